This is an optimization exercise on Yosys and OpenROAD, whose aim is small area, not a production implementation. Where RTL was checked, it was by simulation tests only, not by an equivalence proof against the original. Runs are listed by start time; runs that overlapped did not see each other's results, and the first one shown may already differ from the original design. Not every run is shown, and edits may drop behaviour that the tests do not exercise. For runs 1 and 2, only the layout was checked, not whether the RTL still works. Power figures rest on the tool's default switching activity, not on a simulated workload.

[config.mk]
export PLATFORM = sky130hd
export DESIGN_NAME = Digital_Clock
export DESIGN_NICKNAME = Digital_Clock
export VERILOG_FILES = /design/flow/design.v
export SDC_FILE = /design/flow/constraint.sdc
export NUM_CORES = 4
export LEC_CHECK = 0
export CAP_MARGIN = 20
export CORE_MARGIN = 2
export CORE_UTILIZATION = 40
export SLEW_MARGIN = 20
[constraint.sdc]
create_clock -name core_clock -period 20.0 [get_ports {clock}]
set_input_delay 4.0000 -clock core_clock [delete_from_list [all_inputs] [get_ports {clock}]]
set_output_delay 4.0000 -clock core_clock [all_outputs]
set_load 0.01 [all_outputs]
[design.v]
module Digital_Clock(clock, rst, button1, button2, switches, timeZone, LEDArray, audioOut, dOnesHours, dTensHours, dOnesMins, dTensMins, dMeridiem, dTimeZone);
    input clock;  
    input rst;
    input button1, button2;
	 input [6:0] switches;
	 input [2:0] timeZone;
	 reg [5:0] prevTZ;
	 reg [5:0] valueTZ;
	 reg changeTZ;
	 output reg [9:0] LEDArray;
	 reg audioPlay;
	 output audioOut;
    reg [5:0] seconds;
    reg [5:0] minutes;
    reg [5:0] hours; 
	 reg [5:0] displayHours;
	 reg [5:0] displayMinutes;
	 reg [5:0] displaySeconds;
	 reg reset;
	 reg [5:0] timerSeconds;
	 reg [5:0] timerMinutes;
	 reg [5:0] timerHours;
	 reg [3:0] timerComplete;
	 reg [2:0] timerSet;
	 reg [5:0] alarmSeconds;
	 reg [5:0] alarmMinutes;
	 reg [5:0] alarmHours;
	 reg [3:0] alarmBlinker;
	 reg [2:0] alarmSet;
	 output [6:0] dTensHours; 
    output [6:0] dOnesHours;
	 output [6:0] dTensMins; 
	 output [6:0] dOnesMins; 
	 output [6:0] dMeridiem; 
	 output [6:0] dTimeZone;
	 reg [1:0] meridiem;
	 wire dividedClock;
	 wire secTick;
	 ClockDivider oneSec(clock, rst, dividedClock, secTick);
	 music alarmSound(clock, rst, audioPlay, audioOut);
				always @(*) begin
						casex (timeZone)
							3'b000: valueTZ = 6'b000000;  
							3'b001: valueTZ = 6'b000011;  
							3'b010: valueTZ = 6'b000100;  
							3'b011: valueTZ = 6'b000101;  
							3'b100: valueTZ = 6'b000110;  
							3'b101: valueTZ = 6'b000111;  
							3'b110: valueTZ = 6'b001000;  
							3'b111: valueTZ = 6'b001001;  
							default: valueTZ = 6'b000000;
						endcase
						changeTZ = (valueTZ != prevTZ);
				end
	 always @(*) begin
		if (~button1 && ~button2) begin
		reset = 1'b1;
		end
		else begin
		reset = 1'b0;
		end
	 end
    always @(posedge clock) begin
		if (rst) begin
			LEDArray <= 10'd0; audioPlay <= 1'b0; meridiem <= 2'b00; prevTZ <= 6'd0;
			seconds <= 6'd0; minutes <= 6'd0; hours <= 6'd0;
			displaySeconds = 6'd0; displayMinutes = 6'd0; displayHours = 6'd0;
			timerSeconds <= 6'd0; timerMinutes <= 6'd0; timerHours <= 6'd0;
			timerComplete <= 4'd0; timerSet <= 3'd0;
			alarmSeconds <= 6'd0; alarmMinutes <= 6'd0; alarmHours <= 6'd0;
			alarmBlinker <= 4'd0; alarmSet <= 3'd0;
		end
		else if (secTick) begin
		prevTZ <= valueTZ;
		if(switches[0]) begin
			if (switches[4]) begin
				if((~switches[2]) & (~switches[3])) begin
					if (~button1) begin
						if(seconds >=  6'b111011) begin
						seconds <= 6'b000000;
						end 
						else begin
						seconds <= seconds + 6'b000001;
						end
					end
					else if (~button2) begin
						if(seconds == 6'b000000) begin
						seconds <= 6'b111011;
						end 
						else begin
						seconds <= seconds - 6'b000001;
						end
					end 
					displaySeconds = seconds;
				end
				else if((switches[2]) & (~switches[3])) begin
					if (~button1) begin
						if(timerSeconds >=  6'b111011) begin
						timerSeconds <= 6'b000000;
						end 
						else begin
						timerSeconds <= timerSeconds + 6'b000001;
						end
					end
					else if (~button2) begin
						if(timerSeconds == 6'b000000) begin
						timerSeconds <= 6'b111011;
						end 
						else begin
						timerSeconds <= timerSeconds - 6'b000001;
						end
					end 
					timerSet[0] <= 1'b1;
					displaySeconds = timerSeconds;
				end
				if((~switches[2]) & (switches[3])) begin
					if (~button1) begin
						if(alarmSeconds >=  6'b111011) begin
						alarmSeconds <= 6'b000000;
						end 
						else begin
						alarmSeconds <= alarmSeconds + 6'b000001;
						end
					end
					else if (~button2) begin
						if(alarmSeconds == 6'b000000) begin
						alarmSeconds <= 6'b111011;
						end 
						else begin
						alarmSeconds <= alarmSeconds - 6'b000001;
						end
					end 
					alarmSet[0] <= 1'b1;
					displaySeconds = alarmSeconds;
				end
			end
			if (switches[5]) begin
				if((~switches[2]) & (~switches[3])) begin
					if (~button1) begin
						if(minutes >= 6'b111011) begin
						minutes <= 6'b000000;
						end
						else begin
						minutes <= minutes + 6'b000001;
						end
					end 
					else if (~button2) begin
						if(minutes == 6'b000000) begin
						minutes <= 6'b111011;
						end 
						else begin
						minutes <= minutes - 6'b000001;
						end
					end 
					displayMinutes = minutes;
				end
				else if((switches[2]) & (~switches[3])) begin
					if (~button1) begin
						if(timerMinutes >= 6'b111011) begin
						timerMinutes <= 6'b000000;
						end
						else begin
						timerMinutes <= timerMinutes + 6'b000001;
						end
					end 
					else if (~button2) begin
						if(timerMinutes == 6'b000000) begin
						timerMinutes <= 6'b111011;
						end 
						else begin
						timerMinutes <= timerMinutes - 6'b000001;
						end
					end 
					timerSet[1] <= 1'b1;
					displayMinutes = timerMinutes;
				end
						if((~switches[2]) & (switches[3])) begin
							if (~button1) begin
						if(alarmMinutes >= 6'b111011) begin
						alarmMinutes <= 6'b000000;
						end
						else begin
						alarmMinutes <= alarmMinutes + 6'b000001;
						end
					end 
					else if (~button2) begin
						if(alarmMinutes == 6'b000000) begin
						alarmMinutes <= 6'b111011;
						end 
						else begin
						alarmMinutes <= alarmMinutes - 6'b000001;
						end
					end 
					alarmSet[1] <= 1'b1;
					displayMinutes = alarmMinutes;
				end
			end
			if (switches[6]) begin
				if((~switches[2]) & (~switches[3])) begin
					if (~button1) begin
						if(hours >=  6'b010111) begin
						hours <= 6'b000000;
						end 
						else begin
						hours <= hours + 6'b000001;
						end
					end 
					else if (~button2) begin
						if(hours == 6'b000000) begin
						hours <= 6'b010111;
						end 
						else begin
						hours <= hours - 6'b000001;
						end
					end 
					displayHours = hours;
				end
				if((switches[2]) & (~switches[3])) begin
					if (~button1) begin
						if(timerHours >=  6'b010111) begin
						timerHours <= 6'b000000;
						end 
						else begin
						timerHours <= timerHours + 6'b000001;
						end
					end 
					else if (~button2) begin
						if(timerHours == 6'b000000) begin
						timerHours <= 6'b010111;
						end 
						else begin
						timerHours <= timerHours - 6'b000001;
						end
					end 
					timerSet[2] <= 1'b1;
					displayHours = timerHours;
				end
				if((~switches[2]) & (switches[3])) begin
					if (~button1) begin
						if(alarmHours >=  6'b010111) begin
						alarmHours <= 6'b000000;
						end 
						else begin
						alarmHours <= alarmHours + 6'b000001;
						end
					end 
					else if (~button2) begin
						if(alarmHours == 6'b000000) begin
						alarmHours <= 6'b010111;
						end 
						else begin
						alarmHours <= alarmHours - 6'b000001;
						end
					end 
					alarmSet[2] <= 1'b1;
					displayHours = alarmHours;
				end
			end
		end
		if ((~switches[0]) & (switches[3])) begin
		  if(((alarmSet == 3'b111)) & ((alarmSeconds == seconds) & (alarmMinutes == minutes) & (alarmHours == hours)) | (alarmBlinker != 4'b0000)) begin
						audioPlay <= 1'b1;
				if(secTick) begin
						alarmBlinker <= alarmBlinker + 4'b0001;
							if(~button1 | ~button2) begin
							alarmBlinker <= 4'b1111;
							end
							if(alarmBlinker == 4'b1101) begin
							alarmBlinker <= 4'b0000;
							end
							else if(alarmBlinker == 4'b1111) begin
							alarmBlinker <= 4'b0000;
							audioPlay <= 1'b0;
							end
							else if(alarmBlinker[0] == 1'b1) begin
							LEDArray <= 10'b0000000000;
							end
							else begin
							LEDArray <= 10'b1111111111;
							end
				end
			end
	 end
	if ((~switches[0]) & (switches[2])) begin
	if(timerSet == 3'b111) begin
		if(timerComplete == 4'b0000) begin
		if(secTick) begin
			timerSeconds <= timerSeconds - 6'b000001;
			if(timerSeconds == 6'b000000) begin
				if(timerMinutes > 6'b000000) begin
				timerSeconds <= 6'b111011;
				timerMinutes <= timerMinutes - 6'b000001;
				end
				else begin
					if(timerHours > 6'b000000)begin
						timerMinutes <= 6'b111011;
						timerSeconds <= 6'b111011;
						timerHours <= timerHours - 6'b000001;
					end
					else begin
							timerComplete <= timerComplete + 4'b0001;
					end
				end
			end 
		end
		displaySeconds = timerSeconds;
		displayMinutes = timerMinutes;
		displayHours = timerHours;
	end
		else begin
				audioPlay <= 1'b1;
						if(~button1 | ~button2) begin
							timerComplete <= 4'b1111;
						end
						if(timerComplete == 4'b1101) begin
							timerComplete <= 4'b0000;
							end
						else if(timerComplete == 4'b1111) begin
							timerComplete <= 4'b0000;
							audioPlay <= 1'b0;
							timerSet <= 3'b000;
							end
							else if(timerComplete[0] == 1'b1) begin
							LEDArray <= 10'b0000000000;
							end
							else begin
							LEDArray <= 10'b1111111111;
							end
				displaySeconds = timerSeconds;
				displayMinutes = timerMinutes;
				displayHours = timerHours;
			end
		end 
	 end 
	 if(~switches[0]) begin
        if(reset == 1'b1) begin 
            seconds <= 6'b000000;
            minutes <= 6'b000000;
            hours <= 6'b000000;  
		  end
        else if(secTick) begin 
            seconds <= seconds + 6'b000001;
            if(seconds >= 6'b111011) begin 
                seconds <= 6'b000000;  
                minutes <= minutes + 6'b000001; 
                if(minutes >= 6'b111011) begin 
                    minutes <= 6'b000000;  
                    hours <= hours + 6'b000001; 
                   if(hours >=  6'b011000) begin  
                        hours <= 6'b000000; 
                    end 
                end
            end 
			end
		  if(~switches[2]) begin
		  displayMinutes = minutes;
		  displaySeconds = seconds;
		  displayHours = hours;
			end
		  if(changeTZ) begin
		  displayHours = 6'b000000;
		  end
		  else begin
					if(hours < valueTZ) begin
						displayHours = 6'b011000 - (valueTZ - hours);
						end 
					else begin
						displayHours = hours - valueTZ;
					end
					if(valueTZ == 6'b000011) begin
						if(minutes > 6'b011101) begin
							displayMinutes = minutes - 6'b011110;
							if(displayMinutes == 6'b000000) begin
								displayHours = displayHours + 6'b000001;
							end
						end
						else if (minutes < 6'b011110) begin
						if(displayMinutes == 6'b111011) begin
								displayHours = displayHours + 6'b000001;
							end
						displayMinutes = displayMinutes + 6'b011110;
						end
					displayHours = displayHours - 6'b000001;
					end
					if(displayHours >= 6'b011000) begin
					displayHours = displayHours - 6'b011000;
					end
			  end
			end
	   if (displayHours >= 6'b001100) begin
		meridiem <= 2'b10;
		end
		else begin
		meridiem <= 2'b01;
		end
		end
	end
		meridiemSevenSeg meridiemDisplay(switches[1], displaySeconds, meridiem, dMeridiem);
		timeZoneSevenSeg timeZoneDisplay (switches[1], displaySeconds, timeZone, dTimeZone);
		onesSevenSeg minOnesDisplay(0,displayMinutes, dOnesMins);
		tensSevenSeg minTensDisplay(0,displayMinutes, dTensMins);
		onesSevenSeg hourOnesDisplay(switches[1],displayHours, dOnesHours);
		tensSevenSeg hourTensDisplay(switches[1],displayHours, dTensHours);
endmodule
module onesSevenSeg (choice, x, d);
input choice;
input [5:0] x;
output [6:0] d;
assign d[0] = (((~choice) & ((~x[5] & ~x[4] & ~x[3] & ~x[2] & ~x[1] & x[0]) | (~x[5] & ~x[4] & ~x[3] & x[2] & ~x[1] & ~x[0]) | (~x[5] & ~x[4] & x[3] & ~x[2] & x[1] & x[0]) | (~x[5] & ~x[4] & x[3] & x[2] & x[1] & ~x[0]) | (~x[5] & x[4] & ~x[3] & x[2] & ~x[1] & x[0]) | (~x[5] & x[4] & x[3] & ~x[2] & ~x[1] & ~x[0]) | (~x[5] & x[4] & x[3] & x[2] & x[1] & x[0]) | (x[5] & ~x[4] & ~x[3] & ~x[2] & x[1] & ~x[0]) | (x[5] & ~x[4] & x[3] & ~x[2] & ~x[1] & x[0]) | (x[5] & ~x[4] & x[3] & x[2] & ~x[1] & ~x[0]) | (x[5] & x[4] & ~x[3] & ~x[2] & x[1] & x[0]) | (x[5] & x[4] & ~x[3] & x[2] & x[1] & ~x[0]) | (x[5] & x[4] & x[3] & x[2] & ~x[1] & x[0]))) | ((choice) & ((~x[4] & ~x[3] & ~x[2] & ~x[1] & x[0]) | (~x[4] & ~x[3] & x[2] & ~x[1] & ~x[0]) | (x[3] & ~x[2] & x[1] & x[0]) | (x[3] & x[2] & ~x[1] & x[0]) | (x[4] & ~x[2] & ~x[1] & ~x[0]) | (x[4] & x[2] & x[1] & x[0]) | (x[4] & x[3]) | (x[5]))));
assign d[1] = (((~choice) & ((~x[5] & ~x[4] & ~x[3] & x[2] & ~x[1] & x[0]) | (~x[5] & ~x[4] & ~x[3] & x[2] & x[1] & ~x[0]) | (~x[5] & ~x[4] & x[3] & x[2] & x[1] & x[0]) | (~x[5] & x[4] & ~x[3] & ~x[2] & ~x[1] & ~x[0]) | (~x[5] & x[4] & x[3] & ~x[2] & ~x[1] & x[0]) | (~x[5] & x[4] & x[3] & ~x[2] & x[1] & ~x[0]) | (x[5] & ~x[4] & ~x[3] & ~x[2] & x[1] & x[0]) | (x[5] & ~x[4] & ~x[3] & x[2] & ~x[1] & ~x[0]) | (x[5] & ~x[4] & x[3] & x[2] & ~x[1] & x[0]) | (x[5] & ~x[4] & x[3] & x[2] & x[1] & ~x[0]) | (x[5] & x[4] & ~x[3] & x[2] & x[1] & x[0]) | (x[5] & x[4] & x[3] & ~x[2] & ~x[1] & ~x[0]))) | ((choice) & ((~x[4] & ~x[3] & x[2] & ~x[1] & x[0]) | (~x[4] & ~x[3] & x[2] & x[1] & ~x[0]) | (x[4] & ~x[2] & ~x[1] & x[0]) | (x[4] & ~x[2] & x[1] & ~x[0]) | (x[4] & x[3]) | (x[5]))));
assign d[2] = (((~choice) & ((~x[5] & ~x[4] & ~x[3] & ~x[2] & x[1] & ~x[0]) | (~x[5] & ~x[4] & x[3] & x[2] & ~x[1] & ~x[0]) | (~x[5] & x[4] & ~x[3] & x[2] & x[1] & ~x[0]) | (x[5] & ~x[4] & ~x[3] & ~x[2] & ~x[1] & ~x[0]) | (x[5] & ~x[4] & x[3] & ~x[2] & x[1] & ~x[0]) | (x[5] & x[4] & ~x[3] & x[2] & ~x[1] & ~x[0]) | (x[5] & x[4] & x[3] & x[2] & x[1] & ~x[0]))) | ((choice) & ((~x[4] & ~x[3] & ~x[2] & ~x[0]) | (x[3] & x[2] & ~x[0]) | (x[4] & x[3]) | (x[5]))));
assign d[3] = (((~choice) & ((~x[5] & ~x[4] & ~x[3] & x[2] & ~x[1] & ~x[0]) | (~x[4] & ~x[3] & x[2] & x[1] & x[0]) | (~x[5] & ~x[4] & x[3] & x[2] & x[1] & ~x[0]) | (~x[5] & x[4] & x[3] & ~x[2] & ~x[1] & ~x[0]) | (x[5] & ~x[4] & ~x[3] & ~x[2] & x[1] & ~x[0]) | (x[5] & ~x[4] & ~x[3] & x[2] & x[0]) | (x[5] & ~x[4] & x[3] & x[2] & ~x[1] & ~x[0]) | (x[5] & ~x[4] & x[2] & x[1] & x[0]) | (x[5] & x[4] & ~x[3] & x[2] & x[1] & ~x[0]) | (~x[5] & ~x[4] & ~x[2] & ~x[1] & x[0]) | (~x[5] & ~x[4] & x[3] & ~x[2] & x[0]) | (~x[5] & x[4] & ~x[3] & ~x[1] & x[0]) | (x[4] & ~x[2] & x[1] & x[0]) | (~x[5] & x[4] & x[3] & x[2] & x[0]) | (~x[4] & x[3] & ~x[2] & ~x[1] & x[0]) | (x[4] & ~x[3] & ~x[2] & x[0]) | (x[5] & x[4] & x[3] & ~x[1] & x[0]))) | ((choice) & ((~x[4] & ~x[2] & ~x[1] & x[0]) | (~x[4] & ~x[3] & x[2] & ~x[1] & ~x[0]) | (~x[3] & x[2] & x[1] & x[0]) | (x[3] & ~x[2] & x[0]) | (x[3] & ~x[1] & x[0]) | (x[4] & ~x[2] & ~x[1] & ~x[0]) | (x[4] & x[1] & x[0]) | (x[4] & x[2] & x[0]) | (x[4] & x[3]) | (x[5]))));
assign d[4] = (((~choice) & ((x[0]) | (~x[5] & ~x[4] & ~x[3] & x[2] & ~x[1]) | (~x[5] & ~x[4] & x[3] & x[2] & x[1]) | (~x[5] & x[4] & x[3] & ~x[2] & ~x[1]) | (x[5] & ~x[4] & ~x[3] & ~x[2] & x[1]) | (x[5] & ~x[4] & x[3] & x[2] & ~x[1]) | (x[5] & x[4] & ~x[3] & x[2] & x[1]))) | ((choice) & ((x[0]) | (~x[4] & ~x[3] & x[2] & ~x[1]) | (x[4] & ~x[2] & ~x[1]) | (x[4] & x[3]) | (x[5]))));
assign d[5] = (((~choice) & ((~x[5] & ~x[4] & ~x[3] & ~x[2] & x[1]) | (~x[5] & ~x[4] & x[3] & x[2] & ~x[1]) | (~x[5] & x[4] & ~x[3] & x[2] & x[1]) | (x[5] & ~x[4] & ~x[3] & ~x[2] & ~x[1]) | (x[5] & ~x[4] & x[3] & ~x[2] & x[1]) | (x[5] & x[4] & ~x[3] & ~x[2] & x[1] & x[0]) | (x[5] & x[4] & ~x[3] & x[2] & ~x[1]) | (x[5] & x[4] & x[3] & x[2] & x[1]) | (~x[5] & ~x[4] & ~x[3] & ~x[2] & x[0]) | (~x[5] & ~x[4] & ~x[3] & x[1] & x[0]) | (~x[5] & ~x[4] & ~x[2] & x[1] & x[0]) | (~x[5] & x[4] & ~x[3] & ~x[1] & x[0]) | (~x[5] & x[4] & x[3] & x[1] & x[0]) | (x[5] & ~x[4] & ~x[3] & ~x[1] & x[0]) | (x[5] & ~x[4] & ~x[2] & ~x[1] & x[0]) | (x[5] & ~x[4] & x[3] & x[1] & x[0]) | (x[5] & x[4] & x[3] & ~x[1] & x[0]))) | ((choice) & ((~x[4] & ~x[3] & ~x[2]) | (x[1] & x[0]) | (x[3] & x[2]) | (x[4] & x[3]) | (x[5]))));
assign d[6] = (((~choice) & ((~x[5] & ~x[4] & ~x[3] & ~x[2] & ~x[1]) | (~x[5] & ~x[4] & ~x[3] & x[2] & x[1] & x[0]) | (~x[5] & ~x[4] & x[3] & ~x[2] & x[1]) | (~x[5] & x[4] & ~x[3] & x[2] & ~x[1]) | (~x[5] & x[4] & x[3] & x[2] & x[1]) | (x[5] & ~x[4] & ~x[3] & x[2] & ~x[1] & x[0]) | (x[5] & ~x[4] & x[3] & ~x[2] & ~x[1]) | (x[5] & ~x[4] & x[3] & x[2] & x[1] & x[0]) | (x[5] & x[4] & ~x[3] & ~x[2] & x[1]) | (x[5] & x[4] & x[3] & x[2] & ~x[1]) | (~x[5] & ~x[3] & ~x[2] & ~x[1] & x[0]) | (~x[5] & x[3] & ~x[2] & x[1] & x[0]) | (x[5] & x[3] & ~x[2] & ~x[1] & x[0]))) | ((choice) & ( (~x[4] & ~x[3] & ~x[2] & ~x[1] & x[0]) | (~x[3] & x[2] & x[1] & x[0]) | (x[3] & ~x[2] & x[1]) | (x[3] & x[2] & ~x[1] & x[0]) | (x[4] & x[1] & x[0]) | (x[4] & x[2] & x[1]) | (x[4] & x[3]) | (x[5]))));
endmodule
module tensSevenSeg (choice, x, d);
input choice;
input [5:0] x;
output [6:0] d;
assign d[0] = (((~choice) & ((~x[4] & x[3] & x[1]) | (~x[4] & x[3] & x[2]) | (~x[5] & x[4] & ~x[3] & ~x[2]) | (x[5] & ~x[4] & x[3]) | (x[4] & ~x[3] & ~x[2] & ~x[1]))) | (choice));
assign d[1] = (((~choice) & ((x[5] & x[4] & x[1]) | (x[5] & x[4] & x[2]) | (x[5] & x[4] & x[3]))) | ((choice) & ((x[3] & ~x[2] & ~x[1]) | (x[5]) | (~x[1] & x[0]) | (~x[4] & ~x[3] & x[1]) | (~x[4] & ~x[3] & x[2]) | (x[3] & x[2] & x[1]) | (x[4] & ~x[2]) | (x[4] & ~x[1]))));
assign d[2] = (((~choice) & ((~x[5] & x[4] & ~x[3] & x[2]) | (~x[5] & x[4] & x[3] & ~x[2]) | (~x[5] & x[4] & x[2] & ~x[1]))) | ((choice) & ((x[3] & ~x[2] & ~x[1]) | (x[5]) | (~x[1] & x[0]) | (~x[4] & ~x[3] & x[1]) | (~x[4] & ~x[3] & x[2]) | (x[3] & x[2] & x[1]) | (x[4] & ~x[2]) | (x[4] & ~x[1]))));
assign d[3] = (((~choice) & ((~x[4] & x[3] & x[1]) | (~x[4] & x[3] & x[2]) | (~x[5] & x[4] & ~x[3] & ~x[2]) | (x[5] & ~x[4] & x[3]) | (x[4] & ~x[3] & ~x[2] & ~x[1]))) | (choice));
assign d[4] = (((~choice) & ((~x[4] & x[3] & x[1]) | (~x[4] & x[3] & x[2]) | (x[4] & ~x[3] & ~x[2]) | (~x[5] & x[3] & x[2] & x[1]) | (x[5] & ~x[3]) | (x[5] & ~x[2]))) | (choice));
assign d[5] = (((~choice) & ((~x[5] & x[3] & x[1]) | (~x[5] & x[3] & x[2]) | (~x[5] & x[4]) | (x[5] & ~x[4] & ~x[3]))) | (choice));
assign d[6] = (((~choice) & ((~x[5] & ~x[4]) | (~x[5] & ~x[3] & ~x[2]))) | (choice));
endmodule
module meridiemSevenSeg (choice, x, xx, d);
input choice;
input [5:0] x;
input [1:0] xx;
output [6:0] d;
assign d[0] = (((choice) & ((~xx[1] & ~xx[0])|(xx[1] & xx[0]))) | ((~choice) & ((~x[4] & x[3] & x[1]) | (~x[4] & x[3] & x[2]) | (~x[5] & x[4] & ~x[3] & ~x[2]) | (x[5] & ~x[4] & x[3]) | (x[4] & ~x[3] & ~x[2] & ~x[1]))));
assign d[1] = (((choice) & ((~xx[1] & ~xx[0])|(xx[1] & xx[0]))) | ((~choice) & ((x[5] & x[4] & x[1]) | (x[5] & x[4] & x[2]) | (x[5] & x[4] & x[3]))));
assign d[2] = (((choice) & ((~xx[0])|(xx[1] & xx[0]))) | ((~choice) & ((~x[5] & x[4] & ~x[3] & x[2]) | (~x[5] & x[4] & x[3] & ~x[2]) | (~x[5] & x[4] & x[2] & ~x[1]))));
assign d[3] = (((choice) & 1) | ((~choice) & ((~x[4] & x[3] & x[1]) | (~x[4] & x[3] & x[2]) | (~x[5] & x[4] & ~x[3] & ~x[2]) | (x[5] & ~x[4] & x[3]) | (x[4] & ~x[3] & ~x[2] & ~x[1]))));
assign d[4] = (((choice) & ((~xx[1] & ~xx[0])|(xx[1] & xx[0]))) | ((~choice) & ((~x[4] & x[3] & x[1]) | (~x[4] & x[3] & x[2]) | (x[4] & ~x[3] & ~x[2]) | (~x[5] & x[3] & x[2] & x[1]) | (x[5] & ~x[3]) | (x[5] & ~x[2]))));
assign d[5] = (((choice) & ((~xx[1] & ~xx[0])|(xx[1] & xx[0]))) | ((~choice) & ((~x[5] & x[3] & x[1]) | (~x[5] & x[3] & x[2]) | (~x[5] & x[4]) | (x[5] & ~x[4] & ~x[3]))));
assign d[6] = (((choice) & ((~xx[1] & ~xx[0])|(xx[1] & xx[0]))) | ((~choice) & ((~x[5] & ~x[4]) | (~x[5] & ~x[3] & ~x[2]))));
endmodule
module timeZoneSevenSeg (choice, x, xx, d);
input choice;
input [5:0] x; 
input [2:0] xx;
output [6:0] d;
assign d[0] = (((choice) & ((~xx[2] & ~xx[1] & ~xx[0]) | (xx[2] & xx[1] & xx[0]))) | ((~choice) & ((~x[5] & ~x[4] & ~x[3] & ~x[2] & ~x[1] & x[0]) | (~x[5] & ~x[4] & ~x[3] & x[2] & ~x[1] & ~x[0]) | (~x[5] & ~x[4] & x[3] & ~x[2] & x[1] & x[0]) | (~x[5] & ~x[4] & x[3] & x[2] & x[1] & ~x[0]) | (~x[5] & x[4] & ~x[3] & x[2] & ~x[1] & x[0]) | (~x[5] & x[4] & x[3] & ~x[2] & ~x[1] & ~x[0]) | (~x[5] & x[4] & x[3] & x[2] & x[1] & x[0]) | (x[5] & ~x[4] & ~x[3] & ~x[2] & x[1] & ~x[0]) | (x[5] & ~x[4] & x[3] & ~x[2] & ~x[1] & x[0]) | (x[5] & ~x[4] & x[3] & x[2] & ~x[1] & ~x[0]) | (x[5] & x[4] & ~x[3] & ~x[2] & x[1] & x[0]) | (x[5] & x[4] & ~x[3] & x[2] & x[1] & ~x[0]) | (x[5] & x[4] & x[3] & x[2] & ~x[1] & x[0])))  );
assign d[1] = (((choice) & ((~xx[2] & xx[1] & xx[0]) | (xx[2] & ~xx[1])))  | ( (~choice) & ((~x[5] & ~x[4] & ~x[3] & x[2] & ~x[1] & x[0]) | (~x[5] & ~x[4] & ~x[3] & x[2] & x[1] & ~x[0]) | (~x[5] & ~x[4] & x[3] & x[2] & x[1] & x[0]) | (~x[5] & x[4] & ~x[3] & ~x[2] & ~x[1] & ~x[0]) | (~x[5] & x[4] & x[3] & ~x[2] & ~x[1] & x[0]) | (~x[5] & x[4] & x[3] & ~x[2] & x[1] & ~x[0]) | (x[5] & ~x[4] & ~x[3] & ~x[2] & x[1] & x[0]) | (x[5] & ~x[4] & ~x[3] & x[2] & ~x[1] & ~x[0]) | (x[5] & ~x[4] & x[3] & x[2] & ~x[1] & x[0]) | (x[5] & ~x[4] & x[3] & x[2] & x[1] & ~x[0]) | (x[5] & x[4] & ~x[3] & x[2] & x[1] & x[0]) | (x[5] & x[4] & x[3] & ~x[2] & ~x[1] & ~x[0])) )  );
assign d[2] = (((choice) & ((~xx[2] & xx[1] & xx[0]) | (xx[2] & ~xx[0])))  | ( (~choice) & ((~x[5] & ~x[4] & ~x[3] & ~x[2] & x[1] & ~x[0]) | (~x[5] & ~x[4] & x[3] & x[2] & ~x[1] & ~x[0]) | (~x[5] & x[4] & ~x[3] & x[2] & x[1] & ~x[0]) | (x[5] & ~x[4] & ~x[3] & ~x[2] & ~x[1] & ~x[0]) | (x[5] & ~x[4] & x[3] & ~x[2] & x[1] & ~x[0]) | (x[5] & x[4] & ~x[3] & x[2] & ~x[1] & ~x[0]) | (x[5] & x[4] & x[3] & x[2] & x[1] & ~x[0])) )  );
assign d[3] = (((choice) & ((~xx[2] & ~xx[1] & xx[0]) | (xx[1] & ~xx[0]))) |  ( (~choice) & ((~x[5] & ~x[4] & ~x[3] & x[2] & ~x[1] & ~x[0]) | (~x[4] & ~x[3] & x[2] & x[1] & x[0]) | (~x[5] & ~x[4] & x[3] & x[2] & x[1] & ~x[0]) | (~x[5] & x[4] & x[3] & ~x[2] & ~x[1] & ~x[0]) | (x[5] & ~x[4] & ~x[3] & ~x[2] & x[1] & ~x[0]) | (x[5] & ~x[4] & ~x[3] & x[2] & x[0]) | (x[5] & ~x[4] & x[3] & x[2] & ~x[1] & ~x[0]) | (x[5] & ~x[4] & x[2] & x[1] & x[0]) | (x[5] & x[4] & ~x[3] & x[2] & x[1] & ~x[0]) | (~x[5] & ~x[4] & ~x[2] & ~x[1] & x[0]) | (~x[5] & ~x[4] & x[3] & ~x[2] & x[0]) | (~x[5] & x[4] & ~x[3] & ~x[1] & x[0]) | (x[4] & ~x[2] & x[1] & x[0]) | (~x[5] & x[4] & x[3] & x[2] & x[0]) | (~x[4] & x[3] & ~x[2] & ~x[1] & x[0]) | (x[4] & ~x[3] & ~x[2] & x[0]) | (x[5] & x[4] & x[3] & ~x[1] & x[0])) )  );
assign d[4] = (((choice) & (xx[2] & xx[0])) |  ( (~choice) & ((x[0]) | (~x[5] & ~x[4] & ~x[3] & x[2] & ~x[1]) | (~x[5] & ~x[4] & x[3] & x[2] & x[1]) | (~x[5] & x[4] & x[3] & ~x[2] & ~x[1]) | (x[5] & ~x[4] & ~x[3] & ~x[2] & x[1]) | (x[5] & ~x[4] & x[3] & x[2] & ~x[1]) | (x[5] & x[4] & ~x[3] & x[2] & x[1])) )  );
assign d[5] = (((choice) & 0))  | ( (~choice) & ((~x[5] & ~x[4] & ~x[3] & ~x[2] & x[1]) | (~x[5] & ~x[4] & x[3] & x[2] & ~x[1]) | (~x[5] & x[4] & ~x[3] & x[2] & x[1]) | (x[5] & ~x[4] & ~x[3] & ~x[2] & ~x[1]) | (x[5] & ~x[4] & x[3] & ~x[2] & x[1]) | (x[5] & x[4] & ~x[3] & ~x[2] & x[1] & x[0]) | (x[5] & x[4] & ~x[3] & x[2] & ~x[1]) | (x[5] & x[4] & x[3] & x[2] & x[1]) | (~x[5] & ~x[4] & ~x[3] & ~x[2] & x[0]) | (~x[5] & ~x[4] & ~x[3] & x[1] & x[0]) | (~x[5] & ~x[4] & ~x[2] & x[1] & x[0]) | (~x[5] & x[4] & ~x[3] & ~x[1] & x[0]) | (~x[5] & x[4] & x[3] & x[1] & x[0]) | (x[5] & ~x[4] & ~x[3] & ~x[1] & x[0]) | (x[5] & ~x[4] & ~x[2] & ~x[1] & x[0]) | (x[5] & ~x[4] & x[3] & x[1] & x[0]) | (x[5] & x[4] & x[3] & ~x[1] & x[0])) )  ;
assign d[6] = (((choice) & ((~xx[2] & ~xx[1]) | (~xx[1] & ~xx[0]))) |  ( (~choice) & ((~x[5] & ~x[4] & ~x[3] & ~x[2] & ~x[1]) | (~x[5] & ~x[4] & ~x[3] & x[2] & x[1] & x[0]) | (~x[5] & ~x[4] & x[3] & ~x[2] & x[1]) | (~x[5] & x[4] & ~x[3] & x[2] & ~x[1]) | (~x[5] & x[4] & x[3] & x[2] & x[1]) | (x[5] & ~x[4] & ~x[3] & x[2] & ~x[1] & x[0]) | (x[5] & ~x[4] & x[3] & ~x[2] & ~x[1]) | (x[5] & ~x[4] & x[3] & x[2] & x[1] & x[0]) | (x[5] & x[4] & ~x[3] & ~x[2] & x[1]) | (x[5] & x[4] & x[3] & x[2] & ~x[1]) | (~x[5] & ~x[3] & ~x[2] & ~x[1] & x[0]) | (~x[5] & x[3] & ~x[2] & x[1] & x[0]) | (x[5] & x[3] & ~x[2] & ~x[1] & x[0])) )  );
endmodule
module ClockDivider(cin,rst,cout,tick);
input cin;
input rst;
output reg cout;
output tick;
parameter D = 30;
reg[4:0] count; 
assign tick = (count >= (D-1)) & ~cout;
always @(posedge cin)
begin
   if (rst) begin
      count <= 5'd0;
      cout <= 1'b0;
   end
   else begin
      count <= count + 5'd1;
      if (count >= (D-1)) begin
         cout <= ~cout;
         count <= 5'd0;
      end
   end
end
endmodule
module music(clk, rst, play, speaker);
input clk;
input rst;
input play;
output reg speaker;
parameter clkdivider = 10;
reg [7:0] tone;
reg [3:0] counter;
always @(posedge clk) begin
	if (rst) begin
		tone <= 8'd0;
		counter <= 4'd0;
		speaker <= 1'b0;
	end
	else if(play) begin
		tone <= tone+1;
		if(counter==0) counter <= (tone[7] ? clkdivider-1 : clkdivider/2-1); else counter <= counter-1;
		if(counter==0) speaker <= ~speaker;
	end
end
endmodule
[run.sh]
#!/bin/bash
# synth_recipe.tcl (not shown) runs the flow's synth.tcl, then flattens the netlist and writes it again
# the make line also repeats each setting of config.mk as NAME=value (left out here)
make -C /OpenROAD-flow-scripts/flow DESIGN_CONFIG=/design/flow/config.mk WORK_HOME=/design/flow/orfs CLKGATE_MAP_FILE= SYNTH_SCRIPT=/design/flow/synth_recipe.tcl finish
==> results.toml, run 1 <==
[grt]
grt_pass1_vias = 12200
gr-max-usage-layer = "met2"
met2_usage_pct = 37.5
grt_max_degree = 68
grt_use_total_pct = 22.9
grt_pass1_wl_um = 62600
grt_antenna_before_repair = 0
gr-usage-met3_pct = 3.29
overflow = 0
grt_util_met1_pct = 30.5

[detailed_routing]
drtIter0Drc = 1326
drt-total-wl_um = 38200
ant_nets = 0
post_drt_wl_per_cell_um = 17.3
drtPass1Iterations = 6
via_per_inst = 6.16
post-route-drc-count = 0
routed-via-count = 13600

[place]
gp_congestion = 0.918
placement.io_buffers = 66
dpl.cell_count = 2174
dp_hpwl_um = 26100

[power_and_ir_drop]
power_leakage_nw = 4.98
internal-power_uw = 461
swShare_pct = 29.1
p_sw_uw = 189
p_comb_share_pct = 12.1
p_per_area_nw_per_um2 = 47.1
pwr-share-seq_pct = 37.6
ir_drop_uv = 35.9
p_clk_share_pct = 50.4

[floorplan]
die_h_um = 181
num_rows = 64
initial_utilization_pct = 40.9
dieArea_um2 = 32900
die_w_um = 181
design.core.area_um2 = 30700
io_pins = 67

[timing]
slew_headroom_pct = 28.3
setup_violations = 0
tightest_slew_ns = 1.05
final.min_clock_period_ns = 10.19
finalSetupTns_ns = 0
hold_ws_ns = 0.450
drv_slew = 0
timing.fmax_mhz = 98.1
period_share_pct = 50.9
hold_viol = 0
rsz0062_at_grt = "no"
fin_skew_ns = 0.0167

[synthesis]
muxShareOfSynthArea_pct = 4.24
syn_area_um2 = 12600
synthCells = 1861
netlist.area_leader.share_pct = 19.4
yosysUniqueCellTypes = 87
synthFlopType = "dfxtp_1"
ys_seq_elements = 122
synth_edf_count = 0
netlist.top_cell.by_area = "dfxtp_1"
syn_nets = 1933
synth_top_family_by_area = "compound AO/OA/AOI/OAI gates"
synthTopCellsByArea = "dfxtp_1 19%, a21oi_1 7.0%, o21ai_0 6.5%"
synth-xor-area-share_pct = 5.10
ys_warn_count = 5
synth-async-reset-ratio_pct = 0
synth-simple-area-share_pct = 26.3
synth_adder_area_share_pct = 5.89
postSynthAreaPerCell_um2 = 6.76
yosysSeqAreaShare_pct = 19.4
synth_compound_area_share_pct = 31.6

[clock_network]
clock_sinks = 122
cts_max_level = 4
cts_buffers = 17
holdBufCountCts = 0
clock_path_buffers = 2
clkTransAtPathRegs_ns = 0.06
cts_resized = 0
cts_root_buf = "clkbuf_16"
postCtsSetupBuffers = 0
cts_tree = "yes"
worstSkewPairLatency_ns = 0.44

[layout]
nets = 1869
fillerInstances = 3198
drive_above_1_share_pct = 5.69
areaGrowthSynthToFinish_pct = 9.62
final_common_cell = "nor2_1"
fin_cells = 2206
final_cell_mix = "216 x nor2_1, 198 x nand2_1, 176 x a21oi_1"
diodes = 0

[critical_path]
worst-path-max-fanout = 29
worst-setup-path-type = "primary input to primary output"
cp-start-kind = "primary input"
crit_required_ns = 16.00
crit_arrival_ns = 6.19
cp-end-kind = "primary output"

[outcome]
status = "finished clean"

[min_path]
holdCritPathClass = "flop to flop"

[run]
cap_violations = 0
## synthesized netlist by cell type (10+ instances only)
cell type    n
a211oi_1    51
a21oi_1    176
a221oi_1    10
a22oi_1     15
a311oi_1    17
a31oi_1     28
a32oi_1     10
and3_1      11
buf_1       18
clkbuf_1   133
dfxtp_1    122
ha_1        56
inv_1       68
mux2i_1     20
mux4_2      12
nand2_1    198
nand2b_1    20
nand3_1     78
nand4_1     17
nor2_1     216
nor2b_1     28
nor3_1      62
nor3b_1     10
nor4_1      12
o211ai_1    13
o21a_1      13
o21ai_0    164
o22ai_1     30
o31ai_1     14
or2_2       11
or3_1       16
xnor2_1     27
xor2_1      40
## sequential cells by signal, summed over array words and instances (netlist names), 6 cells and up
register	cells
alarmHours	6
timerSeconds	6
timerHours	6
minutes	6
timerMinutes	6
displayHours	6
seconds	6
alarmSeconds	6
alarmSound.tone	8
hours	6
displaySeconds	6
alarmMinutes	6
LEDArray	10
displayMinutes	6
## cell families (layout without fill, tap and decap cells)
kind of cell | after synthesis | after routing
and+or+nand+nor | 711 | 711
AOI/OAI and AO/OA | 626 | 626
buffers and inverters | 237 | 186
DFF | 122 | 122
xor gates and xnor gates | 70 | 70
adders and majority gates | 58 | 58
muxes | 37 | 37
## worst max-delay path: stages
cell	delay (ns)
clkdlybuf4s50_1	0.46
buf_4	0.28
inv_1	0.24
nand3_1	0.13
o21ai_0	0.08
a22oi_1	0.15
a21oi_1	0.09
a211o_1	0.27
clkdlybuf4s50_1	0.48
## per-layer routing
layer  wire [um]  vias up
met3        2300       63
met1       17500     6402
met5           0        -
met2       17500      464
met4         997        0
li1            -     6650
## power groups by stage
stage,registers [mW],clock network (mW),logic (mW)
global placement,0.249,0,0.0766
global route,0.244,0.344,0.0861
floorplan,0.249,0,0.0567
finish,0.244,0.327,0.0785
detailed placement,0.249,0,0.0776
CTS,0.244,0.332,0.0780
## final timing paths
| path | startpoint | endpoint | slack, ns | cells past startpoint |
|---|---|---|---|---|
| setup reg to reg | minutes[1] | meridiem[0] | 14.80 | 20 |
| hold reg to reg | alarmSet[2] | alarmSet[2] | 0.45 | 2 |
| setup / recovery | switches[1] | dOnesHours[4] | 9.81 | 9 |
| hold / removal | alarmSet[2] | alarmSet[2] | 0.45 | 2 |
## through the flow
step | total power, mW | area (um^2) | setup slack [ns] | util, %
global placement | 0.326 | 13200 | 9.80 | 42.9
floorplan | 0.306 | 12600 | 11.07 | -
CTS | 0.654 | 13800 | 9.81 | 44.9
detailed placement | 0.327 | 13200 | 9.83 | 42.9
finish | 0.650 | 13800 | 9.81 | 44.9
global route | 0.674 | 13800 | 9.68 | 44.9
## layout make-up
type	count	area [um^2]	area share (%)
Sequential cell	122	2440	17.7
Tap cell	396	495	3.59
Inverter	70	263	1.90
Timing Repair Buffer	84	778	5.64
Multi-Input combinational cell	1502	9210	66.8
Clock inverter	15	183	1.32
Clock buffer	17	425	3.08
==> run 2: changes to the inputs <==
==> design.v (replaced) <==
module Digital_Clock(clock, rst, button1, button2, switches, timeZone, LEDArray, audioOut, dOnesHours, dTensHours, dOnesMins, dTensMins, dMeridiem, dTimeZone);
    input clock;
    input rst;
    input button1, button2;
    input [6:0] switches;
    input [2:0] timeZone;
    output [9:0] LEDArray;
    output audioOut;
    output [6:0] dTensHours;
    output [6:0] dOnesHours;
    output [6:0] dTensMins;
    output [6:0] dOnesMins;
    output [6:0] dMeridiem;
    output [6:0] dTimeZone;
    reg [4:0] divCnt;
    reg       divHalf;
    wire      tick = (divCnt == 5'd29) & ~divHalf;
    always @(posedge clock) begin
        if (rst) begin
            divCnt <= 5'd0; divHalf <= 1'b0;
        end else if (divCnt == 5'd29) begin
            divCnt <= 5'd0; divHalf <= ~divHalf;
        end else
            divCnt <= divCnt + 5'd1;
    end
    reg [6:0] clkS, clkM; reg [4:0] clkH;
    reg [6:0] tmrS, tmrM; reg [4:0] tmrH;
    reg [6:0] almS, almM; reg [4:0] almH;
    reg [6:0] dS, dM;     reg [4:0] dH;      
    reg [2:0] tmrSet, almSet;
    reg       tmrDone, tmrStop;               
    reg [3:0] blink;
    reg       led, play, merValid;
    reg [2:0] prevTZ;
    wire b1 = ~button1;
    wire b2 = ~button2;
    wire sw0 = switches[0], sw2 = switches[2], sw3 = switches[3];
    wire gC = ~sw2 & ~sw3, gT = sw2 & ~sw3, gA = ~sw2 & sw3;
    wire anyG = ~(sw2 & sw3);
    function [6:0] up59;
        input [6:0] v;
        if (v[6:4] >= 3'd6 || v == 7'h59) up59 = 7'h00;
        else if (v[3:0] == 4'd9) up59 = {v[6:4] + 3'd1, 4'd0};
        else up59 = {v[6:4], v[3:0] + 4'd1};
    endfunction
    function [6:0] dn59;
        input [6:0] v;
        if (v == 7'h00) dn59 = 7'h59;
        else if (v[3:0] == 4'd0) dn59 = {v[6:4] - 3'd1, 4'd9};
        else dn59 = {v[6:4], v[3:0] - 4'd1};
    endfunction
    function [6:0] add30;
        input [6:0] v;
        if (v[6:4] < 3'd3 || (v[6:4] == 3'd3 && v[3:0] < 4'd4)) add30 = {v[6:4] + 3'd3, v[3:0]};
        else if (v[3:0] >= 4'd4) add30 = {v[6:4] - 3'd3, v[3:0] - 4'd4};
        else add30 = {v[6:4] - 3'd4, v[3:0] + 4'd6};
    endfunction
    wire selT = sw0 & gT, selA = sw0 & gA;
    wire up = ~sw0 | b1;
    wire [6:0] uinS = selT ? tmrS : selA ? almS : clkS;
    wire [6:0] uinM = selT ? tmrM : selA ? almM : clkM;
    wire [4:0] uinH = selT ? tmrH : selA ? almH : clkH;
    wire [6:0] uoutS = up ? up59(uinS) : dn59(uinS);
    wire [6:0] uoutM = up ? up59(uinM) : dn59(uinM);
    wire hWrap = sw0 ? (uinH >= 5'd23) : (uinH >= 5'd24);
    wire [4:0] uoutH = up ? (hWrap ? 5'd0 : uinH + 5'd1) : ((uinH == 5'd0) ? 5'd23 : uinH - 5'd1);
    wire stepAny = b1 | b2;
    wire tSetAll = (tmrSet == 3'b111);
    wire tRun = ~sw0 & sw2 & tSetAll;
    wire tsZ = (tmrS == 7'd0), tmZ = (tmrM == 7'd0), thZ = (tmrH == 5'd0);
    wire tBorrowM = tsZ & ~(tmZ & thZ);
    wire tBorrowH = tsZ & tmZ & ~thZ;
    wire tFinish  = tsZ & tmZ & thZ;
    wire aMatch = (almSet == 3'b111) & (almS == clkS) & (almM == clkM) & (almH == clkH);
    wire aRun = ~sw0 & sw3 & (aMatch | (blink != 4'd0));
    wire both = b1 & b2;
    wire sCarry = (clkS == 7'h59);
    wire mCarry = sCarry & (clkM == 7'h59);
    wire [3:0] tzOff = (timeZone == 3'd0) ? 4'd0 : {1'b0, timeZone} + 4'd2;
    wire chTZ = (timeZone != prevTZ);
    wire nst = (timeZone == 3'd1);
    wire [6:0] dMpre = ~sw2 ? clkM : (tSetAll ? tmrM : dM);
    wire [6:0] dSrun = ~sw2 ? clkS : (tSetAll ? tmrS : dS);
    wire mGe30 = (clkM[6:4] >= 3'd3);
    wire inc = nst & ((clkM == 7'h30) | (~mGe30 & (dMpre == 7'h59)));
    wire [6:0] dMrun = (~chTZ & nst) ? (mGe30 ? {clkM[6:4] - 3'd3, clkM[3:0]} : add30(dMpre)) : dMpre;
    wire [3:0] off = nst ? (inc ? 4'd3 : 4'd4) : tzOff;
    wire [4:0] h24 = (clkH == 5'd24) ? 5'd0 : clkH;
    wire [5:0] hdiff = {1'b0, h24} - {2'b0, off};
    wire [4:0] hmod = hdiff[5] ? hdiff[4:0] + 5'd24 : hdiff[4:0];
    wire [4:0] dHrun = chTZ ? 5'd0 : (nst & (clkH == 5'd3) & ~inc) ? 5'd26 : hmod;
    always @(posedge clock) begin
        if (rst) begin
            clkS <= 0; clkM <= 0; clkH <= 0;
            tmrS <= 0; tmrM <= 0; tmrH <= 0;
            almS <= 0; almM <= 0; almH <= 0;
            dS <= 0; dM <= 0; dH <= 0;
            tmrSet <= 0; almSet <= 0; tmrDone <= 0; tmrStop <= 0;
            blink <= 0; led <= 0; play <= 0; merValid <= 0; prevTZ <= 0;
        end else if (tick) begin
            prevTZ <= timeZone;
            merValid <= 1'b1;
            if (sw0) begin
                if (switches[4] & anyG) begin
                    dS <= uinS;
                    if (stepAny) begin
                        if (gC) clkS <= uoutS;
                        if (gT) tmrS <= uoutS;
                        if (gA) almS <= uoutS;
                    end
                    if (gT) tmrSet[0] <= 1'b1;
                    if (gA) almSet[0] <= 1'b1;
                end
                if (switches[5] & anyG) begin
                    dM <= uinM;
                    if (stepAny) begin
                        if (gC) clkM <= uoutM;
                        if (gT) tmrM <= uoutM;
                        if (gA) almM <= uoutM;
                    end
                    if (gT) tmrSet[1] <= 1'b1;
                    if (gA) almSet[1] <= 1'b1;
                end
                if (switches[6] & anyG) begin
                    dH <= uinH;
                    if (stepAny) begin
                        if (gC) clkH <= uoutH;
                        if (gT) tmrH <= uoutH;
                        if (gA) almH <= uoutH;
                    end
                    if (gT) tmrSet[2] <= 1'b1;
                    if (gA) almSet[2] <= 1'b1;
                end
            end else begin
                if (both) begin
                    clkS <= 0; clkM <= 0; clkH <= 0;
                end else begin
                    clkS <= uoutS;
                    if (sCarry) clkM <= uoutM;
                    if (mCarry) clkH <= uoutH;
                end
                dS <= dSrun;
                dM <= dMrun;
                dH <= dHrun;
                if (aRun) begin
                    play <= 1'b1;
                    if (blink == 4'd13 || blink == 4'd15) blink <= 4'd0;
                    else if (stepAny) blink <= 4'd15;
                    else blink <= blink + 4'd1;
                    if (blink == 4'd15) play <= 1'b0;
                    else if (blink != 4'd13) led <= ~blink[0];
                end
                if (tRun) begin
                    if (~tmrDone & ~tmrStop) begin
                        tmrS <= (tsZ & ~tBorrowM) ? 7'h63 : dn59(tmrS);
                        if (tBorrowM) tmrM <= dn59(tmrM);
                        if (tBorrowH) tmrH <= tmrH - 5'd1;
                        if (tFinish) tmrDone <= 1'b1;
                    end else begin
                        play <= 1'b1;
                        if (tmrStop) begin
                            tmrStop <= 1'b0; tmrDone <= 1'b0;
                            play <= 1'b0;
                            tmrSet <= 3'b000;
                        end else begin
                            led <= 1'b0;
                            if (stepAny) begin tmrStop <= 1'b1; tmrDone <= 1'b0; end
                        end
                    end
                end
            end
        end
    end
    reg [7:0] tone;
    reg [3:0] tcnt;
    reg       spk;
    always @(posedge clock) begin
        if (rst) begin
            tone <= 0; tcnt <= 0; spk <= 0;
        end else if (play) begin
            tone <= tone + 8'd1;
            if (tcnt == 4'd0) begin
                tcnt <= tone[7] ? 4'd9 : 4'd4;
                spk <= ~spk;
            end else
                tcnt <= tcnt - 4'd1;
        end
    end
    assign audioOut = spk;
    assign LEDArray = {10{led}};
    wire sw1 = switches[1];
    wire [6:0] segSo, segSt, segMo, segMt;
    assign segSo[0] = (~dS[3] & ~dS[2] & ~dS[1] & dS[0]) | (dS[2] & ~dS[1] & ~dS[0]);
    assign segSo[1] = (dS[2] & ~dS[1] & dS[0]) | (dS[2] & dS[1] & ~dS[0]);
    assign segSo[2] = (~dS[2] & dS[1] & ~dS[0]);
    assign segSo[3] = (~dS[2] & ~dS[1] & dS[0]) | (dS[2] & ~dS[1] & ~dS[0]) | (dS[2] & dS[1] & dS[0]);
    assign segSo[4] = (dS[0]) | (dS[2] & ~dS[1]);
    assign segSo[5] = (~dS[3] & ~dS[2] & dS[0]) | (~dS[2] & dS[1]) | (dS[1] & dS[0]);
    assign segSo[6] = (~dS[3] & ~dS[2] & ~dS[1]) | (dS[2] & dS[1] & dS[0]);
    assign segSt[0] = (~dS[6] & ~dS[5] & dS[4]) | (dS[6] & ~dS[5] & ~dS[4]);
    assign segSt[1] = (dS[6] & dS[4]) | (dS[6] & dS[5]);
    assign segSt[2] = (~dS[6] & dS[5] & ~dS[4]);
    assign segSt[3] = (~dS[6] & ~dS[5] & dS[4]) | (dS[6] & ~dS[5] & ~dS[4]);
    assign segSt[4] = (dS[4]) | (dS[6] & ~dS[5]);
    assign segSt[5] = (~dS[6] & dS[4]) | (~dS[6] & dS[5]);
    assign segSt[6] = (~dS[6] & ~dS[5]);
    assign segMo[0] = (~dM[3] & ~dM[2] & ~dM[1] & dM[0]) | (dM[2] & ~dM[1] & ~dM[0]);
    assign segMo[1] = (dM[2] & ~dM[1] & dM[0]) | (dM[2] & dM[1] & ~dM[0]);
    assign segMo[2] = (~dM[2] & dM[1] & ~dM[0]);
    assign segMo[3] = (~dM[2] & ~dM[1] & dM[0]) | (dM[2] & ~dM[1] & ~dM[0]) | (dM[2] & dM[1] & dM[0]);
    assign segMo[4] = (dM[0]) | (dM[2] & ~dM[1]);
    assign segMo[5] = (~dM[3] & ~dM[2] & dM[0]) | (~dM[2] & dM[1]) | (dM[1] & dM[0]);
    assign segMo[6] = (~dM[3] & ~dM[2] & ~dM[1]) | (dM[2] & dM[1] & dM[0]);
    assign segMt[0] = (~dM[6] & ~dM[5] & dM[4]) | (dM[6] & ~dM[5] & ~dM[4]);
    assign segMt[1] = (dM[6] & dM[4]) | (dM[6] & dM[5]);
    assign segMt[2] = (~dM[6] & dM[5] & ~dM[4]);
    assign segMt[3] = (~dM[6] & ~dM[5] & dM[4]) | (dM[6] & ~dM[5] & ~dM[4]);
    assign segMt[4] = (dM[4]) | (dM[6] & ~dM[5]);
    assign segMt[5] = (~dM[6] & dM[4]) | (~dM[6] & dM[5]);
    assign segMt[6] = (~dM[6] & ~dM[5]);
    assign dTensMins = segMt;
    assign dOnesMins = segMo;
    wire [13:0] hSeg;
    assign hSeg[0] = (~dH[4] & ~dH[3] & ~dH[2] & ~dH[1] & dH[0]) | (~dH[4] & ~dH[3] & dH[2] & ~dH[1] & ~dH[0]) | (sw1 & dH[4] & dH[3]) | (dH[3] & ~dH[2] & dH[1] & dH[0]) | (sw1 & dH[3] & dH[2] & ~dH[1] & dH[0]) | (~sw1 & dH[3] & dH[2] & dH[1] & ~dH[0]) | (sw1 & dH[4] & ~dH[2] & ~dH[1] & ~dH[0]) | (~sw1 & dH[4] & dH[2] & ~dH[1] & dH[0]) | (sw1 & dH[4] & dH[2] & dH[1] & dH[0]) | (dH[4] & dH[3] & ~dH[1]);
    assign hSeg[1] = (~dH[4] & ~dH[3] & dH[2] & ~dH[1] & dH[0]) | (~dH[4] & ~dH[3] & dH[2] & dH[1] & ~dH[0]) | (~sw1 & dH[3] & dH[2] & dH[1] & dH[0]) | (~sw1 & dH[4] & ~dH[3] & ~dH[2] & ~dH[1] & ~dH[0]) | (sw1 & dH[4] & ~dH[2] & ~dH[1] & dH[0]) | (sw1 & dH[4] & ~dH[2] & dH[1] & ~dH[0]) | (sw1 & dH[4] & dH[3]);
    assign hSeg[2] = (sw1 & ~dH[4] & ~dH[3] & ~dH[2] & ~dH[0]) | (~dH[4] & ~dH[3] & ~dH[2] & dH[1] & ~dH[0]) | (dH[3] & dH[2] & ~dH[1] & ~dH[0]) | (sw1 & dH[3] & dH[2] & ~dH[0]) | (~sw1 & dH[4] & dH[2] & dH[1] & ~dH[0]) | (sw1 & dH[4] & dH[3]);
    assign hSeg[3] = (~dH[4] & ~dH[3] & dH[2] & ~dH[1] & ~dH[0]) | (~dH[4] & ~dH[3] & dH[2] & dH[1] & dH[0]) | (dH[3] & ~dH[2] & dH[0]) | (~sw1 & dH[3] & dH[2] & dH[1] & ~dH[0]) | (dH[4] & dH[3]) | (~dH[4] & ~dH[2] & ~dH[1] & dH[0]) | (sw1 & dH[3] & ~dH[1] & dH[0]) | (sw1 & dH[4] & ~dH[2] & ~dH[1] & ~dH[0]) | (sw1 & dH[4] & dH[1] & dH[0]) | (~sw1 & dH[4] & ~dH[2] & dH[0]) | (dH[4] & dH[2] & ~dH[1] & dH[0]);
    assign hSeg[4] = (dH[0]) | (~dH[4] & ~dH[3] & dH[2] & ~dH[1]) | (~sw1 & dH[3] & dH[2] & dH[1]) | (dH[4] & dH[3]) | (sw1 & dH[4] & ~dH[2] & ~dH[1]);
    assign hSeg[5] = (~dH[4] & ~dH[3] & ~dH[2] & dH[1]) | (dH[3] & dH[2] & ~dH[1]) | (~sw1 & dH[4] & dH[2] & dH[1]) | (sw1 & ~dH[4] & ~dH[3] & ~dH[2]) | (sw1 & dH[3] & dH[2]) | (sw1 & dH[1] & dH[0]) | (sw1 & dH[4] & dH[3]) | (~sw1 & dH[4] & ~dH[1] & dH[0]) | (~dH[4] & ~dH[2] & dH[1] & dH[0]) | (~dH[4] & ~dH[3] & ~dH[2] & dH[0]) | (~dH[4] & ~dH[3] & dH[1] & dH[0]);
    assign hSeg[6] = (~sw1 & ~dH[4] & ~dH[3] & ~dH[2] & ~dH[1]) | (~dH[4] & ~dH[3] & dH[2] & dH[1] & dH[0]) | (~dH[4] & dH[3] & ~dH[2] & dH[1]) | (~sw1 & dH[4] & dH[2] & ~dH[1]) | (~dH[4] & ~dH[3] & ~dH[2] & ~dH[1] & dH[0]) | (sw1 & dH[3] & dH[2] & ~dH[1] & dH[0]) | (sw1 & dH[4] & dH[1] & dH[0]) | (sw1 & dH[4] & dH[2] & dH[1]) | (sw1 & dH[4] & dH[3]) | (~sw1 & dH[4] & ~dH[1] & dH[0]);
    assign hSeg[7] = (~dH[4] & dH[3] & dH[1]) | (dH[3] & dH[2]) | (dH[4] & ~dH[3] & ~dH[2]) | (sw1);
    assign hSeg[8] = (sw1 & dH[3] & ~dH[2] & ~dH[1]) | (sw1 & dH[4] & ~dH[2]) | (sw1 & ~dH[1] & dH[0]) | (sw1 & ~dH[4] & dH[2] & dH[1]) | (sw1 & ~dH[3] & ~dH[2] & dH[1]) | (sw1 & ~dH[3] & dH[2] & ~dH[1]);
    assign hSeg[9] = (~sw1 & dH[4] & dH[2]) | (dH[4] & dH[3] & ~dH[1]) | (sw1 & dH[3] & ~dH[2] & ~dH[1]) | (sw1 & ~dH[1] & dH[0]) | (sw1 & dH[4] & ~dH[2]) | (sw1 & ~dH[4] & dH[2] & dH[1]) | (sw1 & ~dH[4] & ~dH[3] & dH[1]) | (sw1 & ~dH[3] & dH[2] & ~dH[1]);
    assign hSeg[10] = (~dH[4] & dH[3] & dH[1]) | (dH[3] & dH[2]) | (dH[4] & ~dH[3] & ~dH[2]) | (sw1);
    assign hSeg[11] = (dH[3] & dH[1]) | (dH[3] & dH[2]) | (dH[4] & ~dH[3] & ~dH[2]) | (sw1);
    assign hSeg[12] = (dH[3] & dH[1]) | (dH[3] & dH[2]) | (dH[4]) | (sw1);
    assign hSeg[13] = (~dH[4]) | (~dH[3] & ~dH[2]) | (sw1);
    assign dTensHours = hSeg[13:7];
    assign dOnesHours = hSeg[6:0];
    wire pm = (dH >= 5'd12);
    assign dMeridiem = sw1 ? (~merValid ? 7'b1111111 : pm ? 7'b0001100 : 7'b0001000) : segSt;
    function [6:0] tzLetter;
        input [2:0] z;
        case (z)
            3'd0: tzLetter = 7'b1000001;
            3'd1: tzLetter = 7'b1001000;
            3'd2: tzLetter = 7'b0001000;
            3'd3: tzLetter = 7'b0000110;
            3'd4: tzLetter = 7'b1000110;
            3'd5: tzLetter = 7'b0010010;
            3'd6: tzLetter = 7'b0001100;
            default: tzLetter = 7'b0010001;
        endcase
    endfunction
    wire [6:0] tzSeg = tzLetter(timeZone);
    assign dTimeZone = sw1 ? tzSeg : segSo;
endmodule
==> flow/run.sh (new file) <==
#!/bin/bash
# Own layout flow: the standard ORFS flow, with synthesis using an
# area-oriented ABC script (flow/my_synth.tcl, flow/abc_area.scr).
set -euo pipefail
WORK=$(pwd)
FLOWDIR=$WORK/flow
export MY_ABC_SCRIPT=$FLOWDIR/abc_area.scr
# same make command as standard.sh, with our synthesis script
sed -E "s#SYNTH_SCRIPT=[^ ]+#SYNTH_SCRIPT=$FLOWDIR/my_synth.tcl#" standard.sh > my_standard.sh
grep -q "SYNTH_SCRIPT=$FLOWDIR/my_synth.tcl" my_standard.sh
bash my_standard.sh "BUFFER_PORTS_ARGS=-buffer_cell sky130_fd_sc_hd__buf_1" finish > "$WORK/flow_make.log" 2>&1
==> flow/abc_area.scr (new file) <==
strash
&get -n
&deepsyn -T 30
&put
dch -f
amap
==> flow/my_synth.tcl (new file) <==
# ORFS synthesis as synth_recipe.tcl runs it, with an area-oriented ABC script
# and without the half/full-adder extraction (ABC maps that logic instead).
proc synth {args} { yosys synth -nofsm -noshare {*}$args }
proc extract_fa {args} { puts "extract_fa skipped" }
proc abc {args} {
  set i [lsearch $args -script]
  if {$i >= 0} {
    set args [lreplace $args [expr {$i+1}] [expr {$i+1}] $::env(MY_ABC_SCRIPT)]
  }
  yosys abc {*}$args
}
source $::env(SCRIPTS_DIR)/synth.tcl
# left out here: clear keep_hierarchy, flatten, clean up, hide names made inside functions, write 1_2_yosys.v
==> standard.sh (new file) <==
#!/bin/bash
# synth_recipe.tcl (not shown) runs the flow's synth.tcl, then flattens the netlist and writes it again
# the make line also repeats each setting of config.mk as NAME=value (left out here)
make -C /OpenROAD-flow-scripts/flow DESIGN_CONFIG=/design/flow/config.mk WORK_HOME=/design/flow/orfs CLKGATE_MAP_FILE= SYNTH_SCRIPT=/design/flow/synth_recipe.tcl "${@:-finish}"
removed: run.sh
==> run 2 against run 1 <==
Against the previous run: die area fell by 46%; clock-buffer cell count unchanged; still clean; sequential share of layout area grew 11 points; final area decreased by 43%; worst hold slack about the same; first-iteration DRC count shrank 36%; global-route usage up 2.6 points; non-clock buffer count fell by 8; critical path type unchanged; register-to-register slack gained 1.5 ns; largest cell class unchanged; sequential power shrank 7%.
==> results.toml, run 2 <==
[timing]
drv_slew = 0
final.min_clock_period_ns = 10.41
rsz0062_at_grt = "no"
timing.fmax_mhz = 96.0
fin_skew_ns = 0.0117
hold_viol = 0
tightest_slew_ns = 0.993
period_share_pct = 52.1
slew_headroom_pct = 33.8
finalSetupTns_ns = 0
setup_violations = 0

[synthesis]
synthTopCellsByArea = "dfxtp_1 34%, nor2_1 10%, clkinv_1 8.5%"
synth_edf_count = 0
netlist.area_leader.share_pct = 33.8
synth_common_cells = "178 x nor2_1, 151 x clkinv_1, 113 x dfxtp_1"
syn_nets = 975
yosysSeqAreaShare_pct = 33.8
ys_warn_count = 1
synthFlopType = "dfxtp_1"
netlist.top_cell.by_area = "dfxtp_1"
synthCells = 961
syn_area_um2 = 6690
synth-async-reset-ratio_pct = 0
postSynthAreaPerCell_um2 = 6.96
yosysUniqueCellTypes = 44
ys_seq_elements = 113
synth_most_common_cell = "nor2_1"

[floorplan]
design.core.area_um2 = 16500
io_pins = 67
initial_utilization_pct = 40.6
die_w_um = 133
dieArea_um2 = 17800
die_h_um = 133
num_rows = 47

[power_and_ir_drop]
ir_drop_uv = 56.5
swShare_pct = 25.8
pwr-share-seq_pct = 38.6
p_clk_share_pct = 55.4
p_per_area_nw_per_um2 = 74.9
internal-power_uw = 435
p_sw_uw = 151
p_comb_share_pct = 6.0
power_leakage_nw = 2.65

[clock_network]
clock_path_buffers = 2
cts_resized = 0
worstSkewPairLatency_ns = 0.43
cts_root_buf = "clkbuf_16"
clock_sinks = 113
postCtsSetupBuffers = 0
cts_buffers = 17
holdBufCountCts = 0
clkTransAtPathRegs_ns = 0.06
cts_tree = "yes"
cts_max_level = 4

[detailed_routing]
drt-total-wl_um = 22600
via_per_inst = 5.97
post-route-drc-count = 0
routed-via-count = 7621
drtIter0Drc = 852
drtPass1Iterations = 9
ant_nets = 0
post_drt_wl_per_cell_um = 17.7

[critical_path]
cp-end-kind = "primary output"
worst-path-max-fanout = 18
crit_required_ns = 16.00
worst-setup-path-type = "primary input to primary output"
crit_arrival_ns = 6.41
cp-start-kind = "primary input"

[grt]
grt_max_degree = 37
grt_antenna_before_repair = 0
grt_pass1_vias = 6772
grt_use_total_pct = 25.5
overflow = 0
grt_pass1_wl_um = 35900

[layout]
fin_cells = 1277
diodes = 0
final_common_cell = "nor2_1"
top_register = "tone"
final_cell_mix = "178 x nor2_1, 151 x clkinv_1, 113 x dfxtp_1"
largest_reg_flops = 8
nets = 1058
areaGrowthSynthToFinish_pct = 16.8
drive_above_1_share_pct = 4.07

[place]
dp_hpwl_um = 16900
dpl.cell_count = 1244
placement.io_buffers = 66
gp_congestion = 0.951

[run]
cap_violations = 0

[outcome]
status = "finished clean"

[min_path]
holdCritPathClass = "flop to flop"
## run 2: changes by cell type in the layout (fill, tap and decap cells not counted), moves of 56 or more
cell and change:
inv_1 -68, a21oi_1 -141, buf_1 +65, ha_1 -56, clkdlybuf4s50_1 -62, o21ai_0 -112
clkinv_1 +150, nand2_1 -125
## run 2: worst paths after layout
kind	end	depth (start not counted)	start	slack [ns]
setup reg to reg	dH[4]	14	tmrSet[1]	16.29
hold reg to reg	spk	1	spk	0.45
setup / recovery	dOnesHours[0]	11	switches[1]	9.59
hold / removal	spk	1	spk	0.45
## run 2: layout make-up
cell class                 instances  area (um^2)
clock buffer                      17          425
clock inverter                    15          194
fill                            1711         8650
inverter                         151          567
multi-input combinational        685         3770
sequential                       113         2260
tap                              220          275
timing repair buffer              76          322
## run 2: cells by family (layout without fill, tap and decap cells)
logic type	Yosys count	in the layout	share of synthesized area, %
AO/OA/AOI/OAI	294	294	30.3
buffers and inverters	163	259	9.82
flip-flops	113	113	33.8
AND/OR/NAND/NOR	391	391	26.0
## run 2: layer usage
layer	vias up	GRT usage [%]	wire length (um)
li1	3707	-	-
met1	3535	34.7	10200
met2	340	40.1	10200
met3	39	5.37	1770
met4	0	8.92	526
met5	-	0	0
## run 2: critical path, stage by stage
cell	delay, ns
buf_1	0.07
buf_4	0.21
clkinv_1	0.36
o32ai_1	0.45
o21ai_0	0.13
o21ai_0	0.12
o21bai_1	0.17
o221ai_1	0.20
or4_1	0.44
o2111ai_1	0.09
buf_1	0.17
## run 2: metrics by stage
step | hold slack [ns] | total power, mW | setup slack (ns) | instance area (um^2) | util (%)
floorplan | 0.416 | 0.251 | 10.43 | 6690 | -
global placement | 0.435 | 0.266 | 9.68 | 7190 | 43.7
detailed placement | 0.446 | 0.266 | 9.65 | 7190 | 43.7
CTS | 0.452 | 0.587 | 9.65 | 7810 | 47.4
global route | 0.486 | 0.603 | 9.31 | 7820 | 47.5
finish | 0.449 | 0.586 | 9.59 | 7820 | 47.5
## run 2: power by group through the flow
| stage | clock, mW | sequential (mW) | combinational [mW] |
|---|---|---|---|
| after CTS | 0.326 | 0.226 | 0.0346 |
| after floorplan | 0 | 0.231 | 0.0202 |
| after global routing | 0.338 | 0.226 | 0.0384 |
| after detailed placement | 0 | 0.231 | 0.0344 |
| after global placement | 0 | 0.231 | 0.0344 |
| final | 0.324 | 0.226 | 0.0354 |
==> run 3: changes to the inputs <==
--- a/design.v
+++ b/design.v
@@ -14,15 +14,39 @@
     output [6:0] dTimeZone;
     reg [4:0] divCnt;
     reg       divHalf;
-    wire      tick = (divCnt == 5'd29) & ~divHalf;
+    wire      divEnd = (divCnt == 5'd29);
+    wire      tick = divEnd & ~divHalf;
     always @(posedge clock) begin
         if (rst) begin
             divCnt <= 5'd0; divHalf <= 1'b0;
-        end else if (divCnt == 5'd29) begin
+        end else if (divEnd) begin
             divCnt <= 5'd0; divHalf <= ~divHalf;
         end else
             divCnt <= divCnt + 5'd1;
     end
+    function [6:0] up59;             
+        input [6:0] v;
+        if (v[6:4] >= 3'd6 || v == 7'h59) up59 = 7'h00;
+        else if (v[3:0] == 4'd9) up59 = {v[6:4] + 3'd1, 4'd0};
+        else up59 = {v[6:4], v[3:0] + 4'd1};
+    endfunction
+    function [6:0] dn59;             
+        input [6:0] v;
+        if (v == 7'h00) dn59 = 7'h59;
+        else if (v[3:0] == 4'd0) dn59 = {v[6:4] - 3'd1, 4'd9};
+        else dn59 = {v[6:4], v[3:0] - 4'd1};
+    endfunction
+    function [6:0] inc59;            
+        input [6:0] v;
+        if (v[3:0] == 4'd9) inc59 = (v[6:4] == 3'd5) ? 7'h00 : {v[6:4] + 3'd1, 4'd0};
+        else inc59 = {v[6:4], v[3:0] + 4'd1};
+    endfunction
+    function [6:0] add30;            
+        input [6:0] v;
+        if (v[6:4] < 3'd3 || (v[6:4] == 3'd3 && v[3:0] < 4'd4)) add30 = {v[6:4] + 3'd3, v[3:0]};
+        else if (v[3:0] >= 4'd4) add30 = {v[6:4] - 3'd3, v[3:0] - 4'd4};
+        else add30 = {v[6:4] - 3'd4, v[3:0] + 4'd6};
+    endfunction
     reg [6:0] clkS, clkM; reg [4:0] clkH;
     reg [6:0] tmrS, tmrM; reg [4:0] tmrH;
     reg [6:0] almS, almM; reg [4:0] almH;
@@ -34,53 +58,39 @@
     reg [2:0] prevTZ;
     wire b1 = ~button1;
     wire b2 = ~button2;
+    wire stepAny = b1 | b2;
+    wire both = b1 & b2;
     wire sw0 = switches[0], sw2 = switches[2], sw3 = switches[3];
     wire gC = ~sw2 & ~sw3, gT = sw2 & ~sw3, gA = ~sw2 & sw3;
     wire anyG = ~(sw2 & sw3);
-    function [6:0] up59;
-        input [6:0] v;
-        if (v[6:4] >= 3'd6 || v == 7'h59) up59 = 7'h00;
-        else if (v[3:0] == 4'd9) up59 = {v[6:4] + 3'd1, 4'd0};
-        else up59 = {v[6:4], v[3:0] + 4'd1};
-    endfunction
-    function [6:0] dn59;
-        input [6:0] v;
-        if (v == 7'h00) dn59 = 7'h59;
-        else if (v[3:0] == 4'd0) dn59 = {v[6:4] - 3'd1, 4'd9};
-        else dn59 = {v[6:4], v[3:0] - 4'd1};
-    endfunction
-    function [6:0] add30;
-        input [6:0] v;
-        if (v[6:4] < 3'd3 || (v[6:4] == 3'd3 && v[3:0] < 4'd4)) add30 = {v[6:4] + 3'd3, v[3:0]};
-        else if (v[3:0] >= 4'd4) add30 = {v[6:4] - 3'd3, v[3:0] - 4'd4};
-        else add30 = {v[6:4] - 3'd4, v[3:0] + 4'd6};
-    endfunction
-    wire selT = sw0 & gT, selA = sw0 & gA;
-    wire up = ~sw0 | b1;
-    wire [6:0] uinS = selT ? tmrS : selA ? almS : clkS;
-    wire [6:0] uinM = selT ? tmrM : selA ? almM : clkM;
-    wire [4:0] uinH = selT ? tmrH : selA ? almH : clkH;
+    wire tSetAll = (tmrSet == 3'b111);
+    wire selA = sw0 & gA;
+    wire selT = sw0 ? gT : sw2;
+    wire up = sw0 & b1;
+    wire [6:0] uinS = selA ? almS : selT ? tmrS : clkS;
+    wire [6:0] uinM = selA ? almM : selT ? tmrM : clkM;
+    wire [4:0] uinH = selA ? almH : selT ? tmrH : clkH;
     wire [6:0] uoutS = up ? up59(uinS) : dn59(uinS);
     wire [6:0] uoutM = up ? up59(uinM) : dn59(uinM);
-    wire hWrap = sw0 ? (uinH >= 5'd23) : (uinH >= 5'd24);
-    wire [4:0] uoutH = up ? (hWrap ? 5'd0 : uinH + 5'd1) : ((uinH == 5'd0) ? 5'd23 : uinH - 5'd1);
-    wire stepAny = b1 | b2;
-    wire tSetAll = (tmrSet == 3'b111);
+    wire [4:0] uoutH = up ? ((uinH >= 5'd23) ? 5'd0 : uinH + 5'd1) : ((uinH == 5'd0) ? 5'd23 : uinH - 5'd1);
     wire tRun = ~sw0 & sw2 & tSetAll;
+    wire tCount = tRun & ~tmrDone & ~tmrStop;
     wire tsZ = (tmrS == 7'd0), tmZ = (tmrM == 7'd0), thZ = (tmrH == 5'd0);
     wire tBorrowM = tsZ & ~(tmZ & thZ);
     wire tBorrowH = tsZ & tmZ & ~thZ;
     wire tFinish  = tsZ & tmZ & thZ;
     wire aMatch = (almSet == 3'b111) & (almS == clkS) & (almM == clkM) & (almH == clkH);
     wire aRun = ~sw0 & sw3 & (aMatch | (blink != 4'd0));
-    wire both = b1 & b2;
     wire sCarry = (clkS == 7'h59);
     wire mCarry = sCarry & (clkM == 7'h59);
+    wire [6:0] incS = inc59(clkS);
+    wire [6:0] incM = inc59(clkM);
+    wire [4:0] incH = (clkH == 5'd24) ? 5'd0 : clkH + 5'd1;
     wire [3:0] tzOff = (timeZone == 3'd0) ? 4'd0 : {1'b0, timeZone} + 4'd2;
     wire chTZ = (timeZone != prevTZ);
     wire nst = (timeZone == 3'd1);
-    wire [6:0] dMpre = ~sw2 ? clkM : (tSetAll ? tmrM : dM);
-    wire [6:0] dSrun = ~sw2 ? clkS : (tSetAll ? tmrS : dS);
+    wire dShow = ~sw2 | tSetAll;              
+    wire [6:0] dMpre = dShow ? uinM : dM;
     wire mGe30 = (clkM[6:4] >= 3'd3);
     wire inc = nst & ((clkM == 7'h30) | (~mGe30 & (dMpre == 7'h59)));
     wire [6:0] dMrun = (~chTZ & nst) ? (mGe30 ? {clkM[6:4] - 3'd3, clkM[3:0]} : add30(dMpre)) : dMpre;
@@ -135,11 +145,11 @@
                 if (both) begin
                     clkS <= 0; clkM <= 0; clkH <= 0;
                 end else begin
-                    clkS <= uoutS;
-                    if (sCarry) clkM <= uoutM;
-                    if (mCarry) clkH <= uoutH;
-                end
-                dS <= dSrun;
+                    clkS <= incS;
+                    if (sCarry) clkM <= incM;
+                    if (mCarry) clkH <= incH;
+                end
+                if (dShow) dS <= uinS;
                 dM <= dMrun;
                 dH <= dHrun;
                 if (aRun) begin
@@ -150,22 +160,20 @@
                     if (blink == 4'd15) play <= 1'b0;
                     else if (blink != 4'd13) led <= ~blink[0];
                 end
-                if (tRun) begin
-                    if (~tmrDone & ~tmrStop) begin
-                        tmrS <= (tsZ & ~tBorrowM) ? 7'h63 : dn59(tmrS);
-                        if (tBorrowM) tmrM <= dn59(tmrM);
-                        if (tBorrowH) tmrH <= tmrH - 5'd1;
-                        if (tFinish) tmrDone <= 1'b1;
+                if (tCount) begin
+                    tmrS <= (tsZ & ~tBorrowM) ? 7'h63 : uoutS;
+                    if (tBorrowM) tmrM <= uoutM;
+                    if (tBorrowH) tmrH <= uoutH;
+                    if (tFinish) tmrDone <= 1'b1;
+                end
+                if (tRun & (tmrDone | tmrStop)) begin
+                    play <= ~tmrStop;
+                    if (tmrStop) begin
+                        tmrStop <= 1'b0;
+                        tmrSet <= 3'b000;
                     end else begin
-                        play <= 1'b1;
-                        if (tmrStop) begin
-                            tmrStop <= 1'b0; tmrDone <= 1'b0;
-                            play <= 1'b0;
-                            tmrSet <= 3'b000;
-                        end else begin
-                            led <= 1'b0;
-                            if (stepAny) begin tmrStop <= 1'b1; tmrDone <= 1'b0; end
-                        end
+                        led <= 1'b0;
+                        if (stepAny) begin tmrStop <= 1'b1; tmrDone <= 1'b0; end
                     end
                 end
             end
@@ -252,6 +260,5 @@
             default: tzLetter = 7'b0010001;
         endcase
     endfunction
-    wire [6:0] tzSeg = tzLetter(timeZone);
-    assign dTimeZone = sw1 ? tzSeg : segSo;
+    assign dTimeZone = sw1 ? tzLetter(timeZone) : segSo;
 endmodule
==> flow/run.sh (replaced) <==
#!/bin/bash
# Own layout flow: the standard ORFS flow (standard.sh), with
#  - synthesis through flow/my_synth.tcl: ORFS synthesis with an area-oriented
#    ABC script (flow/abc_area.scr) and no half/full-adder extraction;
#  - port buffers of the smallest buffer cell;
#  - clock tree of clkbuf_4 cells without dummy loads.
# Each tool's output goes to the ORFS logs under orfs/logs; make's own output
# goes to flow_make.log in this folder.
set -euo pipefail
WORK=$(pwd)
FLOWDIR=$WORK/flow
export MY_ABC_SCRIPT=$FLOWDIR/abc_area.scr
sed -E "s#SYNTH_SCRIPT=[^ ]+#SYNTH_SCRIPT=$FLOWDIR/my_synth.tcl#" standard.sh > my_standard.sh
grep -q "SYNTH_SCRIPT=$FLOWDIR/my_synth.tcl" my_standard.sh
bash my_standard.sh \
  "BUFFER_PORTS_ARGS=-buffer_cell sky130_fd_sc_hd__buf_1" \
  "CTS_ARGS=-sink_clustering_enable -repair_clock_nets -buf_list sky130_fd_sc_hd__clkbuf_4 -dont_use_dummy_load" \
  finish > "$WORK/flow_make.log" 2>&1
==> run 3 against run 2 <==
Against the previous run: still clean; clock power decreased by 65%; clock-buffer cell count unchanged; sequential share of layout area increased by 2.4 points; sequential power about the same; power decreased by 32%; global-route usage decreased by 1.6 points; clock skew increased by 0.028 ns; combinational power increased by 68%; worst hold slack improved by 0.012 ns; final area decreased by 7.7%; core utilization decreased by 2.4 points; critical path type unchanged.
==> results.toml, run 3 <==
[power_and_ir_drop]
ir_drop_uv = 49.8
p_total_uw = 400
power_leakage_nw = 2.40
p_per_area_nw_per_um2 = 55.4

[synthesis]
ys_seq_elements = 113
syn_nets = 968
postSynthAreaPerCell_um2 = 6.92
netlist.top_cell.by_area = "dfxtp_1"
ys_warn_count = 1
synthFlopType = "dfxtp_1"
synth_most_common_cell = "nor2_1"
netlist.area_leader.share_pct = 34.3
synth-async-reset-ratio_pct = 0
syn_area_um2 = 6600
synthCells = 954
synthTopCellsByArea = "dfxtp_1 34%, nor2_1 10%, clkinv_1 9.4%"
synth_common_cells = "175 x nor2_1, 165 x clkinv_1, 113 x dfxtp_1"
yosysSeqAreaShare_pct = 34.3
synth_edf_count = 0
yosysUniqueCellTypes = 43

[floorplan]
die_w_um = 132
design.core.area_um2 = 16000
die_h_um = 132
io_pins = 67
num_rows = 46
dieArea_um2 = 17500
initial_utilization_pct = 41.2

[layout]
largest_reg_flops = 8
final_util_pct = 45.1
final_cell_mix = "175 x nor2_1, 165 x clkinv_1, 113 x dfxtp_1"
final_common_cell = "nor2_1"
top_register = "tone"
multi_input_area_um2 = 3630
fin_cells = 1250
nets = 1049
drive_above_1_share_pct = 2.42
fillerInstances = 1718
areaGrowthSynthToFinish_pct = 9.37
register_area_um2 = 2260

[critical_path]
reg2regPathDepth = 19
worst-path-buf-inv = 4
worst-path-max-fanout = 16
slowest_delay_ns = 0.55
crit_arrival_ns = 6.39
crit_required_ns = 16.00
worst-path-stages = 11
cp-start-kind = "primary input"
crit_slowest_cell = "clkinv_1"
path_delay_family = "buffers and inverters"
crit_chain = "buf_1, clkinv_1, nor2_1, clkinv_1, o32ai_1, a32oi_1, nor2_1, nor4_1, nand2_1, o221ai_1, buf_1"
cp-end-kind = "primary output"
worst-setup-path-type = "primary input to primary output"

[timing]
slew_headroom_pct = 33.5
hold_viol = 0
setup_violations = 0
final.min_clock_period_ns = 10.39
tightest_slew_ns = 0.987
timing.final.ws_setup_ns = 9.61
drv_slew = 0
fin_skew_ns = 0.0394
rsz0062_at_grt = "no"
period_share_pct = 51.9
timing.fmax_mhz = 96.3
finalSetupTns_ns = 0

[clock_network]
clock_sinks = 113
cts_max_level = 4
cts_root_buf = "clkbuf_4"
worstSkewPairLatency_ns = 0.54
postCtsSetupBuffers = 0
cts_buffers = 17
clkTransAtPathRegs_ns = 0.09
cts_resized = 0
clock_path_buffers = 2
cts_tree = "yes"
holdBufCountCts = 0

[place]
dp_slack_ns = 9.67
gp_congestion = 0.969
dp_hpwl_um = 16000
placement.io_buffers = 66
dpl.cell_count = 1232

[grt]
grt_pass1_wl_um = 33600
grt_antenna_before_repair = 1
grt_pass1_vias = 6556
grt_max_degree = 32
overflow = 0
grt_use_total_pct = 23.9

[min_path]
holdPathStages = 1
holdCritPathClass = "flop to flop"

[detailed_routing]
ant_nets = 0
drtPass1Iterations = 6
via_per_inst = 5.92
drt-total-wl_um = 21100
post_drt_wl_per_cell_um = 16.9
routed-via-count = 7404
post-route-drc-count = 0
drtIter0Drc = 710

[outcome]
status = "finished clean"

[run]
cap_violations = 0
run 3: cell types whose count changed in the layout (fill, tap and decap cells not counted), sizes merged, moves of 11 or more:
cell,previous run,this run
clkinv,154,165
o22ai,65,76
o221ai,27,16
o21ai,52,68
run 3: area by class of cell:
type	instances	area share, %
flip-flops and latches	113	31.4
repair buffers	74	4.27
well taps	216	3.75
multi-input cells	664	50.3
clock buffers	17	1.77
inverters	165	8.58
diodes	1	0.0347
run 3: per-layer routing:
| layer | track usage (%) | wire (um) |
|---|---|---|
| met1 | 33.1 | 9700 |
| met2 | 36.0 | 8970 |
| met3 | 6.48 | 1860 |
| met4 | 8.06 | 563 |
| met5 | 0 | 0 |
run 3: cell families after synthesis:
group                  synth area share [%]
AOI/OAI and AO/OA                      31.7
buffers and inverters                  10.8
DFF                                    34.3
and+or+nand+nor                        23.3
run 3: through the flow:
step	cell area [um^2]	hold slack, ns
global placement	7090	0.444
detailed placement	7090	0.447
global route	7220	0.490
finish	7220	0.462
floorplan	6600	0.426
CTS	7210	0.462
run 3: report_power, final:
group,switching (mW),total (mW),internal (mW)
sequential,0.00216,0.229,0.227
clock,0.0733,0.112,0.0386
combinational,0.0420,0.0594,0.0175
total,0.117,0.400,0.283
run 3: path summary, 6_finish.rpt:
check,start,end,slack (ns)
max reg2reg,clkM[2],dH[4],15.30
min reg2reg,almH[0],almH[0],0.46
max,switches[1],dOnesHours[1],9.61
min,almH[0],almH[0],0.46
==> run 4: changes to the inputs <==
--- a/design.v
+++ b/design.v
@@ -12,17 +12,16 @@
     output [6:0] dOnesMins;
     output [6:0] dMeridiem;
     output [6:0] dTimeZone;
-    reg [4:0] divCnt;
-    reg       divHalf;
-    wire      divEnd = (divCnt == 5'd29);
-    wire      tick = divEnd & ~divHalf;
+    reg [1:0] divQ;
+    reg [3:0] divL;
+    wire      tick = (divQ == 2'd1) & (divL == 4'b1000);
     always @(posedge clock) begin
         if (rst) begin
-            divCnt <= 5'd0; divHalf <= 1'b0;
-        end else if (divEnd) begin
-            divCnt <= 5'd0; divHalf <= ~divHalf;
-        end else
-            divCnt <= divCnt + 5'd1;
+            divQ <= 2'd0; divL <= 4'd0;
+        end else begin
+            divQ <= divQ + 2'd1;
+            divL <= {divL[2:0], ~(divL[3] ^ divL[2])};
+        end
     end
     function [6:0] up59;             
         input [6:0] v;
@@ -35,11 +34,6 @@
         if (v == 7'h00) dn59 = 7'h59;
         else if (v[3:0] == 4'd0) dn59 = {v[6:4] - 3'd1, 4'd9};
         else dn59 = {v[6:4], v[3:0] - 4'd1};
-    endfunction
-    function [6:0] inc59;            
-        input [6:0] v;
-        if (v[3:0] == 4'd9) inc59 = (v[6:4] == 3'd5) ? 7'h00 : {v[6:4] + 3'd1, 4'd0};
-        else inc59 = {v[6:4], v[3:0] + 4'd1};
     endfunction
     function [6:0] add30;            
         input [6:0] v;
@@ -64,15 +58,17 @@
     wire gC = ~sw2 & ~sw3, gT = sw2 & ~sw3, gA = ~sw2 & sw3;
     wire anyG = ~(sw2 & sw3);
     wire tSetAll = (tmrSet == 3'b111);
-    wire selA = sw0 & gA;
-    wire selT = sw0 ? gT : sw2;
-    wire up = sw0 & b1;
+    reg  clkPend;
+    wire selA = ~clkPend & sw0 & gA;
+    wire selT = ~clkPend & (sw0 ? gT : sw2);
+    wire up = clkPend | (sw0 & b1);
     wire [6:0] uinS = selA ? almS : selT ? tmrS : clkS;
     wire [6:0] uinM = selA ? almM : selT ? tmrM : clkM;
     wire [4:0] uinH = selA ? almH : selT ? tmrH : clkH;
     wire [6:0] uoutS = up ? up59(uinS) : dn59(uinS);
     wire [6:0] uoutM = up ? up59(uinM) : dn59(uinM);
-    wire [4:0] uoutH = up ? ((uinH >= 5'd23) ? 5'd0 : uinH + 5'd1) : ((uinH == 5'd0) ? 5'd23 : uinH - 5'd1);
+    wire hWrap = clkPend ? (uinH == 5'd24) : (uinH >= 5'd23);
+    wire [4:0] uoutH = up ? (hWrap ? 5'd0 : uinH + 5'd1) : ((uinH == 5'd0) ? 5'd23 : uinH - 5'd1);
     wire tRun = ~sw0 & sw2 & tSetAll;
     wire tCount = tRun & ~tmrDone & ~tmrStop;
     wire tsZ = (tmrS == 7'd0), tmZ = (tmrM == 7'd0), thZ = (tmrH == 5'd0);
@@ -83,9 +79,6 @@
     wire aRun = ~sw0 & sw3 & (aMatch | (blink != 4'd0));
     wire sCarry = (clkS == 7'h59);
     wire mCarry = sCarry & (clkM == 7'h59);
-    wire [6:0] incS = inc59(clkS);
-    wire [6:0] incM = inc59(clkM);
-    wire [4:0] incH = (clkH == 5'd24) ? 5'd0 : clkH + 5'd1;
     wire [3:0] tzOff = (timeZone == 3'd0) ? 4'd0 : {1'b0, timeZone} + 4'd2;
     wire chTZ = (timeZone != prevTZ);
     wire nst = (timeZone == 3'd1);
@@ -107,6 +100,12 @@
             dS <= 0; dM <= 0; dH <= 0;
             tmrSet <= 0; almSet <= 0; tmrDone <= 0; tmrStop <= 0;
             blink <= 0; led <= 0; play <= 0; merValid <= 0; prevTZ <= 0;
+            clkPend <= 0;
+        end else if (clkPend) begin
+            clkPend <= 1'b0;
+            clkS <= uoutS;
+            if (sCarry) clkM <= uoutM;
+            if (mCarry) clkH <= uoutH;
         end else if (tick) begin
             prevTZ <= timeZone;
             merValid <= 1'b1;
@@ -144,11 +143,8 @@
             end else begin
                 if (both) begin
                     clkS <= 0; clkM <= 0; clkH <= 0;
-                end else begin
-                    clkS <= incS;
-                    if (sCarry) clkM <= incM;
-                    if (mCarry) clkH <= incH;
-                end
+                end else
+                    clkPend <= 1'b1;
                 if (dShow) dS <= uinS;
                 dM <= dMrun;
                 dH <= dHrun;
==> run 4 against run 3 <==
Against the previous run: still clean; sequential share of layout area is 2.3 points higher; non-clock buffer count is 1 lower; worst hold slack worse by 0.030 ns; global-route usage is 0.39 points lower; flip-flop and latch count is 1 higher; critical path type unchanged; largest cell class unchanged.
==> results.toml, run 4 <==
[outcome]
status = "finished clean"

[timing]
finalSetupTns_ns = 0
drv_slew = 0
slew_headroom_pct = 29.2
fin_skew_ns = 0.0300
period_share_pct = 49.6
rsz0062_at_grt = "no"
hold_ws_ns = 0.432
timing.final.ws_setup_ns = 10.09
tightest_slew_ns = 1.05
setup_violations = 0
timing.fmax_mhz = 101
hold_viol = 0
final.min_clock_period_ns = 9.91

[min_path]
holdCritPathClass = "flop to flop"
holdPathStages = 2

[floorplan]
die_h_um = 128
initial_utilization_pct = 40.9
num_rows = 45
io_pins = 67
dieArea_um2 = 16500
design.core.area_um2 = 15100
die_w_um = 128

[place]
dpl.cell_count = 1114
dp_slack_ns = 10.11
placement.io_buffers = 66
gp_congestion = 0.916
dp_hpwl_um = 14500
placed_area_um2 = 6650

[synthesis]
netlist.top_cell.by_area = "dfxtp_1"
yosysUniqueCellTypes = 47
syn_area_um2 = 6200
synthCells = 865
muxShareOfSynthArea_pct = 0
synth-xor-area-share_pct = 0
synthFlopType = "dfxtp_1"
ys_seq_elements = 114
netlist.area_leader.share_pct = 36.8
postSynthAreaPerCell_um2 = 7.17
synth_edf_count = 0
synth_compound_area_share_pct = 29.9
synth_most_common_cell = "nor2_1"
synth-simple-area-share_pct = 23.4
synthTopCellsByArea = "dfxtp_1 37%, nor2_1 8.8%, clkinv_1 8.4%"
syn_nets = 879
synth-async-reset-ratio_pct = 0
yosysSeqAreaShare_pct = 36.8
ys_warn_count = 1
synth_common_cells = "146 x nor2_1, 139 x clkinv_1, 114 x dfxtp_1"
synth_adder_area_share_pct = 0
synth_top_family_by_area = "compound AO/OA/AOI/OAI gates"

[clock_network]
clock_path_buffers = 2
clock_sinks = 114
cts_root_buf = "clkbuf_4"
clkTransAtPathRegs_ns = 0.08
worstSkewPairLatency_ns = 0.54
cts_buffers = 17
cts_resized = 0
cts_max_level = 4
holdBufCountCts = 0
cts_tree = "yes"
postCtsSetupBuffers = 0

[power_and_ir_drop]
p_clk_share_pct = 29.4
power_leakage_nw = 2.26
ir_drop_uv = 26.6
internal-power_uw = 278
swShare_pct = 27.0
pwr-share-seq_pct = 60.1
p_comb_share_pct = 10.5
p_sw_uw = 103
p_per_area_nw_per_um2 = 56.2
p_total_uw = 381

[layout]
final_common_cell = "nor2_1"
top_register = "tone"
stdcell_area_um2 = 6780
largest_reg_flops = 8
nets = 959
final_cell_mix = "146 x nor2_1, 139 x clkinv_1, 114 x dfxtp_1"
fillerInstances = 1592
final_util_pct = 44.8
areaGrowthSynthToFinish_pct = 9.39
fin_cells = 1132
drive_above_1_share_pct = 2.76

[detailed_routing]
post-route-drc-count = 0
via_per_inst = 5.96
routed-via-count = 6743
drtIter0Drc = 629
drt-total-wl_um = 19200
ant_nets = 0
post_drt_wl_per_cell_um = 17.0
drtPass1Iterations = 5

[critical_path]
reg2regPathDepth = 19
worst-setup-path-type = "primary input to primary output"
crit_required_ns = 16.00
crit_arrival_ns = 5.91
cp-start-kind = "primary input"
worst-path-max-fanout = 15
r2r_setup_slack_ns = 14.97
crit_path_end = "dOnesHours[0]"
r2r_start = "clkPend"
cp-end-kind = "primary output"
setup.worst_path.start = "switches[1]"
r2r_end = "dH[4]"

[grt]
grt_max_degree = 37
overflow = 0
grt_pass1_vias = 5852
grt_use_total_pct = 23.5
grt_antenna_before_repair = 1
grt_pass1_wl_um = 30500

[run]
cap_violations = 0
==> run 4: cell count changes after synthesis, sizes merged, moves of 5 or more <==
cell,change
a22oi,-8
nand2,+16
clkinv,-26
o22ai,-6
nor2,-29
a211oi,-7
o21ai,-27
a222oi,+13
o221ai,-6
o21a,+5
==> run 4: worst max-delay path: stages <==
cell and delay, ns:
buf_1 0.47, clkinv_1 0.48, a31oi_1 0.29, nor2_1 0.07
or4_1 0.46, buf_1 0.14
==> run 4: metal layers <==
layer | track usage (%) | routed length [um]
met1 | 31.4 | 8750
met2 | 37.9 | 8610
met3 | 5.11 | 1440
met4 | 7.89 | 405
met5 | 0 | 0
==> run 4: cell type report <==
type / instances / area [um^2] / area share, %
multi-input cells: 600 / 3310 / 48.8
flip-flops and latches: 114 / 2280 / 33.7
inverters: 139 / 522 / 7.70
repair buffers: 73 / 302 / 4.45
well taps: 188 / 235 / 3.47
clock buffers: 17 / 128 / 1.88
diodes: 1 / 2.50 / 0.0369
==> run 4: worst min path at each step <==
stage / slack [ns] / from / to
after global placement: 0.42 / divL[1] / divL[2]
after floorplan: 0.40 / divL[1] / divL[2]
final: 0.43 / divL[1] / divL[2]
after global routing: 0.45 / divL[0] / divL[1]
after CTS: 0.44 / divL[1] / divL[2]
after detailed placement: 0.42 / divL[1] / divL[2]
==> run 4: cell families (layout without fill, tap and decap cells) <==
family,Yosys count,after routing
flip-flops,114,114
other,0,1
AO/OA/AOI/OAI,267,267
buffers and inverters,151,229
AND/OR/NAND/NOR,333,333
==> run 4: power by group through the flow <==
stage               Sequential, mW  Combinational (mW)  Clock (mW)
finish                       0.229              0.0401       0.112
detailed placement           0.234              0.0394           0
global placement             0.234              0.0397           0
floorplan                    0.234              0.0253           0
CTS                          0.229              0.0396       0.115
global route                 0.229              0.0439       0.126
==> run 5: changes to the inputs <==
--- a/design.v
+++ b/design.v
@@ -23,28 +23,10 @@
             divL <= {divL[2:0], ~(divL[3] ^ divL[2])};
         end
     end
-    function [6:0] up59;             
-        input [6:0] v;
-        if (v[6:4] >= 3'd6 || v == 7'h59) up59 = 7'h00;
-        else if (v[3:0] == 4'd9) up59 = {v[6:4] + 3'd1, 4'd0};
-        else up59 = {v[6:4], v[3:0] + 4'd1};
-    endfunction
-    function [6:0] dn59;             
-        input [6:0] v;
-        if (v == 7'h00) dn59 = 7'h59;
-        else if (v[3:0] == 4'd0) dn59 = {v[6:4] - 3'd1, 4'd9};
-        else dn59 = {v[6:4], v[3:0] - 4'd1};
-    endfunction
-    function [6:0] add30;            
-        input [6:0] v;
-        if (v[6:4] < 3'd3 || (v[6:4] == 3'd3 && v[3:0] < 4'd4)) add30 = {v[6:4] + 3'd3, v[3:0]};
-        else if (v[3:0] >= 4'd4) add30 = {v[6:4] - 3'd3, v[3:0] - 4'd4};
-        else add30 = {v[6:4] - 3'd4, v[3:0] + 4'd6};
-    endfunction
-    reg [6:0] clkS, clkM; reg [4:0] clkH;
-    reg [6:0] tmrS, tmrM; reg [4:0] tmrH;
-    reg [6:0] almS, almM; reg [4:0] almH;
-    reg [6:0] dS, dM;     reg [4:0] dH;      
+    reg [5:0] clkS, clkM; reg [4:0] clkH;
+    reg [5:0] tmrS, tmrM; reg [4:0] tmrH;
+    reg [5:0] almS, almM; reg [4:0] almH;
+    reg [5:0] dS, dM;     reg [4:0] dH;      
     reg [2:0] tmrSet, almSet;
     reg       tmrDone, tmrStop;               
     reg [3:0] blink;
@@ -62,31 +44,31 @@
     wire selA = ~clkPend & sw0 & gA;
     wire selT = ~clkPend & (sw0 ? gT : sw2);
     wire up = clkPend | (sw0 & b1);
-    wire [6:0] uinS = selA ? almS : selT ? tmrS : clkS;
-    wire [6:0] uinM = selA ? almM : selT ? tmrM : clkM;
+    wire [5:0] uinS = selA ? almS : selT ? tmrS : clkS;
+    wire [5:0] uinM = selA ? almM : selT ? tmrM : clkM;
     wire [4:0] uinH = selA ? almH : selT ? tmrH : clkH;
-    wire [6:0] uoutS = up ? up59(uinS) : dn59(uinS);
-    wire [6:0] uoutM = up ? up59(uinM) : dn59(uinM);
+    wire [5:0] uoutS = up ? ((uinS >= 6'd59) ? 6'd0 : uinS + 6'd1) : ((uinS == 6'd0) ? 6'd59 : uinS - 6'd1);
+    wire [5:0] uoutM = up ? ((uinM >= 6'd59) ? 6'd0 : uinM + 6'd1) : ((uinM == 6'd0) ? 6'd59 : uinM - 6'd1);
     wire hWrap = clkPend ? (uinH == 5'd24) : (uinH >= 5'd23);
     wire [4:0] uoutH = up ? (hWrap ? 5'd0 : uinH + 5'd1) : ((uinH == 5'd0) ? 5'd23 : uinH - 5'd1);
     wire tRun = ~sw0 & sw2 & tSetAll;
     wire tCount = tRun & ~tmrDone & ~tmrStop;
-    wire tsZ = (tmrS == 7'd0), tmZ = (tmrM == 7'd0), thZ = (tmrH == 5'd0);
+    wire tsZ = (tmrS == 6'd0), tmZ = (tmrM == 6'd0), thZ = (tmrH == 5'd0);
     wire tBorrowM = tsZ & ~(tmZ & thZ);
     wire tBorrowH = tsZ & tmZ & ~thZ;
     wire tFinish  = tsZ & tmZ & thZ;
     wire aMatch = (almSet == 3'b111) & (almS == clkS) & (almM == clkM) & (almH == clkH);
     wire aRun = ~sw0 & sw3 & (aMatch | (blink != 4'd0));
-    wire sCarry = (clkS == 7'h59);
-    wire mCarry = sCarry & (clkM == 7'h59);
+    wire sCarry = (clkS == 6'd59);
+    wire mCarry = sCarry & (clkM == 6'd59);
     wire [3:0] tzOff = (timeZone == 3'd0) ? 4'd0 : {1'b0, timeZone} + 4'd2;
     wire chTZ = (timeZone != prevTZ);
     wire nst = (timeZone == 3'd1);
     wire dShow = ~sw2 | tSetAll;              
-    wire [6:0] dMpre = dShow ? uinM : dM;
-    wire mGe30 = (clkM[6:4] >= 3'd3);
-    wire inc = nst & ((clkM == 7'h30) | (~mGe30 & (dMpre == 7'h59)));
-    wire [6:0] dMrun = (~chTZ & nst) ? (mGe30 ? {clkM[6:4] - 3'd3, clkM[3:0]} : add30(dMpre)) : dMpre;
+    wire [5:0] dMpre = dShow ? uinM : dM;
+    wire mGe30 = (clkM >= 6'd30);
+    wire inc = nst & ((clkM == 6'd30) | (~mGe30 & (dMpre == 6'd59)));
+    wire [5:0] dMrun = (~chTZ & nst) ? (mGe30 ? clkM - 6'd30 : dMpre + 6'd30) : dMpre;
     wire [3:0] off = nst ? (inc ? 4'd3 : 4'd4) : tzOff;
     wire [4:0] h24 = (clkH == 5'd24) ? 5'd0 : clkH;
     wire [5:0] hdiff = {1'b0, h24} - {2'b0, off};
@@ -157,7 +139,7 @@
                     else if (blink != 4'd13) led <= ~blink[0];
                 end
                 if (tCount) begin
-                    tmrS <= (tsZ & ~tBorrowM) ? 7'h63 : uoutS;
+                    tmrS <= (tsZ & ~tBorrowM) ? 6'd63 : uoutS;
                     if (tBorrowM) tmrM <= uoutM;
                     if (tBorrowH) tmrH <= uoutH;
                     if (tFinish) tmrDone <= 1'b1;
@@ -194,34 +176,34 @@
     assign LEDArray = {10{led}};
     wire sw1 = switches[1];
     wire [6:0] segSo, segSt, segMo, segMt;
-    assign segSo[0] = (~dS[3] & ~dS[2] & ~dS[1] & dS[0]) | (dS[2] & ~dS[1] & ~dS[0]);
-    assign segSo[1] = (dS[2] & ~dS[1] & dS[0]) | (dS[2] & dS[1] & ~dS[0]);
-    assign segSo[2] = (~dS[2] & dS[1] & ~dS[0]);
-    assign segSo[3] = (~dS[2] & ~dS[1] & dS[0]) | (dS[2] & ~dS[1] & ~dS[0]) | (dS[2] & dS[1] & dS[0]);
-    assign segSo[4] = (dS[0]) | (dS[2] & ~dS[1]);
-    assign segSo[5] = (~dS[3] & ~dS[2] & dS[0]) | (~dS[2] & dS[1]) | (dS[1] & dS[0]);
-    assign segSo[6] = (~dS[3] & ~dS[2] & ~dS[1]) | (dS[2] & dS[1] & dS[0]);
-    assign segSt[0] = (~dS[6] & ~dS[5] & dS[4]) | (dS[6] & ~dS[5] & ~dS[4]);
-    assign segSt[1] = (dS[6] & dS[4]) | (dS[6] & dS[5]);
-    assign segSt[2] = (~dS[6] & dS[5] & ~dS[4]);
-    assign segSt[3] = (~dS[6] & ~dS[5] & dS[4]) | (dS[6] & ~dS[5] & ~dS[4]);
-    assign segSt[4] = (dS[4]) | (dS[6] & ~dS[5]);
-    assign segSt[5] = (~dS[6] & dS[4]) | (~dS[6] & dS[5]);
-    assign segSt[6] = (~dS[6] & ~dS[5]);
-    assign segMo[0] = (~dM[3] & ~dM[2] & ~dM[1] & dM[0]) | (dM[2] & ~dM[1] & ~dM[0]);
-    assign segMo[1] = (dM[2] & ~dM[1] & dM[0]) | (dM[2] & dM[1] & ~dM[0]);
-    assign segMo[2] = (~dM[2] & dM[1] & ~dM[0]);
-    assign segMo[3] = (~dM[2] & ~dM[1] & dM[0]) | (dM[2] & ~dM[1] & ~dM[0]) | (dM[2] & dM[1] & dM[0]);
-    assign segMo[4] = (dM[0]) | (dM[2] & ~dM[1]);
-    assign segMo[5] = (~dM[3] & ~dM[2] & dM[0]) | (~dM[2] & dM[1]) | (dM[1] & dM[0]);
-    assign segMo[6] = (~dM[3] & ~dM[2] & ~dM[1]) | (dM[2] & dM[1] & dM[0]);
-    assign segMt[0] = (~dM[6] & ~dM[5] & dM[4]) | (dM[6] & ~dM[5] & ~dM[4]);
-    assign segMt[1] = (dM[6] & dM[4]) | (dM[6] & dM[5]);
-    assign segMt[2] = (~dM[6] & dM[5] & ~dM[4]);
-    assign segMt[3] = (~dM[6] & ~dM[5] & dM[4]) | (dM[6] & ~dM[5] & ~dM[4]);
-    assign segMt[4] = (dM[4]) | (dM[6] & ~dM[5]);
-    assign segMt[5] = (~dM[6] & dM[4]) | (~dM[6] & dM[5]);
-    assign segMt[6] = (~dM[6] & ~dM[5]);
+    assign segSo[0] = (~dS[5] & ~dS[4] & ~dS[3] & ~dS[2] & ~dS[1] & dS[0]) | (dS[5] & ~dS[4] & ~dS[3] & ~dS[2] & dS[1] & ~dS[0]) | (~dS[5] & ~dS[4] & ~dS[3] & dS[2] & ~dS[1] & ~dS[0]) | (dS[5] & ~dS[4] & dS[3] & ~dS[2] & ~dS[1] & dS[0]) | (~dS[5] & ~dS[4] & dS[3] & ~dS[2] & dS[1] & dS[0]) | (dS[5] & ~dS[4] & dS[3] & dS[2] & ~dS[1] & ~dS[0]) | (~dS[5] & ~dS[4] & dS[3] & dS[2] & dS[1] & ~dS[0]) | (dS[5] & dS[4] & ~dS[3] & ~dS[2] & dS[1] & dS[0]) | (~dS[5] & dS[4] & ~dS[3] & dS[2] & ~dS[1] & dS[0]) | (dS[5] & dS[4] & ~dS[3] & dS[2] & dS[1] & ~dS[0]) | (~dS[5] & dS[4] & dS[3] & ~dS[2] & ~dS[1] & ~dS[0]) | (dS[5] & dS[4] & dS[3] & dS[2] & ~dS[1] & dS[0]) | (~dS[5] & dS[4] & dS[3] & dS[2] & dS[1] & dS[0]);
+    assign segSo[1] = (dS[5] & ~dS[4] & ~dS[3] & ~dS[2] & dS[1] & dS[0]) | (dS[5] & ~dS[4] & ~dS[3] & dS[2] & ~dS[1] & ~dS[0]) | (~dS[5] & ~dS[4] & ~dS[3] & dS[2] & ~dS[1] & dS[0]) | (~dS[5] & ~dS[4] & ~dS[3] & dS[2] & dS[1] & ~dS[0]) | (dS[5] & ~dS[4] & dS[3] & dS[2] & ~dS[1] & dS[0]) | (dS[5] & ~dS[4] & dS[3] & dS[2] & dS[1] & ~dS[0]) | (~dS[5] & ~dS[4] & dS[3] & dS[2] & dS[1] & dS[0]) | (~dS[5] & dS[4] & ~dS[3] & ~dS[2] & ~dS[1] & ~dS[0]) | (dS[5] & dS[4] & ~dS[3] & dS[2] & dS[1] & dS[0]) | (dS[5] & dS[4] & dS[3] & ~dS[2] & ~dS[1] & ~dS[0]) | (~dS[5] & dS[4] & dS[3] & ~dS[2] & ~dS[1] & dS[0]) | (~dS[5] & dS[4] & dS[3] & ~dS[2] & dS[1] & ~dS[0]);
+    assign segSo[2] = (dS[5] & ~dS[4] & ~dS[3] & ~dS[2] & ~dS[1] & ~dS[0]) | (~dS[5] & ~dS[4] & ~dS[3] & ~dS[2] & dS[1] & ~dS[0]) | (dS[5] & dS[4] & ~dS[3] & dS[2] & ~dS[1] & ~dS[0]) | (~dS[5] & dS[4] & ~dS[3] & dS[2] & dS[1] & ~dS[0]) | (dS[5] & ~dS[4] & dS[3] & ~dS[2] & dS[1] & ~dS[0]) | (~dS[5] & ~dS[4] & dS[3] & dS[2] & ~dS[1] & ~dS[0]) | (dS[5] & dS[4] & dS[3] & dS[2] & dS[1] & ~dS[0]);
+    assign segSo[3] = (~dS[5] & ~dS[4] & ~dS[3] & dS[2] & ~dS[1] & ~dS[0]) | (~dS[4] & ~dS[3] & dS[2] & dS[1] & dS[0]) | (~dS[5] & ~dS[4] & dS[3] & dS[2] & dS[1] & ~dS[0]) | (~dS[5] & dS[4] & dS[3] & ~dS[2] & ~dS[1] & ~dS[0]) | (dS[5] & ~dS[4] & ~dS[3] & ~dS[2] & dS[1] & ~dS[0]) | (dS[5] & ~dS[4] & ~dS[3] & dS[2] & dS[0]) | (dS[5] & ~dS[4] & dS[3] & dS[2] & ~dS[1] & ~dS[0]) | (dS[5] & ~dS[4] & dS[2] & dS[1] & dS[0]) | (dS[5] & dS[4] & ~dS[3] & dS[2] & dS[1] & ~dS[0]) | (dS[5] & dS[4] & ~dS[2] & dS[0]) | (dS[4] & ~dS[3] & ~dS[2] & dS[0]) | (~dS[5] & dS[3] & ~dS[2] & dS[1] & dS[0]) | (~dS[5] & ~dS[4] & ~dS[2] & ~dS[1] & dS[0]) | (dS[4] & dS[3] & dS[2] & ~dS[1] & dS[0]) | (~dS[5] & dS[4] & dS[3] & dS[1] & dS[0]) | (~dS[5] & dS[4] & dS[2] & ~dS[1] & dS[0]) | (~dS[4] & dS[3] & ~dS[2] & ~dS[1] & dS[0]);
+    assign segSo[4] = (dS[0]) | (dS[5] & ~dS[4] & ~dS[3] & ~dS[2] & dS[1]) | (~dS[5] & ~dS[4] & ~dS[3] & dS[2] & ~dS[1]) | (dS[5] & ~dS[4] & dS[3] & dS[2] & ~dS[1]) | (~dS[5] & ~dS[4] & dS[3] & dS[2] & dS[1]) | (dS[5] & dS[4] & ~dS[3] & dS[2] & dS[1]) | (~dS[5] & dS[4] & dS[3] & ~dS[2] & ~dS[1]);
+    assign segSo[5] = (~dS[5] & ~dS[4] & ~dS[3] & ~dS[2] & dS[1]) | (~dS[5] & ~dS[4] & dS[3] & dS[2] & ~dS[1]) | (~dS[5] & dS[4] & ~dS[3] & dS[2] & dS[1]) | (dS[5] & ~dS[4] & ~dS[3] & ~dS[2] & ~dS[1]) | (dS[5] & ~dS[4] & dS[3] & ~dS[2] & dS[1]) | (dS[5] & dS[4] & ~dS[3] & ~dS[2] & dS[1] & dS[0]) | (dS[5] & dS[4] & ~dS[3] & dS[2] & ~dS[1]) | (dS[5] & dS[4] & dS[3] & dS[2] & dS[1]) | (~dS[5] & dS[4] & dS[3] & dS[1] & dS[0]) | (dS[5] & dS[4] & dS[3] & ~dS[1] & dS[0]) | (~dS[5] & dS[4] & ~dS[3] & ~dS[1] & dS[0]) | (~dS[5] & ~dS[4] & ~dS[3] & dS[1] & dS[0]) | (dS[5] & dS[3] & dS[2] & dS[1] & dS[0]) | (dS[5] & ~dS[4] & ~dS[2] & ~dS[1] & dS[0]) | (~dS[4] & dS[3] & ~dS[2] & dS[1] & dS[0]) | (dS[5] & ~dS[4] & ~dS[3] & ~dS[1] & dS[0]) | (~dS[5] & ~dS[4] & ~dS[3] & ~dS[2] & dS[0]);
+    assign segSo[6] = (~dS[5] & ~dS[4] & ~dS[3] & ~dS[2] & ~dS[1]) | (~dS[5] & ~dS[4] & ~dS[3] & dS[2] & dS[1] & dS[0]) | (~dS[5] & ~dS[4] & dS[3] & ~dS[2] & dS[1]) | (~dS[5] & dS[4] & ~dS[3] & dS[2] & ~dS[1]) | (~dS[5] & dS[4] & dS[3] & dS[2] & dS[1]) | (dS[5] & ~dS[4] & ~dS[3] & dS[2] & ~dS[1] & dS[0]) | (dS[5] & ~dS[4] & dS[3] & ~dS[2] & ~dS[1]) | (dS[5] & ~dS[4] & dS[3] & dS[2] & dS[1] & dS[0]) | (dS[5] & dS[4] & ~dS[3] & ~dS[2] & dS[1]) | (dS[5] & dS[4] & dS[3] & dS[2] & ~dS[1]) | (dS[5] & dS[4] & dS[3] & ~dS[1] & dS[0]) | (~dS[5] & dS[3] & ~dS[2] & dS[1] & dS[0]) | (~dS[5] & dS[4] & ~dS[3] & ~dS[1] & dS[0]);
+    assign segSt[0] = (~dS[4] & dS[3] & dS[1]) | (~dS[4] & dS[3] & dS[2]) | (~dS[5] & dS[4] & ~dS[3] & ~dS[2]) | (dS[5] & ~dS[4] & dS[3]) | (dS[4] & ~dS[3] & ~dS[2] & ~dS[1]);
+    assign segSt[1] = (dS[5] & dS[4] & dS[1]) | (dS[5] & dS[4] & dS[2]) | (dS[5] & dS[4] & dS[3]);
+    assign segSt[2] = (~dS[5] & dS[4] & ~dS[3] & dS[2]) | (~dS[5] & dS[4] & dS[3] & ~dS[2]) | (~dS[5] & dS[4] & dS[3] & ~dS[1]);
+    assign segSt[3] = (~dS[4] & dS[3] & dS[1]) | (~dS[4] & dS[3] & dS[2]) | (~dS[5] & dS[4] & ~dS[3] & ~dS[2]) | (dS[5] & ~dS[4] & dS[3]) | (dS[4] & ~dS[3] & ~dS[2] & ~dS[1]);
+    assign segSt[4] = (~dS[4] & dS[3] & dS[1]) | (~dS[4] & dS[3] & dS[2]) | (dS[4] & ~dS[3] & ~dS[2]) | (~dS[5] & dS[3] & dS[2] & dS[1]) | (dS[5] & ~dS[3]) | (dS[5] & ~dS[2]);
+    assign segSt[5] = (~dS[5] & dS[3] & dS[1]) | (~dS[5] & dS[3] & dS[2]) | (~dS[5] & dS[4]) | (dS[5] & ~dS[4] & ~dS[3]);
+    assign segSt[6] = (~dS[5] & ~dS[4]) | (~dS[5] & ~dS[3] & ~dS[2]);
+    assign segMo[0] = (~dM[5] & ~dM[4] & ~dM[3] & ~dM[2] & ~dM[1] & dM[0]) | (dM[5] & ~dM[4] & ~dM[3] & ~dM[2] & dM[1] & ~dM[0]) | (~dM[5] & ~dM[4] & ~dM[3] & dM[2] & ~dM[1] & ~dM[0]) | (dM[5] & ~dM[4] & dM[3] & ~dM[2] & ~dM[1] & dM[0]) | (~dM[5] & ~dM[4] & dM[3] & ~dM[2] & dM[1] & dM[0]) | (dM[5] & ~dM[4] & dM[3] & dM[2] & ~dM[1] & ~dM[0]) | (~dM[5] & ~dM[4] & dM[3] & dM[2] & dM[1] & ~dM[0]) | (dM[5] & dM[4] & ~dM[3] & ~dM[2] & dM[1] & dM[0]) | (~dM[5] & dM[4] & ~dM[3] & dM[2] & ~dM[1] & dM[0]) | (dM[5] & dM[4] & ~dM[3] & dM[2] & dM[1] & ~dM[0]) | (~dM[5] & dM[4] & dM[3] & ~dM[2] & ~dM[1] & ~dM[0]) | (dM[5] & dM[4] & dM[3] & dM[2] & ~dM[1] & dM[0]) | (~dM[5] & dM[4] & dM[3] & dM[2] & dM[1] & dM[0]);
+    assign segMo[1] = (dM[5] & ~dM[4] & ~dM[3] & ~dM[2] & dM[1] & dM[0]) | (dM[5] & ~dM[4] & ~dM[3] & dM[2] & ~dM[1] & ~dM[0]) | (~dM[5] & ~dM[4] & ~dM[3] & dM[2] & ~dM[1] & dM[0]) | (~dM[5] & ~dM[4] & ~dM[3] & dM[2] & dM[1] & ~dM[0]) | (dM[5] & ~dM[4] & dM[3] & dM[2] & ~dM[1] & dM[0]) | (dM[5] & ~dM[4] & dM[3] & dM[2] & dM[1] & ~dM[0]) | (~dM[5] & ~dM[4] & dM[3] & dM[2] & dM[1] & dM[0]) | (~dM[5] & dM[4] & ~dM[3] & ~dM[2] & ~dM[1] & ~dM[0]) | (dM[5] & dM[4] & ~dM[3] & dM[2] & dM[1] & dM[0]) | (dM[5] & dM[4] & dM[3] & ~dM[2] & ~dM[1] & ~dM[0]) | (~dM[5] & dM[4] & dM[3] & ~dM[2] & ~dM[1] & dM[0]) | (~dM[5] & dM[4] & dM[3] & ~dM[2] & dM[1] & ~dM[0]);
+    assign segMo[2] = (dM[5] & ~dM[4] & ~dM[3] & ~dM[2] & ~dM[1] & ~dM[0]) | (~dM[5] & ~dM[4] & ~dM[3] & ~dM[2] & dM[1] & ~dM[0]) | (dM[5] & dM[4] & ~dM[3] & dM[2] & ~dM[1] & ~dM[0]) | (~dM[5] & dM[4] & ~dM[3] & dM[2] & dM[1] & ~dM[0]) | (dM[5] & ~dM[4] & dM[3] & ~dM[2] & dM[1] & ~dM[0]) | (~dM[5] & ~dM[4] & dM[3] & dM[2] & ~dM[1] & ~dM[0]) | (dM[5] & dM[4] & dM[3] & dM[2] & dM[1] & ~dM[0]);
+    assign segMo[3] = (~dM[5] & ~dM[4] & ~dM[3] & dM[2] & ~dM[1] & ~dM[0]) | (~dM[4] & ~dM[3] & dM[2] & dM[1] & dM[0]) | (~dM[5] & ~dM[4] & dM[3] & dM[2] & dM[1] & ~dM[0]) | (~dM[5] & dM[4] & dM[3] & ~dM[2] & ~dM[1] & ~dM[0]) | (dM[5] & ~dM[4] & ~dM[3] & ~dM[2] & dM[1] & ~dM[0]) | (dM[5] & ~dM[4] & ~dM[3] & dM[2] & dM[0]) | (dM[5] & ~dM[4] & dM[3] & dM[2] & ~dM[1] & ~dM[0]) | (dM[5] & ~dM[4] & dM[2] & dM[1] & dM[0]) | (dM[5] & dM[4] & ~dM[3] & dM[2] & dM[1] & ~dM[0]) | (dM[5] & dM[4] & ~dM[2] & dM[0]) | (dM[4] & ~dM[3] & ~dM[2] & dM[0]) | (~dM[5] & dM[3] & ~dM[2] & dM[1] & dM[0]) | (~dM[5] & ~dM[4] & ~dM[2] & ~dM[1] & dM[0]) | (dM[4] & dM[3] & dM[2] & ~dM[1] & dM[0]) | (~dM[5] & dM[4] & dM[3] & dM[1] & dM[0]) | (~dM[5] & dM[4] & dM[2] & ~dM[1] & dM[0]) | (~dM[4] & dM[3] & ~dM[2] & ~dM[1] & dM[0]);
+    assign segMo[4] = (dM[0]) | (dM[5] & ~dM[4] & ~dM[3] & ~dM[2] & dM[1]) | (~dM[5] & ~dM[4] & ~dM[3] & dM[2] & ~dM[1]) | (dM[5] & ~dM[4] & dM[3] & dM[2] & ~dM[1]) | (~dM[5] & ~dM[4] & dM[3] & dM[2] & dM[1]) | (dM[5] & dM[4] & ~dM[3] & dM[2] & dM[1]) | (~dM[5] & dM[4] & dM[3] & ~dM[2] & ~dM[1]);
+    assign segMo[5] = (~dM[5] & ~dM[4] & ~dM[3] & ~dM[2] & dM[1]) | (~dM[5] & ~dM[4] & dM[3] & dM[2] & ~dM[1]) | (~dM[5] & dM[4] & ~dM[3] & dM[2] & dM[1]) | (dM[5] & ~dM[4] & ~dM[3] & ~dM[2] & ~dM[1]) | (dM[5] & ~dM[4] & dM[3] & ~dM[2] & dM[1]) | (dM[5] & dM[4] & ~dM[3] & ~dM[2] & dM[1] & dM[0]) | (dM[5] & dM[4] & ~dM[3] & dM[2] & ~dM[1]) | (dM[5] & dM[4] & dM[3] & dM[2] & dM[1]) | (~dM[5] & dM[4] & dM[3] & dM[1] & dM[0]) | (dM[5] & dM[4] & dM[3] & ~dM[1] & dM[0]) | (~dM[5] & dM[4] & ~dM[3] & ~dM[1] & dM[0]) | (~dM[5] & ~dM[4] & ~dM[3] & dM[1] & dM[0]) | (dM[5] & dM[3] & dM[2] & dM[1] & dM[0]) | (dM[5] & ~dM[4] & ~dM[2] & ~dM[1] & dM[0]) | (~dM[4] & dM[3] & ~dM[2] & dM[1] & dM[0]) | (dM[5] & ~dM[4] & ~dM[3] & ~dM[1] & dM[0]) | (~dM[5] & ~dM[4] & ~dM[3] & ~dM[2] & dM[0]);
+    assign segMo[6] = (~dM[5] & ~dM[4] & ~dM[3] & ~dM[2] & ~dM[1]) | (~dM[5] & ~dM[4] & ~dM[3] & dM[2] & dM[1] & dM[0]) | (~dM[5] & ~dM[4] & dM[3] & ~dM[2] & dM[1]) | (~dM[5] & dM[4] & ~dM[3] & dM[2] & ~dM[1]) | (~dM[5] & dM[4] & dM[3] & dM[2] & dM[1]) | (dM[5] & ~dM[4] & ~dM[3] & dM[2] & ~dM[1] & dM[0]) | (dM[5] & ~dM[4] & dM[3] & ~dM[2] & ~dM[1]) | (dM[5] & ~dM[4] & dM[3] & dM[2] & dM[1] & dM[0]) | (dM[5] & dM[4] & ~dM[3] & ~dM[2] & dM[1]) | (dM[5] & dM[4] & dM[3] & dM[2] & ~dM[1]) | (dM[5] & dM[4] & dM[3] & ~dM[1] & dM[0]) | (~dM[5] & dM[3] & ~dM[2] & dM[1] & dM[0]) | (~dM[5] & dM[4] & ~dM[3] & ~dM[1] & dM[0]);
+    assign segMt[0] = (~dM[4] & dM[3] & dM[1]) | (~dM[4] & dM[3] & dM[2]) | (~dM[5] & dM[4] & ~dM[3] & ~dM[2]) | (dM[5] & ~dM[4] & dM[3]) | (dM[4] & ~dM[3] & ~dM[2] & ~dM[1]);
+    assign segMt[1] = (dM[5] & dM[4] & dM[1]) | (dM[5] & dM[4] & dM[2]) | (dM[5] & dM[4] & dM[3]);
+    assign segMt[2] = (~dM[5] & dM[4] & ~dM[3] & dM[2]) | (~dM[5] & dM[4] & dM[3] & ~dM[2]) | (~dM[5] & dM[4] & dM[3] & ~dM[1]);
+    assign segMt[3] = (~dM[4] & dM[3] & dM[1]) | (~dM[4] & dM[3] & dM[2]) | (~dM[5] & dM[4] & ~dM[3] & ~dM[2]) | (dM[5] & ~dM[4] & dM[3]) | (dM[4] & ~dM[3] & ~dM[2] & ~dM[1]);
+    assign segMt[4] = (~dM[4] & dM[3] & dM[1]) | (~dM[4] & dM[3] & dM[2]) | (dM[4] & ~dM[3] & ~dM[2]) | (~dM[5] & dM[3] & dM[2] & dM[1]) | (dM[5] & ~dM[3]) | (dM[5] & ~dM[2]);
+    assign segMt[5] = (~dM[5] & dM[3] & dM[1]) | (~dM[5] & dM[3] & dM[2]) | (~dM[5] & dM[4]) | (dM[5] & ~dM[4] & ~dM[3]);
+    assign segMt[6] = (~dM[5] & ~dM[4]) | (~dM[5] & ~dM[3] & ~dM[2]);
     assign dTensMins = segMt;
     assign dOnesMins = segMo;
     wire [13:0] hSeg;
==> flow/run.sh (replaced) <==
#!/bin/bash
# Own layout flow: the standard ORFS flow (standard.sh), with
#  - synthesis through flow/my_synth.tcl: ORFS synthesis with an area-oriented
#    ABC script (flow/abc_area.scr) and no half/full-adder extraction;
#  - port buffers of the smallest buffer cell;
#  - clock tree of clkbuf_4/clkbuf_8 cells without dummy loads.
# Each tool's output goes to the ORFS logs under orfs/logs; make's own output
# goes to flow_make.log in this folder.
set -euo pipefail
WORK=$(pwd)
FLOWDIR=$WORK/flow
export MY_ABC_SCRIPT=$FLOWDIR/abc_area.scr
sed -E "s#SYNTH_SCRIPT=[^ ]+#SYNTH_SCRIPT=$FLOWDIR/my_synth.tcl#" standard.sh > my_standard.sh
grep -q "SYNTH_SCRIPT=$FLOWDIR/my_synth.tcl" my_standard.sh
bash my_standard.sh \
  "BUFFER_PORTS_ARGS=-buffer_cell sky130_fd_sc_hd__buf_1" \
  "CTS_ARGS=-sink_clustering_enable -repair_clock_nets -buf_list {sky130_fd_sc_hd__clkbuf_4 sky130_fd_sc_hd__clkbuf_8} -dont_use_dummy_load" \
  finish > "$WORK/flow_make.log" 2>&1
==> flow/abc_area.scr (replaced) <==
strash
&get -n
&deepsyn -I 1 -J 200 -T 900
&put
dch -f
amap
==> run 5 against run 4 <==
Against the previous run: first-iteration DRC count rose by 22%; routed wire length fell by 6.3%; final area fell by 2.8%; still clean on timing, DRC and antenna; synthesized cell count fell by 0.92%; clock-buffer cell count fell by 8; synthesized area fell by 3.0%; global-route usage fell by 1.0 points; maximum frequency fell by 3.2%; highest routed layer unchanged; largest power group unchanged; power fell by 0.53%; sequential share of layout area fell by 1.5 points; largest cell class unchanged; combinational power rose by 33%.
==> results.toml, run 5 <==
[clock_network]
worstSkewPairLatency_ns = 0.40
cts_tree = "yes"
clkTransAtPathRegs_ns = 0.10
cts_root_buf = "clkbuf_8"
cts_resized = 0
cts_max_level = 3
clock_path_buffers = 2
cts_buffers = 9
holdBufCountCts = 0
clock_sinks = 106
postCtsSetupBuffers = 0

[timing]
setup_violations = 0
hold_ws_ns = 0.447
hold_viol = 0
timing.final.ws_setup_ns = 9.76
tightest_slew_ns = 0.967
final.min_clock_period_ns = 10.24
fin_skew_ns = 0.0304
finalSetupTns_ns = 0
period_share_pct = 51.2
slew_headroom_pct = 34.7
timing.fmax_mhz = 97.7
rsz0062_at_grt = "no"
drv_slew = 0

[layout]
nets = 945
final_common_cell = "nor2_1"
final_cell_mix = "148 x nor2_1, 142 x clkinv_1, 106 x dfxtp_1"
drive_above_1_share_pct = 1.94
diodes = 0
stdcell_area_um2 = 6590
top_register = "tone"
largest_reg_flops = 8
areaGrowthSynthToFinish_pct = 9.64
final_util_pct = 45.2

[critical_path]
cp-start-kind = "primary input"
crit_required_ns = 16.00
path_delay_family = "buffers and inverters"
crit_chain = "buf_1, clkinv_1, nor2_1, o21ai_0, nor3_1, clkinv_1, o2111ai_1, o21bai_1, buf_1"
worst-path-max-fanout = 17
crit_slowest_cell = "buf_1"
r2r_end = "dH[3]"
slowest_delay_ns = 0.51
worst-path-buf-inv = 4
reg2regPathDepth = 23
crit_arrival_ns = 6.24
r2r_start = "clkPend"
r2r_setup_slack_ns = 14.77
cp-end-kind = "primary output"
setup.worst_path.start = "switches[1]"
worst-setup-path-type = "primary input to primary output"

[synthesis]
synthCells = 857
syn_nets = 871
ys_seq_elements = 106
syn_area_um2 = 6010
synthTopCellsByArea = "dfxtp_1 35%, nor2_1 9.2%, clkinv_1 8.9%"
synth_common_cells = "148 x nor2_1, 142 x clkinv_1, 106 x dfxtp_1"
postSynthAreaPerCell_um2 = 7.01
yosysUniqueCellTypes = 42
netlist.top_cell.by_area = "dfxtp_1"
synthFlopType = "dfxtp_1"
synth_most_common_cell = "nor2_1"
synth-async-reset-ratio_pct = 0
yosysSeqAreaShare_pct = 35.3
netlist.area_leader.share_pct = 35.3
synth_edf_count = 0
ys_warn_count = 1

[grt]
gr-max-usage-layer = "met2"
grt_pass1_vias = 5758
overflow = 0
grt_util_met1_pct = 30.6
grt_pass1_wl_um = 29300
grt_use_total_pct = 22.5
grt_antenna_before_repair = 0
gr-usage-met3_pct = 2.49
grt_max_degree = 26
met2_usage_pct = 36.9

[power_and_ir_drop]
ir_drop_uv = 25.5
power_leakage_nw = 2.22
p_per_area_nw_per_um2 = 57.5

[min_path]
hp-start = "divQ[0]"
holdCritPathClass = "flop to flop"
holdPathStages = 1
whs_endpoint = "divQ[0]"

[detailed_routing]
drt-total-wl_um = 18000
post-route-drc-count = 0
post_drt_wl_per_cell_um = 16.2
routed-via-count = 6472
ant_nets = 0
drtPass1Iterations = 9
drtIter0Drc = 766
via_per_inst = 5.81

[place]
placement.io_buffers = 66
gp_congestion = 0.933
dp_slack_ns = 9.81
placed_area_um2 = 6470
dp_hpwl_um = 13800

[run]
cap_violations = 0

[outcome]
status = "finished clean"

[floorplan]
die_w_um = 127
io_pins = 67
initial_utilization_pct = 41.2
dieArea_um2 = 16000
design.core.area_um2 = 14600
die_h_um = 127
num_rows = 44
run 5: worst max-delay path by stage:
stage | endpoint | slack, ns | depth (start not counted)
after global placement | dTensHours[4] | 9.84 | 9
after floorplan | dTensHours[5] | 10.85 | 7
after global routing | dTensHours[4] | 9.46 | 9
after detailed placement | dTensHours[4] | 9.81 | 9
after CTS | dTensHours[4] | 9.81 | 9
final | dTensHours[4] | 9.76 | 9
run 5: final cells by class:
class / instances / area [um^2]
fill: 1550 / 8000
multi-input combinational: 597 / 3270
sequential: 106 / 2120
inverter: 142 / 533
timing repair buffer: 75 / 315
tap: 184 / 230
clock buffer: 9 / 124
run 5: logic make-up (layout without fill, tap and decap cells):
logic type      after synthesis  after routing  share of synthesized area [%]
buf+inv                     154            226                           10.4
simple gates                320            320                           23.5
compound gates              277            277                           30.8
flops                       106            106                           35.3
run 5: layer usage:
metal	wire length, um	part of all wire [%]
met5	0	0
met2	8240	46
met1	8300	46
met3	1030	5.7
met4	444	2.5
run 5: through the flow:
step / total power, mW / cells
2_1_floorplan: 0.256 / 857
3_3_place_gp: 0.274 / 1104
3_5_place_dp: 0.274 / 1104
4_1_cts: 0.381 / 1113
5_1_grt: 0.396 / 1113
6_report: 0.379 / 1113
run 5: power breakdown:
group          switching (mW)  internal, mW
Clock                  0.0680        0.0406
Combinational          0.0369        0.0165
Sequential            0.00271         0.214

-- afterwards: timing with drivers on the ports --
The results above use ideal ports. As a check the final layouts listed here were re-extracted and re-timed, cells and wires unchanged. Step 1 assumes that a clkbuf_16 drives the clock port and a buf_2 every other input. Step 2 adds t to the input delays and takes it off the output delays; t is the mean of the earliest and latest rising clock arrival at the registers after step 1. Input paths then give back, and output paths get back, about the clock's delay inside the block. Slacks: no drivers / after step 1 / after step 2; pairs: no drivers / after step 1.
run	t (ns)	setup WS [ns]	worst setup path after step 2
run 1	0.486	9.811 / 9.784 / 9.784	input to output
run 2	0.470	9.588 / 9.567 / 9.567	input to output
run 3	0.561	9.613 / 9.584 / 9.584	input to output
run 4	0.565	10.089 / 10.062 / 10.062	input to output
run 5	0.419	9.764 / 9.738 / 9.738	input to output
After both steps setup and hold are still met in every run listed. The setup slack of run 3, which loses most, moves by -0.029 ns with the drivers and by -0.029 ns with both steps.
